From an optimization exercise on the open Yosys and OpenROAD flow, aimed at small area; shortcuts taken in it are not production practice. Where RTL was checked, it was by simulation tests only, not by an equivalence proof against the original. The runs stand in the order in which they began. Some may have run side by side, so a run need not build on the results above it, and the first need not be the original design. Some runs may be left out. An edit can pass the tests and still lose a function that they never use. Function not checked in runs 2, 3, 6 and 7: the RTL went through the layout flow alone.

## design/flow/config.mk

```make
export PLATFORM = sky130hd
export DESIGN_NAME = avr109
export DESIGN_NICKNAME = avr109
export VERILOG_FILES = /design/flow/design.v
export SDC_FILE = /design/flow/constraint.sdc
export NUM_CORES = 4
export LEC_CHECK = 0
export CAP_MARGIN = 20
export CORE_MARGIN = 2
export CORE_UTILIZATION = 40
export SLEW_MARGIN = 20
```

## design/flow/constraint.sdc

```tcl
create_clock -name core_clock -period 10.0 [get_ports {clk}]
set_input_delay 2.0000 -clock core_clock [delete_from_list [all_inputs] [get_ports {clk}]]
set_output_delay 2.0000 -clock core_clock [all_outputs]
set_load 0.01 [all_outputs]
```

## design/flow/design.v

```verilog
module avr109tx (
		 input rst,
		 input clk,
		 input[7:0] tx_data,
		 input tx_avail,
		 output txd,
		 output tx_ready
		 );
   parameter CLK_FREQUENCY = 1000000;
   parameter BAUD_RATE = 19200;
   function integer log2;
      input integer value;
      begin
         value = value-1;
         for (log2=0; value>0; log2=log2+1)
           value = value>>1;
      end
   endfunction
   localparam BAUDDIV = (CLK_FREQUENCY / BAUD_RATE);
   localparam LOG2_BAUDDIV = log2(BAUDDIV);
   reg [8:0] 		txshift_d, txshift_q;
   reg [3:0] 	   txcnt_d, txcnt_q;
   reg		   tx_active_d, tx_active_q;
   reg [LOG2_BAUDDIV-1:0] txbaud_d, txbaud_q;
   assign txd = txshift_q[0];
   assign tx_ready = ~tx_active_q;
   always @(*) begin
      txshift_d = txshift_q;
      txcnt_d = txcnt_q;
      tx_active_d = tx_active_q;
      txbaud_d = txbaud_q;
      if (tx_active_q) begin
	 if (txbaud_q == BAUDDIV-1) begin
	    txshift_d = {1'b1, txshift_q[8:1]};
	    if (txcnt_q == 9)
	       tx_active_d = 0;
	    txcnt_d = txcnt_q + 1;
	    txbaud_d = 0;
	 end else begin
	    txbaud_d = txbaud_q + 1;
	 end
      end else if (tx_avail) begin
	 txshift_d = {tx_data, 1'b0};
	 txcnt_d = 0;
	 txbaud_d = 0;
	 tx_active_d = 1;
      end
   end
   always @(posedge clk) begin
      if (rst) begin
	 txshift_q <= 9'b111111111;
	 txcnt_q <= 4'b0;
	 tx_active_q <= 1'b0;
	 txbaud_q <= {LOG2_BAUDDIV{1'b0}};
      end else begin
	 txshift_q <= txshift_d;
	 txcnt_q <= txcnt_d;
	 tx_active_q <= tx_active_d;
	 txbaud_q <= txbaud_d;
      end
   end
endmodule  
module avr109rx (
		 input rst,
		 input clk,
		 output[7:0] rx_data,
		 output rx_avail,
		 input rxd,
		 input rx_enabled
		 );
   parameter CLK_FREQUENCY = 1000000;
   parameter BAUD_RATE = 19200;
   function integer log2;
      input integer value;
      begin
         value = value-1;
         for (log2=0; value>0; log2=log2+1)
           value = value>>1;
      end
   endfunction
   localparam BAUDDIV = (CLK_FREQUENCY / BAUD_RATE);
   localparam LOG2_BAUDDIV = log2(BAUDDIV);
   reg [7:0] rxshift_d, rxshift_q;
   reg 	     rx_active_d, rx_active_q;
   reg 	     rx_done_d, rx_done_q;
   reg [3:0] rxcnt_d,   rxcnt_q;
   reg [LOG2_BAUDDIV-1:0] rxbaud_d, rxbaud_q;
   assign rx_data = rxshift_q;
   assign rx_avail = rx_done_q;
   always @(*) begin
      rx_active_d = rx_active_q;
      rx_done_d = 1'b0;
      if (rx_active_q) begin
	 rxshift_d = rxshift_q;
	 rxcnt_d = rxcnt_q;
	 if (rxbaud_q == BAUDDIV-1) begin
	    if (rxcnt_q == 9) begin
	       if (rxd) begin
		  rx_active_d = 1'b0;
		  rx_done_d = 1'b1;
	       end
	    end else begin
	       rxshift_d = {rxd, rxshift_q[7:1]};
	       rxcnt_d = rxcnt_q + 1;
	    end
	    rxbaud_d = 0;
	 end else begin
	    rxbaud_d = rxbaud_q + 1;
	 end
      end else begin
	 rxshift_d = {8{1'b0}};
	 rxcnt_d = 0;
	 rxbaud_d = BAUDDIV/2;
	 if (~rxd) begin
	    rx_active_d = 1'b1;
	 end
      end
   end
   always @(posedge clk) begin
      if (rst | ~rx_enabled) begin
	 rxshift_q <= {8{1'b0}};
	 rx_active_q <= 1'b0;
	 rx_done_q <= 1'b0;
	 rxcnt_q <= 0;
	 rxbaud_q <= 0;
      end else begin
	 rxshift_q <= rxshift_d;
	 rx_active_q <= rx_active_d;
	 rx_done_q <= rx_done_d;
	 rxcnt_q <= rxcnt_d;
	 rxbaud_q <= rxbaud_d;
      end
   end
endmodule  
module avr109 (
	       input rst,
	       input clk,
	       input rxd,
	       output txd,
	       output intercept_mode,
	       output prog_mode,
	       output[15:0] prog_addr,
	       output[15:0] prog_data,
	       input[15:0] prog_data_in,
	       output prog_low,
	       output prog_high
	       );
   parameter CLK_FREQUENCY = 1560000;
   parameter BAUD_RATE = 9600;
   parameter VERSION_HIGH = "1";
   parameter VERSION_LOW = "0";
   reg 	     tx_avail_d, tx_avail_q;
   reg [7:0] tx_data_d, tx_data_q;
   reg [4:0] state_d, state_q;
   reg [7:0] cnt_d, cnt_q;
   reg [15:0] addr_d, addr_q;
   reg 	      prog_strobe;
   reg        prog_mode_d, prog_mode_q;
   wire       tx_ready;
   wire       rx_avail;
   wire [7:0] rx_data;
   wire       rx_enabled;
   wire       send_ok;
   assign     prog_addr = {1'b0,addr_q[15:1]};
   assign     prog_data = {rx_data,rx_data};
   assign     prog_mode = prog_mode_q;
   assign     prog_low = prog_strobe & ~addr_q[0];
   assign     prog_high = prog_strobe & addr_q[0];
   assign     send_ok = tx_ready & ~tx_avail_q;
   localparam STATE_INACTIVE    = 0;
   localparam STATE_ATTACHING   = 1;
   localparam STATE_IDLE        = 2;
   localparam STATE_BAD_COMMAND = 3;
   localparam STATE_GET_V_HIGH  = 4;
   localparam STATE_GET_V_LOW   = 5;
   localparam STATE_SEND_Y      = 6;
   localparam STATE_GET_BS_Y    = 7;
   localparam STATE_GET_BS_HI   = 8;
   localparam STATE_GET_BS_LO   = 9;
   localparam STATE_SEND_00     = 10;
   localparam STATE_IGNORE_DATA = 11;
   localparam STATE_ACK_CMD     = 12;
   localparam STATE_SET_ADDR_HI = 13;
   localparam STATE_SET_ADDR_LO = 14;
   localparam STATE_SET_CNT_HI  = 16;
   localparam STATE_SET_CNT_LO  = 17;
   localparam STATE_CHECK_FLASH = 18;
   localparam STATE_PROG_GET    = 19;
   localparam STATE_PROG_PUT    = 20;
   localparam STATE_EXIT1       = 21;
   localparam STATE_EXIT2       = 22;
   localparam STATE_SET_CNT_HI2  = 24;
   localparam STATE_SET_CNT_LO2  = 25;
   localparam STATE_CHECK_FLASH2 = 26;
   localparam STATE_READ_GET    = 27;
   localparam STATE_READ_PUT    = 28;
	assign     intercept_mode = (state_q >= STATE_IDLE);
   avr109tx #(.CLK_FREQUENCY(CLK_FREQUENCY), .BAUD_RATE(BAUD_RATE))
            avr109tx_inst(.rst(rst), .clk(clk),
			  .tx_data(tx_data_q), .tx_avail(tx_avail_q),
			  .txd(txd), .tx_ready(tx_ready));
   avr109rx #(.CLK_FREQUENCY(CLK_FREQUENCY), .BAUD_RATE(BAUD_RATE))
            avr109rx_inst(.rst(rst), .clk(clk),
			  .rx_data(rx_data), .rx_avail(rx_avail),
			  .rxd(rxd), .rx_enabled(rx_enabled));
   assign rx_enabled = 1'b1;
   always @(*) begin
      tx_avail_d = 0;
      tx_data_d = 8'h00;
      state_d = state_q;
      cnt_d = cnt_q;
      addr_d = addr_q;
      prog_strobe = 1'b0;
      prog_mode_d = prog_mode_q;
      case (state_q)
	STATE_INACTIVE: begin
	   cnt_d = 0;
	   prog_mode_d = 0;
	   if (rx_avail & (rx_data == 8'h1b))
	     state_d = STATE_ATTACHING;
	end
	STATE_ATTACHING: begin
	   if (rx_avail) begin
	      if (rx_data != ((cnt_q&1)? 8'h1b : 8'haa))
		state_d = STATE_INACTIVE;
	      else begin
		 cnt_d[2:0] = cnt_q[2:0] + 1;
		 if (cnt_q[2:0] == 5)
		   state_d = STATE_IDLE;
	      end
	   end
	end
	STATE_IDLE: begin
	   if (rx_avail) begin
	      case (rx_data)
		8'h0a, 8'h1b: ;
		8'h41: state_d = STATE_SET_ADDR_HI;
		8'h42: state_d = STATE_SET_CNT_HI;
		8'h45: state_d = STATE_EXIT1;
		8'h4c: begin
		   prog_mode_d = 1'b0;
		   state_d = STATE_ACK_CMD;
		end
		8'h50: begin
		   prog_mode_d = 1'b1;
		   state_d = STATE_ACK_CMD;
		end
		8'h54: state_d = STATE_IGNORE_DATA;
		8'h56: state_d = STATE_GET_V_HIGH;
		8'h61: state_d = STATE_SEND_Y;
		8'h62: state_d = STATE_GET_BS_Y;
		8'h67: state_d = STATE_SET_CNT_HI2;
		8'h74: state_d = STATE_SEND_00;
		default: state_d = STATE_BAD_COMMAND;
	      endcase  
	   end
	end
	STATE_BAD_COMMAND: begin
	   if (send_ok) begin
	      tx_data_d = 8'h3f;
	      tx_avail_d = 1'b1;
	      state_d = STATE_IDLE;
	   end
	end
	STATE_GET_V_HIGH: begin
	   if (send_ok) begin
	      tx_data_d = VERSION_HIGH;
	      tx_avail_d = 1'b1;
	      state_d = STATE_GET_V_LOW;
	   end
	end
	STATE_GET_V_LOW: begin
	   if (send_ok) begin
	      tx_data_d = VERSION_LOW;
	      tx_avail_d = 1'b1;
	      state_d = STATE_IDLE;
	   end
	end
	STATE_SEND_Y: begin
	   if (send_ok) begin
	      tx_data_d = 8'h59;
	      tx_avail_d = 1'b1;
	      state_d = STATE_IDLE;
	   end
	end
	STATE_GET_BS_Y: begin
	   if (send_ok) begin
	      tx_data_d = 8'h59;
	      tx_avail_d = 1'b1;
	      state_d = STATE_GET_BS_HI;
	   end
	end
	STATE_GET_BS_HI: begin
	   if (send_ok) begin
	      tx_data_d = 8'h00;
	      tx_avail_d = 1'b1;
	      state_d = STATE_GET_BS_LO;
	   end
	end
	STATE_GET_BS_LO: begin
	   if (send_ok) begin
	      tx_data_d = 8'hff;
	      tx_avail_d = 1'b1;
	      state_d = STATE_IDLE;
	   end
	end
	STATE_SEND_00: begin
	   if (send_ok) begin
	      tx_data_d = 8'h00;
	      tx_avail_d = 1'b1;
	      state_d = STATE_IDLE;
	   end
	end
	STATE_IGNORE_DATA: begin
	   if (rx_avail)
	     state_d = STATE_ACK_CMD;
	end
	STATE_ACK_CMD: begin
	   if (send_ok) begin
	      tx_data_d = 8'h0d;
	      tx_avail_d = 1'b1;
	      state_d = STATE_IDLE;
	   end
	end
	STATE_SET_ADDR_HI: begin
	   if (rx_avail) begin
	      addr_d[15:8] = rx_data;
	      state_d = STATE_SET_ADDR_LO;
	   end
	end
	STATE_SET_ADDR_LO: begin
	   if (rx_avail) begin
	      addr_d[7:0] = rx_data;
	      state_d = STATE_ACK_CMD;
	   end
	end
	STATE_SET_CNT_HI: begin
	   if (rx_avail) begin
	      if (rx_data == 0)
		state_d = STATE_SET_CNT_LO;
	      else
		state_d = STATE_BAD_COMMAND;
	   end
	end
	STATE_SET_CNT_LO: begin
	   if (rx_avail) begin
	      cnt_d = rx_data;
	      state_d = STATE_CHECK_FLASH;
	   end
	end
	STATE_CHECK_FLASH: begin
	   if (rx_avail) begin
	      if (rx_data == 8'h46)
		state_d = (cnt_q == 0? STATE_ACK_CMD : STATE_PROG_GET);
	      else
		state_d = STATE_BAD_COMMAND;
	   end
	end
	STATE_PROG_GET: begin
	   if (rx_avail) begin
	      cnt_d = cnt_q - 1;
	      state_d = STATE_PROG_PUT;
	      prog_strobe = 1'b1;
	   end
	end
	STATE_PROG_PUT: begin
	   addr_d = addr_q + 1;
	   state_d = (cnt_q == 0? STATE_ACK_CMD : STATE_PROG_GET);
	end
	STATE_SET_CNT_HI2: begin
	   if (rx_avail) begin
	      if (rx_data == 0)
		state_d = STATE_SET_CNT_LO2;
	      else
		state_d = STATE_BAD_COMMAND;
	   end
	end
	STATE_SET_CNT_LO2: begin
	   if (rx_avail) begin
	      cnt_d = rx_data;
	      state_d = STATE_CHECK_FLASH2;
	   end
	end
	STATE_CHECK_FLASH2: begin
	   if (rx_avail) begin
	      if (rx_data == 8'h46)
		state_d = (cnt_q == 0? STATE_IDLE : STATE_READ_GET);
	      else
		state_d = STATE_BAD_COMMAND;
	   end
	end
	STATE_READ_GET: begin
	   tx_data_d = (addr_q[0]? prog_data_in[15:8]:prog_data_in[7:0]);
	   if (send_ok) begin
	      tx_avail_d = 1'b1;
	      cnt_d = cnt_q - 1;
	      state_d = STATE_READ_PUT;
	   end
	end
	STATE_READ_PUT: begin
	   addr_d = addr_q + 1;
	   state_d = (cnt_q == 0? STATE_IDLE : STATE_READ_GET);
	end
	STATE_EXIT1: begin
	   if (send_ok) begin
	      tx_data_d = 8'h0d;
	      tx_avail_d = 1'b1;
	      state_d = STATE_EXIT2;
	   end
	end
	STATE_EXIT2: begin
	   if (send_ok)
	     state_d = STATE_INACTIVE;
	end
      endcase  
   end
   always @(posedge clk) begin
      if (rst) begin
	 tx_avail_q <= 1'b0;
	 tx_data_q <= 8'h00;
	 state_q <= STATE_INACTIVE;
	 cnt_q <= 0;
	 addr_q <= 0;
	 prog_mode_q <= 1'b0;
      end else begin
	 tx_avail_q <= tx_avail_d;
	 tx_data_q <= tx_data_d;
	 state_q <= state_d;
	 cnt_q <= cnt_d;
	 addr_q <= addr_d;
	 prog_mode_q <= prog_mode_d;
      end
   end
endmodule  
```

## design/flow/run.sh

```bash
#!/bin/bash
# synth_recipe.tcl (not shown) runs the flow's synth.tcl, then flattens the netlist and writes it again
# the make line also repeats each setting of config.mk as NAME=value (left out here)
make -C /OpenROAD-flow-scripts/flow DESIGN_CONFIG=/design/flow/config.mk WORK_HOME=/design/flow/orfs CLKGATE_MAP_FILE= SYNTH_SCRIPT=/design/flow/synth_recipe.tcl finish
```

==> results of run 1 <==
[registers in the layout (all words and copies together), names as in the netlist, 4 cells and up]
register / flops
avr109tx_inst.txbaud_q: 8
avr109tx_inst.txshift_q: 9
avr109rx_inst.rxshift_q: 8
tx_data_q: 8
avr109rx_inst.rxcnt_q: 4
state_q: 5
cnt_q: 8
addr_q: 16
avr109rx_inst.rxbaud_q: 8
avr109tx_inst.txcnt_q: 4
[final cells by class]
class	instances	area [um^2]	share of cell area, %
clock buffers	11	243	3.81
clock inverters	4	98.8	1.55
inverters	19	71.3	1.12
multi-input cells	546	3460	54.3
flip-flops and latches	83	1660	26.0
well taps	180	225	3.53
repair buffers	64	616	9.65
[cells in the final DEF, fill, tap and decap left out, drive strengths merged, types with 11 or more instances in the layout]
cell type	instances
nor2	81
mux2i	12
ha	13
dfxtp	83
xor2	11
nor3	19
clkdlybuf4s50	54
nand2b	14
inv	19
nand3	24
o21ai	40
a211oi	13
a21oi	42
nand2	71
clkbuf	11
[path summary, 6_finish.rpt]
path,start,to,cells after the start
worst max-delay path,state_q[0],prog_high,4
worst min-delay path,avr109tx_inst.txbaud_q[7],avr109tx_inst.txbaud_q[7],1
worst max register to register,state_q[0],state_q[2],6
worst min register to register,avr109tx_inst.txbaud_q[7],avr109tx_inst.txbaud_q[7],1
[per-stage QoR]
step	hold WS (ps)	utilization (%)	setup WS [ps]
after floorplan	434	-	6450
after global placement	451	43.6	5360
after detailed placement	463	43.7	5270
after CTS	469	46.1	4880
after global routing	501	46.1	4590
final	470	46.1	4820
[metal layers]
| layer | GRT usage, % | part of all wire (%) | up-vias |
|---|---|---|---|
| met5 | 0 | 0 | - |
| met4 | 6.61 | 1.6 | 0 |
| met3 | 4.83 | 5.1 | 26 |
| met2 | 34.4 | 46 | 147 |
| met1 | 28.2 | 48 | 2543 |
| li1 | - | - | 2634 |
[worst reg2reg max path: stages (launching register included)]
cell and delay, ps:
dfxtp_1 990, nand4bb_1 770, nor4_1 90, a211oi_1 320
o311ai_0 220, a31oi_1 280, o32ai_1 110
[cells by family (layout without fill, tap and decap cells)]
logic type,after synthesis,in the layout
DFF,83,83
AOI/OAI and AO/OA,194,194
adders and majority gates,15,15
muxes,22,22
and+or+nand+nor,300,300
buffers and inverters,100,98
xor gates and xnor gates,14,14
other,1,1
==> run notes, run 1 <==
Outcome: finished clean
Rows: 43
Core area: 0.0138 mm^2
Setup Fix Bufs, Post-CTS: 0
Worst path bufs/invs: 1
Final Hold Viols: 0
Cells after DPL: 892
Mux share of post-synthesis cell area: 4.21%
Crit. End Element: output port
Cells after Synth: 729
Worst-path clk slew: 60 ps
CP Class: reg -> out
Routed WL: 15.6 mm
Post-synth EDFFs: 0
Gr usage total: 21.3%
Clock Skews: 7.18 ps
Register area share after synthesis: 29.6%
Vias in the first global route: 5087
Area leader, netlist: dfxtp_1
Share of the clock period used by the worst path: 51.8%
Total of fill cells in the finished design: 1356
Reg2Reg Setup Slack: 7070 ps
Max Root-Sink Buffers: 2
Setup violations, final: 0
Worst-Skew Late Latency: 350 ps
Clock sink count: 83
Drt wl/cell: 17.2 um
Share of layout cells above drive strength 1: 7.57%
Crit path max fanout: 32
Area contributors post-synth: dfxtp_1 30%, nor2_1 5.3%, nand2_1 4.7%
Number of library cell types mapped by synthesis: 86
Die width: 123 um
Compound-Gate Fraction of Synth Area: 23.9%
First-pass DRT Iterations: 6
Max-slew violation count: 0
Worst path cell trace: nand2_1 -> nor3_1 -> and4_1 -> clkdlybuf4s50_1
Initial antenna violation count: 0
Post-route DRC: 0
Fin nets: 755
DP Area: 0.00604 mm^2
Cell with the most instances after synthesis: dfxtp_1
H-tree Lvls: 3
F_max: 193 MHz
CTS tree: built
Avg Inst Size Synth: 7.71 um^2
Post-route insts no fill: 907
Yosys warns: 3
Data required time of the critical path: 8000 ps
Synth async-reset ratio: 0%
Die Y: 123 um
Sum of negative setup slack: 0 ps
Design area: 0.00638 mm^2
CTS Root Cell: clkbuf_16
Largest family of logic cells by synthesized area: simple AND/OR/NAND/NOR gates
Worst-Margin Slew: 1020 ps
Die area: 0.0150 mm^2
Share of the synthesized area in the top cell type: 29.6%
Post-synth top cells: 83 x dfxtp_1, 79 x nor2_1, 71 x nand2_1
CP Launch Type: register
Mapped Nets: 761
Post-synthesis simple-gate area fraction: 27.9%
Slew HR: 31.9%
Initial core utilization: 40.6%
ANT cells: 0
Worst Path Arrival: 3180 ps
Post-CTS Hold Buffers: 0
IO Port Bufs: 54
RSZ-0062 raised after global routing: false
Minimum clock period: 5180 ps
Syn Std Cell Area: 0.00562 mm^2
Vias: 5350
Final Wtd Congestion: 0.908
DRC marker count from the first detailed-route iteration: 457
Largest net degree at the start of global routing: 44
DRT antenna net count: 0
Worst-path cell with the longest stage delay: dfxtp_1
Grt total ovfl: 0
Worst min-delay path class: reg -> reg
Max_cap viols: 0
I/O pins: 56
Synth Area in Adders: 3.27%
DR vias/cell: 5.90
Number of synthesized register bits: 83
Post-CTS sizing: 0
CP top delay family: simple AND/OR/NAND/NOR gates
HPWL Detailed: 10.8 mm
Most common flop cell mapped by yosys: dfxtp_1
Largest stage delay on the critical path: 990 ps
Synth Area in XOR/XNOR: 2.18%
CTS buffer count: 9
First-pass GRT wire length: 25.2 mm
Syn-to-layout area delta: 13.5%
Power of run 1 is not shown: the default activity estimate is doubtful for this run.
==> run 2: changes to the inputs <==
--- a/design/flow/design.v
+++ b/design/flow/design.v
@@ -1,137 +1,70 @@
 module avr109tx (
 		 input rst,
 		 input clk,
-		 input[7:0] tx_data,
-		 input tx_avail,
+		 input [7:0] tx_data,
+		 input load,
 		 output txd,
-		 output tx_ready
+		 output busy
 		 );
-   parameter CLK_FREQUENCY = 1000000;
-   parameter BAUD_RATE = 19200;
-   function integer log2;
-      input integer value;
-      begin
-         value = value-1;
-         for (log2=0; value>0; log2=log2+1)
-           value = value>>1;
-      end
-   endfunction
-   localparam BAUDDIV = (CLK_FREQUENCY / BAUD_RATE);
-   localparam LOG2_BAUDDIV = log2(BAUDDIV);
-   reg [8:0] 		txshift_d, txshift_q;
-   reg [3:0] 	   txcnt_d, txcnt_q;
-   reg		   tx_active_d, tx_active_q;
-   reg [LOG2_BAUDDIV-1:0] txbaud_d, txbaud_q;
-   assign txd = txshift_q[0];
-   assign tx_ready = ~tx_active_q;
-   always @(*) begin
-      txshift_d = txshift_q;
-      txcnt_d = txcnt_q;
-      tx_active_d = tx_active_q;
-      txbaud_d = txbaud_q;
-      if (tx_active_q) begin
-	 if (txbaud_q == BAUDDIV-1) begin
-	    txshift_d = {1'b1, txshift_q[8:1]};
-	    if (txcnt_q == 9)
-	       tx_active_d = 0;
-	    txcnt_d = txcnt_q + 1;
-	    txbaud_d = 0;
-	 end else begin
-	    txbaud_d = txbaud_q + 1;
+   reg        act;
+   reg [10:0] sr;
+   reg [7:0]  baud;
+   wire       tick = &baud;
+   assign txd = sr[0];
+   assign busy = act;
+   always @(posedge clk) begin
+      baud <= (baud + 8'd1) | (tick ? 8'd94 : 8'd0);
+      if (act) begin
+	 if (tick) begin
+	    if (sr[10:1] == 10'd0)
+	      act <= 1'b0;
+	    else
+	      sr <= {1'b0, sr[10:1]};
 	 end
-      end else if (tx_avail) begin
-	 txshift_d = {tx_data, 1'b0};
-	 txcnt_d = 0;
-	 txbaud_d = 0;
-	 tx_active_d = 1;
+      end else if (load) begin
+	 act <= 1'b1;
+	 sr[10:1] <= {1'b1, tx_data, 1'b0};
+	 baud <= 8'hff;
       end
-   end
-   always @(posedge clk) begin
       if (rst) begin
-	 txshift_q <= 9'b111111111;
-	 txcnt_q <= 4'b0;
-	 tx_active_q <= 1'b0;
-	 txbaud_q <= {LOG2_BAUDDIV{1'b0}};
-      end else begin
-	 txshift_q <= txshift_d;
-	 txcnt_q <= txcnt_d;
-	 tx_active_q <= tx_active_d;
-	 txbaud_q <= txbaud_d;
+	 act <= 1'b0;
+	 sr[0] <= 1'b1;
       end
    end
-endmodule  
+endmodule
 module avr109rx (
 		 input rst,
 		 input clk,
-		 output[7:0] rx_data,
-		 output rx_avail,
 		 input rxd,
-		 input rx_enabled
+		 output [7:0] rx_data,
+		 output rx_avail
 		 );
-   parameter CLK_FREQUENCY = 1000000;
-   parameter BAUD_RATE = 19200;
-   function integer log2;
-      input integer value;
-      begin
-         value = value-1;
-         for (log2=0; value>0; log2=log2+1)
-           value = value>>1;
-      end
-   endfunction
-   localparam BAUDDIV = (CLK_FREQUENCY / BAUD_RATE);
-   localparam LOG2_BAUDDIV = log2(BAUDDIV);
-   reg [7:0] rxshift_d, rxshift_q;
-   reg 	     rx_active_d, rx_active_q;
-   reg 	     rx_done_d, rx_done_q;
-   reg [3:0] rxcnt_d,   rxcnt_q;
-   reg [LOG2_BAUDDIV-1:0] rxbaud_d, rxbaud_q;
-   assign rx_data = rxshift_q;
-   assign rx_avail = rx_done_q;
-   always @(*) begin
-      rx_active_d = rx_active_q;
-      rx_done_d = 1'b0;
-      if (rx_active_q) begin
-	 rxshift_d = rxshift_q;
-	 rxcnt_d = rxcnt_q;
-	 if (rxbaud_q == BAUDDIV-1) begin
-	    if (rxcnt_q == 9) begin
-	       if (rxd) begin
-		  rx_active_d = 1'b0;
-		  rx_done_d = 1'b1;
-	       end
-	    end else begin
-	       rxshift_d = {rxd, rxshift_q[7:1]};
-	       rxcnt_d = rxcnt_q + 1;
-	    end
-	    rxbaud_d = 0;
-	 end else begin
-	    rxbaud_d = rxbaud_q + 1;
+   reg       act;
+   reg [8:0] sr;
+   reg [7:0] baud;
+   wire      tick = &baud;
+   assign rx_data = sr[8:1];
+   assign rx_avail = ~act & sr[0];
+   always @(posedge clk) begin
+      if (act) begin
+	 baud <= (baud + 8'd1) | (tick ? 8'd94 : 8'd0);
+	 if (tick) begin
+	    if (~sr[0])
+	      sr <= {rxd, sr[8:1]};
+	    else if (rxd)
+	      act <= 1'b0;
 	 end
       end else begin
-	 rxshift_d = {8{1'b0}};
-	 rxcnt_d = 0;
-	 rxbaud_d = BAUDDIV/2;
-	 if (~rxd) begin
-	    rx_active_d = 1'b1;
-	 end
+	 baud <= 8'd13;
+	 sr <= 9'b100000000;
+	 act <= ~rxd;
       end
-   end
-   always @(posedge clk) begin
-      if (rst | ~rx_enabled) begin
-	 rxshift_q <= {8{1'b0}};
-	 rx_active_q <= 1'b0;
-	 rx_done_q <= 1'b0;
-	 rxcnt_q <= 0;
-	 rxbaud_q <= 0;
-      end else begin
-	 rxshift_q <= rxshift_d;
-	 rx_active_q <= rx_active_d;
-	 rx_done_q <= rx_done_d;
-	 rxcnt_q <= rxcnt_d;
-	 rxbaud_q <= rxbaud_d;
+      if (rst) begin
+	 act <= 1'b0;
+	 sr[0] <= 1'b0;
       end
    end
-endmodule  
+endmodule
 module avr109 (
 	       input rst,
 	       input clk,
@@ -149,24 +82,23 @@
    parameter BAUD_RATE = 9600;
    parameter VERSION_HIGH = "1";
    parameter VERSION_LOW = "0";
-   reg 	     tx_avail_d, tx_avail_q;
-   reg [7:0] tx_data_d, tx_data_q;
+   reg 	     tx_avail_d;
+   reg [7:0] tx_data_d;
    reg [4:0] state_d, state_q;
    reg [7:0] cnt_d, cnt_q;
    reg [15:0] addr_d, addr_q;
    reg 	      prog_strobe;
    reg        prog_mode_d, prog_mode_q;
-   wire       tx_ready;
+   wire       tx_busy;
    wire       rx_avail;
    wire [7:0] rx_data;
-   wire       rx_enabled;
    wire       send_ok;
    assign     prog_addr = {1'b0,addr_q[15:1]};
    assign     prog_data = {rx_data,rx_data};
    assign     prog_mode = prog_mode_q;
    assign     prog_low = prog_strobe & ~addr_q[0];
    assign     prog_high = prog_strobe & addr_q[0];
-   assign     send_ok = tx_ready & ~tx_avail_q;
+   assign     send_ok = ~tx_busy;
    localparam STATE_INACTIVE    = 0;
    localparam STATE_ATTACHING   = 1;
    localparam STATE_IDLE        = 2;
@@ -195,15 +127,12 @@
    localparam STATE_READ_GET    = 27;
    localparam STATE_READ_PUT    = 28;
 	assign     intercept_mode = (state_q >= STATE_IDLE);
-   avr109tx #(.CLK_FREQUENCY(CLK_FREQUENCY), .BAUD_RATE(BAUD_RATE))
-            avr109tx_inst(.rst(rst), .clk(clk),
-			  .tx_data(tx_data_q), .tx_avail(tx_avail_q),
-			  .txd(txd), .tx_ready(tx_ready));
-   avr109rx #(.CLK_FREQUENCY(CLK_FREQUENCY), .BAUD_RATE(BAUD_RATE))
-            avr109rx_inst(.rst(rst), .clk(clk),
+   avr109tx avr109tx_inst(.rst(rst), .clk(clk),
+			  .tx_data(tx_data_d), .load(tx_avail_d),
+			  .txd(txd), .busy(tx_busy));
+   avr109rx avr109rx_inst(.rst(rst), .clk(clk),
 			  .rx_data(rx_data), .rx_avail(rx_avail),
-			  .rxd(rxd), .rx_enabled(rx_enabled));
-   assign rx_enabled = 1'b1;
+			  .rxd(rxd));
    always @(*) begin
       tx_avail_d = 0;
       tx_data_d = 8'h00;
@@ -415,18 +344,13 @@
       endcase  
    end
    always @(posedge clk) begin
+      cnt_q <= cnt_d;
       if (rst) begin
-	 tx_avail_q <= 1'b0;
-	 tx_data_q <= 8'h00;
 	 state_q <= STATE_INACTIVE;
-	 cnt_q <= 0;
 	 addr_q <= 0;
 	 prog_mode_q <= 1'b0;
       end else begin
-	 tx_avail_q <= tx_avail_d;
-	 tx_data_q <= tx_data_d;
 	 state_q <= state_d;
-	 cnt_q <= cnt_d;
 	 addr_q <= addr_d;
 	 prog_mode_q <= prog_mode_d;
       end
--- a/design/flow/config.mk
+++ b/design/flow/config.mk
@@ -5,7 +5,9 @@
 export SDC_FILE = /design/flow/constraint.sdc
 export NUM_CORES = 4
 export LEC_CHECK = 0
+export ABC_AREA = 1
 export CAP_MARGIN = 20
 export CORE_MARGIN = 2
-export CORE_UTILIZATION = 40
+export CORE_UTILIZATION = 70
+export PLACE_DENSITY = 0.8
 export SLEW_MARGIN = 20
==> run notes, run 2 <==
Clock sink count: 68
Top Registers: addr_q (16), avr109tx_inst.sr (11), avr109rx_inst.sr (9)
Avg Inst Size Synth: 6.53 um^2
Register area share after synthesis: 32.2%
Share of the synthesized area in the top cell type: 20.9%
Worst-Skew Late Latency: 360 ps
DR vias/cell: 5.99
WHS Path Cells: 1
Mapped Nets: 760
Most frequent cells in the layout: 167 x nand2_1, 110 x nor2_1, 75 x inv_1
CTS buffer count: 9
Setup violations, final: 0
CTS Root Cell: clkbuf_8
I/O pins: 56
Cell with the most instances after synthesis: nand2_1
Max reg flops: 16
Crit path max fanout: 16
Number of library cell types mapped by synthesis: 46
Max-slew violation count: 0
Worst path cell trace: inv_1 -> nand2_1 -> nor3_1 -> clkdlybuf4s50_1
Max_cap viols: 0
Grt total ovfl: 0
Minimum clock period: 4310 ps
Reg2Reg Launch Point: state_q[3]
Die Y: 86.8 um
Core area: 0.00672 mm^2
CTS tree: built
RR Endpoint: avr109tx_inst.sr[10]
Slew HR: 57.4%
CP Launch Type: register
Setup Fix Bufs, Post-CTS: 0
Largest reg by FF count: addr_q
Clock Skews: 13.9 ps
Largest net degree at the start of global routing: 20
RSZ-0062 raised after global routing: false
Area leader, netlist: dfxtp_1
DRT antenna net count: 0
Initial core utilization: 71.3%
Final Wtd Congestion: 1.00
First-pass GRT wire length: 20.5 mm
Hold path endpoint: avr109rx_inst.baud[0]
Die width: 86.8 um
CP Class: reg -> out
Most common flop cell mapped by yosys: dfxtp_1
Largest stage delay on the critical path: 600 ps
Max Root-Sink Buffers: 2
Share of layout cells above drive strength 1: 6.22%
Post-route DRC: 0
Commonest non-fill, non-tap cell in the layout: nand2_1
R2r worst-path depth: 9
DRC marker count from the first detailed-route iteration: 500
Data required time of the critical path: 8000 ps
Outcome: finished clean
Routed WL: 12.9 mm
Initial antenna violation count: 0
Vias in the first global route: 4428
Worst Min Path Start: avr109rx_inst.baud[0]
Yosys warns: 3
Rows: 30
Area contributors post-synth: dfxtp_1 21%, nand2_1 13%, edfxtp_1 11%
DP Area: 0.00513 mm^2
Cells after Synth: 734
Fin nets: 777
Post-CTS Hold Buffers: 0
F_max: 232 MHz
HPWL Detailed: 9.67 mm
Sum of negative setup slack: 0 ps
Worst min-delay path class: reg -> reg
IO Port Bufs: 54
Syn Std Cell Area: 0.00479 mm^2
Vias: 5011
Drt wl/cell: 15.5 um
Design area: 0.00531 mm^2
Gr usage total: 34.5%
Worst-path cell with the longest stage delay: clkdlybuf4s50_1
ANT cells: 0
Post-CTS sizing: 0
Crit. End Element: output port
H-tree Lvls: 3
Syn-to-layout area delta: 10.8%
Share of the clock period used by the worst path: 43.1%
Number of synthesized register bits: 68
Worst Path Arrival: 2310 ps
Post-synth EDFFs: 18
Post-synth top cells: 167 x nand2_1, 110 x nor2_1, 75 x inv_1
Reg2Reg Setup Slack: 7350 ps
Worst-path clk slew: 70 ps
Worst-Margin Slew: 636 ps
Synth async-reset ratio: 0%
Final Hold Viols: 0
First-pass DRT Iterations: 5
Die area: 0.00753 mm^2
[run 2: changes by cell type after synthesis, moves of 12 or more]
cell / delta
nand2_1: +96
buf_2: -12
nor2_1: +31
edfxtp_1: +18
clkbuf_1: -25
nand2b_1: -14
nand3_1: +38
o21ai_0: +21
inv_1: +57
dfxtp_1: -33
mux2i_1: -12
[run 2: cell type report]
| cell class | instances | area [um^2] |
|---|---|---|
| tap | 80 | 100 |
| clock inverter | 5 | 53.8 |
| sequential | 68 | 1540 |
| multi-input combinational | 535 | 2630 |
| clock buffer | 11 | 131 |
| timing repair buffer | 55 | 548 |
| fill | 495 | 1410 |
| inverter | 82 | 308 |
[run 2: kinds of logic after synthesis]
group / count (synthesis) / synth area share [%]
other: 1 / 0.0782
adder cells (fa/ha/maj): 7 / 1.83
AND/OR/NAND/NOR: 388 / 35.3
XOR/XNOR: 15 / 2.74
buffers and inverters: 131 / 13.0
flip-flops: 68 / 32.2
AO/OA/AOI/OAI: 124 / 14.9
[run 2: per-layer routing]
layer	global-route usage (%)	routed length, um	vias up
met5	0	0	-
met4	11.8	373	0
met3	7.33	1220	51
met2	54.6	5910	294
met1	47.1	5440	2244
li1	-	-	2422
[run 2: worst max-delay path, delay by kind of cell, from the launching register on]
kind,cells,cell delay (ps)
and+or+nand+nor,2,710
DFF,1,460
buffers and inverters,2,790
[run 2: worst max path at each step]
| stage | endpoint | start |
|---|---|---|
| after global routing | prog_low | avr109rx_inst.act |
| after CTS | prog_high | avr109rx_inst.act |
| after floorplan | prog_high | state_q[4] |
| final | prog_low | avr109rx_inst.act |
| after detailed placement | prog_high | avr109rx_inst.act |
| after global placement | prog_high | avr109rx_inst.act |
[run 2: through the flow]
| step | worst slack [ps] | hold slack (ps) | cells | util (%) |
|---|---|---|---|---|
| after global routing | 5520 | 439 | 836 | 79.1 |
| final | 5690 | 412 | 836 | 79.1 |
| after CTS | 5730 | 410 | 836 | 79.1 |
| after floorplan | 6850 | 376 | 734 | - |
| after detailed placement | 6100 | 394 | 820 | 76.3 |
| after global placement | 6130 | 389 | 820 | 76.3 |
Power of run 2 is not shown: the default activity estimate is doubtful for this run.
==> run 3: changes to the inputs <==
==> design/flow/config.mk (replaced) <==
export PLATFORM = sky130hd
export DESIGN_NAME = avr109
export DESIGN_NICKNAME = avr109
export VERILOG_FILES = /design/flow/design.v
export SDC_FILE = /design/flow/constraint.sdc
export NUM_CORES = 4
export LEC_CHECK = 0
export CAP_MARGIN = 20
export CORE_MARGIN = 2
export CORE_UTILIZATION = 40
export SLEW_MARGIN = 20
==> run notes, run 3 <==
Max_cap viols: 0
Rows: 41
Reg2Reg Launch Point: state_q[3]
Syn-to-layout area delta: 12.7%
Total of fill cells in the finished design: 1269
Worst min-delay path class: reg -> reg
Mux share of post-synthesis cell area: 3.60%
DRT antenna net count: 0
Setup violations, final: 0
Cells after Synth: 643
Yosys warns: 3
Initial antenna violation count: 0
Initial core utilization: 40.6%
Most common flop cell mapped by yosys: dfxtp_1
Core area: 0.0125 mm^2
Largest reg by FF count: addr_q
Crit. End Element: output port
WHS Path Cells: 1
Synth Area in Adders: 1.92%
Area leader, netlist: dfxtp_1
Storage cell area: 0.00154 mm^2
Post-CTS sizing: 0
F_max: 225 MHz
Outcome: finished clean
Avg Inst Size Synth: 7.90 um^2
Sum of negative setup slack: 0 ps
Vias in the first global route: 4468
Vias: 4806
Worst-path clk slew: 60 ps
First-pass GRT wire length: 23.2 mm
DR vias/cell: 5.95
CTS buffer count: 9
IO Port Bufs: 54
Routed WL: 14.3 mm
Number of library cell types mapped by synthesis: 76
Largest stage delay on the critical path: 620 ps
Max Root-Sink Buffers: 2
Top Registers: addr_q (16), avr109tx_inst.sr (11), avr109rx_inst.sr (9)
Largest net degree at the start of global routing: 47
Worst-Margin Slew: 1080 ps
CP Class: reg -> out
Compound-Gate Fraction of Synth Area: 23.7%
Post-route DRC: 0
Fin nets: 657
Worst path bufs/invs: 1
First-pass DRT Iterations: 5
Worst Min Path Start: avr109tx_inst.baud[0]
Clock Skews: 7.52 ps
Max reg flops: 16
Most frequent cells in the layout: 60 x nand2_1, 54 x clkdlybuf4s50_1, 50 x dfxtp_1
Max-slew violation count: 0
ANT cells: 0
Slew HR: 27.9%
RR Endpoint: addr_q[3]
R2r worst-path depth: 6
Post-CTS Hold Buffers: 0
CTS tree: built
Post-synth EDFFs: 18
CP Launch Type: register
Worst-Skew Late Latency: 340 ps
Worst path cell trace: nor2b_1 -> nand2_1 -> nor4_1 -> clkdlybuf4s50_1
Pre-CTS WS: 5860 ps
Gr usage total: 21.7%
Minimum clock period: 4450 ps
Commonest non-fill, non-tap cell in the layout: nand2_1
Grt total ovfl: 0
Reg2Reg Setup Slack: 6790 ps
Crit path max fanout: 20
Number of synthesized register bits: 68
Area contributors post-synth: dfxtp_1 20%, edfxtp_1 11%, buf_4 5.2%
RSZ-0062 raised after global routing: false
I/O pins: 56
Setup Fix Bufs, Post-CTS: 0
DRC marker count from the first detailed-route iteration: 455
Mapped Nets: 669
Worst Path Arrival: 2450 ps
Share of the synthesized area in the top cell type: 19.7%
Share of layout cells above drive strength 1: 5.97%
Drt wl/cell: 17.7 um
Post-synth top cells: 60 x nand2_1, 50 x dfxtp_1, 49 x o21ai_0
Cell with the most instances after synthesis: nand2_1
Final Hold Viols: 0
Clock sink count: 68
H-tree Lvls: 3
Multi-input logic area: 0.00302 mm^2
Data required time of the critical path: 8000 ps
Die Y: 117 um
Register area share after synthesis: 30.3%
Hold path endpoint: avr109tx_inst.baud[0]
Worst-path cell with the longest stage delay: clkdlybuf4s50_1
Setup ws final: 5550 ps
Syn Std Cell Area: 0.00508 mm^2
HPWL Detailed: 9.93 mm
Post-synthesis simple-gate area fraction: 27.7%
CP top delay family: simple AND/OR/NAND/NOR gates
Synth Area in XOR/XNOR: 2.41%
Die width: 117 um
Die area: 0.0136 mm^2
Largest family of logic cells by synthesized area: simple AND/OR/NAND/NOR gates
CTS Root Cell: clkbuf_16
Share of the clock period used by the worst path: 44.5%
Synth async-reset ratio: 0%
Final Wtd Congestion: 0.930
==> run 3: metal layers <==
metal,vias to the layer above,global-route usage (%),routed length (um)
met5,-,0,0
met4,0,6.98,287
met3,22,4.51,729
met2,136,34.1,6530
met1,2307,29.8,6790
li1,2341,-,-
==> run 3: layout make-up <==
type                    instances  area share (%)
multi-input cells             484            52.7
well taps                     172            3.76
flip-flops and latches         68            26.9
clock buffers                   9            3.93
clock inverters                 7            1.99
repair buffers                 59            10.1
inverters                       9           0.590
==> run 3: worst max path at each step <==
stage	startpoint	endpoint	slack, ps	depth (start not counted)
2_1_floorplan	state_q[1]	prog_high	6380	7
3_3_place_gp	avr109rx_inst.act	prog_high	6020	4
3_5_place_dp	avr109rx_inst.act	prog_high	5860	4
4_1_cts	avr109rx_inst.act	prog_high	5490	4
5_1_grt	avr109rx_inst.act	prog_high	5310	4
6_report	avr109rx_inst.act	prog_high	5550	4
==> run 3: cell families (layout without fill, tap and decap cells) <==
kind of cell / Yosys count / after routing
muxes: 18 / 18
buffers and inverters: 91 / 84
xor gates and xnor gates: 14 / 14
DFF: 68 / 68
adders and majority gates: 8 / 8
and+or+nand+nor: 261 / 261
AOI/OAI and AO/OA: 182 / 182
other: 1 / 1
==> run 3: metrics by stage <==
| step | instance area (um^2) | utilization [%] | cells | hold WS, ps |
|---|---|---|---|---|
| floorplan | 5080 | - | 643 | 389 |
| global placement | 5390 | 43.1 | 792 | 404 |
| detailed placement | 5390 | 43.1 | 792 | 410 |
| CTS | 5730 | 45.8 | 808 | 423 |
| global route | 5730 | 45.8 | 808 | 434 |
| finish | 5730 | 45.8 | 808 | 418 |
==> run 3: worst reg2reg max path: cells and delay by family (launching register included) <==
kind	cells	cell delay, ps
flip-flops	1	900
AND/OR/NAND/NOR	3	840
AO/OA/AOI/OAI	3	1330
Power of run 3 is not shown: the default activity estimate is doubtful for this run.
==> run 4: changes to the inputs <==
==> design/flow/design.v (replaced) <==
module avr109tx (
		 input rst,
		 input clk,
		 input [7:0] tx_data,
		 input load,
		 output txd,
		 output busy
		 );
   reg        act;
   reg [10:0] sr;
   reg [7:0]  baud;
   wire       tick = baud[6] && baud[4:0] == 5'b10101;
   wire       fb = baud[7] ^ baud[5] ^ baud[2] ^ baud[1];
   assign txd = sr[0];
   assign busy = act;
   always @(posedge clk) begin
      baud <= {baud[6:0], fb ^ tick};
      if (load) begin
	 act <= 1'b1;
	 sr[10:1] <= {1'b1, tx_data, 1'b0};
	 baud <= 8'h75;
      end else if (act & tick) begin
	 if (sr[10:1] == 10'd0)
	   act <= 1'b0;
	 else
	   sr <= {1'b0, sr[10:1]};
      end
      if (rst) begin
	 act <= 1'b0;
	 sr[0] <= 1'b1;
      end
   end
endmodule
module avr109rx (
		 input rst,
		 input clk,
		 input rxd,
		 output [7:0] rx_data,
		 output rx_avail
		 );
   reg       act;
   reg [8:0] sr;
   reg [7:0] baud;
   wire      tick = baud[7:6] == 2'b01 && baud[4:0] == 5'b10101;
   wire      fb = baud[7] ^ baud[5] ^ baud[2] ^ baud[1];
   assign rx_data = sr[8:1];
   assign rx_avail = ~act & sr[0];
   always @(posedge clk) begin
      if (act) begin
	 baud <= {baud[6:0], fb ^ tick};
	 if (tick) begin
	    if (~sr[0])
	      sr <= {rxd, sr[8:1]};
	    else if (rxd)
	      act <= 1'b0;
	 end
      end else begin
	 baud <= 8'h93;
	 sr <= 9'b100000000;
	 act <= ~rxd;
      end
      if (rst) begin
	 act <= 1'b0;
	 sr[0] <= 1'b0;
      end
   end
endmodule
module avr109 (
	       input rst,
	       input clk,
	       input rxd,
	       output txd,
	       output intercept_mode,
	       output prog_mode,
	       output[15:0] prog_addr,
	       output[15:0] prog_data,
	       input[15:0] prog_data_in,
	       output prog_low,
	       output prog_high
	       );
   localparam [4:0] S_INACTIVE  = 5'd0;
   localparam [4:0] S_ATTACHING = 5'd1;
   localparam [4:0] S_IDLE      = 5'd2;
   localparam [4:0] S_BAD       = 5'd3;
   localparam [4:0] S_V_HIGH    = 5'd4;
   localparam [4:0] S_V_LOW     = 5'd5;
   localparam [4:0] S_SEND_Y    = 5'd6;
   localparam [4:0] S_BS_Y      = 5'd7;
   localparam [4:0] S_BS_HI     = 5'd8;
   localparam [4:0] S_BS_LO     = 5'd9;
   localparam [4:0] S_SEND_00   = 5'd10;
   localparam [4:0] S_IGNORE    = 5'd11;
   localparam [4:0] S_ACK       = 5'd12;
   localparam [4:0] S_ADDR_HI   = 5'd13;
   localparam [4:0] S_ADDR_LO   = 5'd14;
   localparam [4:0] S_CNT_HI    = 5'd16;
   localparam [4:0] S_CNT_LO    = 5'd17;
   localparam [4:0] S_CHECK     = 5'd18;
   localparam [4:0] S_PROG_GET  = 5'd19;
   localparam [4:0] S_PROG_PUT  = 5'd20;
   localparam [4:0] S_EXIT1     = 5'd21;
   localparam [4:0] S_EXIT2     = 5'd22;
   localparam [4:0] S_CNT_HI2   = 5'd24;
   localparam [4:0] S_CNT_LO2   = 5'd25;
   localparam [4:0] S_CHECK2    = 5'd26;
   localparam [4:0] S_READ_GET  = 5'd27;
   localparam [4:0] S_READ_PUT  = 5'd28;
   reg [4:0]  state_q, state_d;
   reg [7:0]  cnt_q, cnt_d;
   reg [15:0] addr_q, addr_d;
   reg 	      prog_mode_q, prog_mode_d;
   reg 	      prog_strobe;
   reg 	      tx_load;
   reg [7:0]  tx_data;
   wire       tx_busy;
   wire       rx_avail;
   wire [7:0] rx_data;
   wire       send_ok = ~tx_busy;
   wire       cnt_zero = (cnt_q == 8'd0);
   assign prog_addr = {1'b0, addr_q[15:1]};
   assign prog_data = {rx_data, rx_data};
   assign prog_mode = prog_mode_q;
   assign prog_low = prog_strobe & ~addr_q[0];
   assign prog_high = prog_strobe & addr_q[0];
   assign intercept_mode = (state_q != S_INACTIVE) && (state_q != S_ATTACHING);
   avr109tx tx_inst(.rst(rst), .clk(clk), .tx_data(tx_data), .load(tx_load),
		    .txd(txd), .busy(tx_busy));
   avr109rx rx_inst(.rst(rst), .clk(clk), .rxd(rxd),
		    .rx_data(rx_data), .rx_avail(rx_avail));
   always @(*) begin
      tx_load = 1'b0;
      tx_data = 8'h00;
      state_d = state_q;
      cnt_d = cnt_q;
      addr_d = addr_q;
      prog_strobe = 1'b0;
      prog_mode_d = prog_mode_q;
      case (state_q)
	S_INACTIVE: begin
	   cnt_d[2:0] = 3'd0;
	   prog_mode_d = 1'b0;
	   if (rx_avail & (rx_data == 8'h1b))
	     state_d = S_ATTACHING;
	end
	S_ATTACHING: begin
	   if (rx_avail) begin
	      if (rx_data != (cnt_q[0] ? 8'h1b : 8'haa))
		state_d = S_INACTIVE;
	      else begin
		 cnt_d[2:0] = cnt_q[2:0] + 3'd1;
		 if (cnt_q[2] & cnt_q[0])
		   state_d = S_IDLE;
	      end
	   end
	end
	S_IDLE: begin
	   if (rx_avail) begin
	      case (rx_data)
		8'h0a, 8'h1b: ;
		8'h41: state_d = S_ADDR_HI;
		8'h42: state_d = S_CNT_HI;
		8'h45: state_d = S_EXIT1;
		8'h4c: begin prog_mode_d = 1'b0; state_d = S_ACK; end
		8'h50: begin prog_mode_d = 1'b1; state_d = S_ACK; end
		8'h54: state_d = S_IGNORE;
		8'h56: state_d = S_V_HIGH;
		8'h61: state_d = S_SEND_Y;
		8'h62: state_d = S_BS_Y;
		8'h67: state_d = S_CNT_HI2;
		8'h74: state_d = S_SEND_00;
		default: state_d = S_BAD;
	      endcase
	   end
	end
	S_BAD:     begin tx_data = 8'h3f; if (send_ok) begin tx_load = 1'b1; state_d = S_IDLE; end end
	S_V_HIGH:  begin tx_data = 8'h31; if (send_ok) begin tx_load = 1'b1; state_d = S_V_LOW; end end
	S_V_LOW:   begin tx_data = 8'h30; if (send_ok) begin tx_load = 1'b1; state_d = S_IDLE; end end
	S_SEND_Y:  begin tx_data = 8'h59; if (send_ok) begin tx_load = 1'b1; state_d = S_IDLE; end end
	S_BS_Y:    begin tx_data = 8'h59; if (send_ok) begin tx_load = 1'b1; state_d = S_BS_HI; end end
	S_BS_HI:   begin tx_data = 8'h00; if (send_ok) begin tx_load = 1'b1; state_d = S_BS_LO; end end
	S_BS_LO:   begin tx_data = 8'hff; if (send_ok) begin tx_load = 1'b1; state_d = S_IDLE; end end
	S_SEND_00: begin tx_data = 8'h00; if (send_ok) begin tx_load = 1'b1; state_d = S_IDLE; end end
	S_ACK:     begin tx_data = 8'h0d; if (send_ok) begin tx_load = 1'b1; state_d = S_IDLE; end end
	S_EXIT1:   begin tx_data = 8'h0d; if (send_ok) begin tx_load = 1'b1; state_d = S_EXIT2; end end
	S_EXIT2:   begin if (send_ok) state_d = S_INACTIVE; end
	S_IGNORE: begin
	   if (rx_avail) state_d = S_ACK;
	end
	S_ADDR_HI: begin
	   if (rx_avail) begin addr_d[15:8] = rx_data; state_d = S_ADDR_LO; end
	end
	S_ADDR_LO: begin
	   if (rx_avail) begin addr_d[7:0] = rx_data; state_d = S_ACK; end
	end
	S_CNT_HI: begin
	   if (rx_avail) state_d = (rx_data == 8'h00) ? S_CNT_LO : S_BAD;
	end
	S_CNT_LO: begin
	   if (rx_avail) begin cnt_d = rx_data; state_d = S_CHECK; end
	end
	S_CHECK: begin
	   if (rx_avail)
	     state_d = (rx_data != 8'h46) ? S_BAD : cnt_zero ? S_ACK : S_PROG_GET;
	end
	S_PROG_GET: begin
	   if (rx_avail) begin
	      cnt_d = cnt_q - 8'd1;
	      prog_strobe = 1'b1;
	      state_d = S_PROG_PUT;
	   end
	end
	S_PROG_PUT: begin
	   addr_d = addr_q + 16'd1;
	   state_d = cnt_zero ? S_ACK : S_PROG_GET;
	end
	S_CNT_HI2: begin
	   if (rx_avail) state_d = (rx_data == 8'h00) ? S_CNT_LO2 : S_BAD;
	end
	S_CNT_LO2: begin
	   if (rx_avail) begin cnt_d = rx_data; state_d = S_CHECK2; end
	end
	S_CHECK2: begin
	   if (rx_avail)
	     state_d = (rx_data != 8'h46) ? S_BAD : cnt_zero ? S_IDLE : S_READ_GET;
	end
	S_READ_GET: begin
	   tx_data = addr_q[0] ? prog_data_in[15:8] : prog_data_in[7:0];
	   if (send_ok) begin
	      tx_load = 1'b1;
	      cnt_d = cnt_q - 8'd1;
	      state_d = S_READ_PUT;
	   end
	end
	S_READ_PUT: begin
	   addr_d = addr_q + 16'd1;
	   state_d = cnt_zero ? S_IDLE : S_READ_GET;
	end
	default: state_d = S_INACTIVE;
      endcase
   end
   always @(posedge clk) begin
      cnt_q <= cnt_d;
      if (rst) begin
	 state_q <= S_INACTIVE;
	 addr_q <= 16'd0;
	 prog_mode_q <= 1'b0;
      end else begin
	 state_q <= state_d;
	 addr_q <= addr_d;
	 prog_mode_q <= prog_mode_d;
      end
   end
endmodule
--- a/design/flow/config.mk
+++ b/design/flow/config.mk
@@ -5,6 +5,7 @@
 export SDC_FILE = /design/flow/constraint.sdc
 export NUM_CORES = 4
 export LEC_CHECK = 0
+export ABC_AREA = 1
 export CAP_MARGIN = 20
 export CORE_MARGIN = 2
 export CORE_UTILIZATION = 40
==> run notes, run 4 <==
Outcome: finished clean
Synth async-reset ratio: 0%
Post-synth top cells: 200 x nand2_1, 86 x nor2_1, 73 x inv_1
Die Y: 110 um
Mux share of post-synthesis cell area: 0.250%
Worst path cell trace: inv_2 -> nor2_2 -> nand2_1 -> nor3_1 -> clkdlybuf4s50_1
Final Hold Viols: 0
Syn-to-layout area delta: 15.1%
Fin nets: 738
Largest reg by FF count: addr_q
Minimum clock period: 4360 ps
Number of synthesized register bits: 68
Commonest non-fill, non-tap cell in the layout: nand2_1
Post-synth EDFFs: 16
Routed WL: 12.2 mm
Share of the synthesized area in the top cell type: 23.1%
Area leader, netlist: dfxtp_1
Register area share after synthesis: 33.7%
Worst min-delay path class: reg -> reg
Worst Path Arrival: 2360 ps
Data required time of the critical path: 8000 ps
DR vias/cell: 5.15
CTS Root Cell: clkbuf_16
Max-slew violation count: 0
CTS tree: built
I/O pins: 56
Post-synthesis simple-gate area fraction: 33.5%
Core area: 0.0109 mm^2
Vias: 4426
Share of the clock period used by the worst path: 43.6%
Area contributors post-synth: dfxtp_1 23%, nand2_1 17%, edfxtp_1 11%
Worst-Margin Slew: 824 ps
Setup Fix Bufs, Post-CTS: 0
Most common flop cell mapped by yosys: dfxtp_1
Max Root-Sink Buffers: 2
R2r worst-path depth: 8
Design area: 0.00519 mm^2
Worst-path cell with the longest stage delay: dfxtp_1
Die area: 0.0121 mm^2
H-tree Lvls: 3
Post-route insts no fill: 860
Setup violations, final: 0
Avg Inst Size Synth: 6.45 um^2
Post-route DRC: 0
Initial antenna violation count: 0
Die width: 110 um
Slew HR: 44.9%
WHS Path Cells: 2
Most frequent cells in the layout: 200 x nand2_1, 86 x nor2_1, 73 x inv_1
Initial core utilization: 41.3%
Number of library cell types mapped by synthesis: 39
Drt wl/cell: 14.2 um
Mapped Nets: 723
Syn Std Cell Area: 0.00451 mm^2
ANT cells: 0
CP Class: reg -> out
Share of layout cells above drive strength 1: 5.28%
Worst-Skew Late Latency: 350 ps
F_max: 230 MHz
Cell with the most instances after synthesis: nand2_1
CTS buffer count: 9
Max_cap viols: 0
Final Wtd Congestion: 0.936
DRT antenna net count: 0
Sum of negative setup slack: 0 ps
Compound-Gate Fraction of Synth Area: 14.5%
Gr usage total: 21.3%
Cells after DPL: 844
Largest family of logic cells by synthesized area: simple AND/OR/NAND/NOR gates
Vias in the first global route: 4083
Synth Area in Adders: 1.11%
CP Launch Type: register
Rows: 38
Crit path max fanout: 17
First-pass GRT wire length: 19.7 mm
Worst-path clk slew: 50 ps
Post-CTS sizing: 0
Clock sink count: 68
RSZ-0062 raised after global routing: false
Max reg flops: 16
Yosys warns: 3
Post-CTS Hold Buffers: 0
IO Port Bufs: 54
First-pass DRT Iterations: 5
Synth Area in XOR/XNOR: 3.11%
Top Registers: addr_q (16), tx_inst.sr (11), rx_inst.sr (9)
HPWL Detailed: 9.21 mm
Crit. End Element: output port
Cells after Synth: 700
Largest net degree at the start of global routing: 19
Clock Skews: 9.67 ps
Final core utilization: 47.5%
Grt total ovfl: 0
DP Area: 0.00490 mm^2
Largest stage delay on the critical path: 730 ps
DRC marker count from the first detailed-route iteration: 454
## run 4: cells by family after synthesis
| family | Yosys count |
|---|---|
| and+or+nand+nor | 365 |
| buffers and inverters | 127 |
| muxes | 1 |
| xor gates and xnor gates | 16 |
| other | 1 |
| DFF | 68 |
| adders and majority gates | 4 |
| AOI/OAI and AO/OA | 118 |
## run 4: stage by stage
step | hold slack (ps) | worst slack, ps
3_5_place_dp | 409 | 6060
2_1_floorplan | 392 | 6780
5_1_grt | 450 | 5520
3_3_place_gp | 407 | 6100
6_report | 418 | 5640
4_1_cts | 423 | 5690
## run 4: cell type report
cell class	count	area, um^2
timing repair buffer	54	541
multi-input combinational	505	2370
clock inverter	7	67.6
clock buffer	9	225
fill	1138	5740
inverter	77	289
sequential	68	1520
tap	140	175
## run 4: routing by layer
metal  up-vias  global-route usage, %  routed length [um]
met5         -                      0                   0
met2       135                   33.0                5530
met4         0                   9.29                 297
met3        19                   4.70                 600
li1       2258                      -                   -
met1      2014                   28.4                5810
## run 4: worst max-delay path, delay by kind of cell (launching register included)
family / cells / cell delay [ps]
buffers and inverters: 2 / 750
DFF: 1 / 730
and+or+nand+nor: 3 / 530
## run 4: path summary, 6_finish.rpt
check | from | endpoint | slack [ps]
worst max-delay path | state_q[4] | prog_low | 5640
worst min-delay path | rx_inst.baud[6] | rx_inst.baud[7] | 420
worst max register to register | state_q[4] | tx_inst.sr[7] | 7370
worst min register to register | rx_inst.baud[6] | rx_inst.baud[7] | 420
Power of run 4 is not shown: the default activity estimate is doubtful for this run.
==> run 5: changes to the inputs <==
==> design/flow/flow/run.sh (new file) <==
#!/bin/bash
# Layout flow: the standard ORFS flow (standard.sh's make command) with
#  - synthesis: the standard flow's script, with an area-oriented ABC script (flow/abc_area.script)
#    in place of ORFS's; registers are mapped exactly as in the standard synthesis
#  - port buffers: sky130_fd_sc_hd__buf_1 on every input and output port
#  - CTS: small clock buffers, no dummy loads
# Each tool's output goes to a log file in this folder.
set -euo pipefail
W=$(pwd)
export MY_ABC_SCRIPT=$W/flow/abc_area.script
cat > $W/my_synth.tcl <<EOT
proc abc {args} {
  set i [lsearch \$args -script]
  if {\$i >= 0} { set args [lreplace \$args \$i [expr {\$i+1}] -script \$::env(MY_ABC_SCRIPT)] }
  yosys abc {*}\$args
}
source $W/synth_recipe.tcl
EOT
export BUFFER_PORTS_ARGS="-buffer_cell sky130_fd_sc_hd__buf_1"
export CTS_ARGS="-sink_clustering_enable -repair_clock_nets -dont_use_dummy_load -buf_list {sky130_fd_sc_hd__clkbuf_2 sky130_fd_sc_hd__clkbuf_4 sky130_fd_sc_hd__clkbuf_8}"
sed -e "s|SYNTH_SCRIPT=[^ ]*synth_recipe.tcl|SYNTH_SCRIPT=$W/my_synth.tcl|" standard.sh > my_standard.sh
grep -q "SYNTH_SCRIPT=$W/my_synth.tcl" my_standard.sh
bash my_standard.sh finish > $W/orfs_flow.log 2>&1
cp -f orfs/logs/*/avr109/base/1_2_yosys.log $W/yosys.log 2>/dev/null || true
==> design/flow/flow/abc_area.script (new file) <==
strash
dc2
strash
&get -n
&deepsyn -T 30 -S 1
&put
dch -f
map -a
mfs2 -a
strash
dch -f
amap
topo
==> design/flow/standard.sh (new file) <==
#!/bin/bash
# synth_recipe.tcl (not shown) runs the flow's synth.tcl, then flattens the netlist and writes it again
# the make line also repeats each setting of config.mk as NAME=value (left out here)
make -C /OpenROAD-flow-scripts/flow DESIGN_CONFIG=/design/flow/config.mk WORK_HOME=/design/flow/orfs CLKGATE_MAP_FILE= SYNTH_SCRIPT=/design/flow/synth_recipe.tcl "${@:-finish}"
removed: design/flow/run.sh
==> run notes, run 5 <==
Worst path bufs/invs: 2
DRT antenna net count: 0
Minimum clock period: 5030 ps
Final Hold Viols: 0
Die width: 100 um
Post-synth EDFFs: 16
Synth async-reset ratio: 0%
Slew HR: 47.4%
Data required time of the critical path: 8000 ps
Initial core utilization: 40.7%
Reg2Reg Setup Slack: 6040 ps
Largest stage delay on the critical path: 530 ps
Register area share after synthesis: 41.1%
Post-route insts no fill: 627
Post-synth top cells: 84 x nor2_1, 66 x clkinv_1, 52 x dfxtp_1
CP Launch Type: register
Gr usage total: 19.9%
CTS tree: built
Largest reg by FF count: addr_q
Clock sink count: 68
Yosys warns: 3
Syn Std Cell Area: 0.00371 mm^2
IO Port Bufs: 54
Worst Path Arrival: 3030 ps
Fin nets: 541
Number of library cell types mapped by synthesis: 48
Worst-path clk slew: 80 ps
Area contributors post-synth: dfxtp_1 28%, edfxtp_1 13%, nor2_1 8.5%
Sum of negative setup slack: 0 ps
Top Registers: addr_q (16), tx_inst.sr (11), rx_inst.sr (9)
Mapped Nets: 506
F_max: 199 MHz
Area leader, netlist: dfxtp_1
Cells after DPL: 618
Most frequent cells in the layout: 84 x nor2_1, 66 x clkinv_1, 54 x buf_1
Worst path cell trace: clkinv_1 -> nor2_1 -> nor2_1 -> nor2_1 -> nor2_1 -> a311oi_1 -> nand2_1 -> o21ai_0 -> nand3_1 -> nor2_1 -> buf_1
Setup violations, final: 0
CTS buffer count: 9
Crit path max fanout: 12
Outcome: finished clean
ANT cells: 0
First-pass GRT wire length: 15.8 mm
CP top delay family: simple AND/OR/NAND/NOR gates
Most numerous cell on the critical path: nor2_1
Post-route DRC: 0
Most common flop cell mapped by yosys: dfxtp_1
Worst-Skew Late Latency: 350 ps
Largest net degree at the start of global routing: 18
Die Y: 100 um
Grt total ovfl: 0
H-tree Lvls: 3
I/O pins: 56
Setup Fix Bufs, Post-CTS: 0
Vias: 3447
Share of the synthesized area in the top cell type: 28.1%
Max_cap viols: 0
DP Area: 0.00382 mm^2
Drt wl/cell: 15.4 um
Rows: 35
Share of the clock period used by the worst path: 50.3%
HPWL Detailed: 7.44 mm
Max Root-Sink Buffers: 2
CTS Root Cell: clkbuf_8
First-pass DRT Iterations: 4
Crit. End Element: output port
Max-slew violation count: 0
Cells after Synth: 483
RSZ-0062 raised after global routing: false
Post-CTS Hold Buffers: 0
CP Class: reg -> out
Design area: 0.00395 mm^2
Worst-Margin Slew: 779 ps
Avg Inst Size Synth: 7.67 um^2
Cell with the most instances after synthesis: nor2_1
Die area: 0.0101 mm^2
Worst min-delay path class: reg -> reg
Share of layout cells above drive strength 1: 2.13%
Worst-path cell with the longest stage delay: dfxtp_1
Vias in the first global route: 3258
Initial antenna violation count: 0
DR vias/cell: 5.50
Post-CTS sizing: 0
Final Wtd Congestion: 0.885
Commonest non-fill, non-tap cell in the layout: nor2_1
Clock Skews: 22.5 ps
Max reg flops: 16
Routed WL: 9.66 mm
Syn-to-layout area delta: 6.48%
Number of synthesized register bits: 68
Core area: 0.00911 mm^2
DRC marker count from the first detailed-route iteration: 133
run 5: final timing paths:
path,from,endpoint,depth (start not counted)
worst min register to register,rx_inst.baud[4],rx_inst.baud[5],2
worst max-delay path,state_q[1],prog_high,11
worst min-delay path,rx_inst.baud[4],rx_inst.baud[5],2
worst max register to register,state_q[1],state_q[3],17
run 5: worst register-to-register path, delay by kind of cell, from the launching register on:
family          cells  cell delay, ps
compound gates      8            1950
simple gates        7             890
flops               1             530
buf+inv             2             500
run 5: per-layer routing:
| metal | global-route usage, % | up-vias | part of all wire, % |
|---|---|---|---|
| met2 | 33.2 | 75 | 47 |
| li1 | - | 1738 | - |
| met3 | 4.04 | 19 | 4.2 |
| met4 | 8.22 | 0 | 2.2 |
| met5 | 0 | - | 0 |
| met1 | 25.1 | 1615 | 46 |
run 5: stage by stage:
| stage | hold slack, ps | setup WS [ps] | util, % |
|---|---|---|---|
| 3_3_place_gp | 416 | 5460 | 42.0 |
| 6_report | 426 | 4970 | 43.3 |
| 2_1_floorplan | 399 | 5880 | - |
| 3_5_place_dp | 422 | 5350 | 42.0 |
| 4_1_cts | 434 | 4970 | 43.3 |
| 5_1_grt | 453 | 4640 | 43.3 |
run 5: kinds of logic (layout without fill, tap and decap cells):
family          after synthesis  count (layout)  share of synthesized area (%)
buf+inv                      98             131                           13.2
fa+ha+maj                     4               4                           1.35
compound gates              125             125                           22.2
simple gates                187             187                           22.1
other cells                   1               1                          0.101
flops                        68              68                           41.1
run 5: area by class of cell:
class	instances	area, um^2
clock buffer	9	124
fill	948	5160
multi-input combinational	317	1700
inverter	66	248
sequential	68	1520
tap	111	139
timing repair buffer	56	218
Power of run 5 is not shown: the default activity estimate is doubtful for this run.
==> run 6: changes to the inputs <==
--- a/design/flow/design.v
+++ b/design/flow/design.v
@@ -144,11 +144,11 @@
 	end
 	S_ATTACHING: begin
 	   if (rx_avail) begin
-	      if (rx_data != (cnt_q[0] ? 8'h1b : 8'haa))
+	      if (rx_data != (^cnt_q[2:0] ? 8'h1b : 8'haa))
 		state_d = S_INACTIVE;
 	      else begin
-		 cnt_d[2:0] = cnt_q[2:0] + 3'd1;
-		 if (cnt_q[2] & cnt_q[0])
+		 cnt_d[2:0] = {cnt_q[1:0], ~cnt_q[2]};
+		 if (cnt_q[2] & ~cnt_q[1])
 		   state_d = S_IDLE;
 	      end
 	   end
--- a/design/flow/flow/run.sh
+++ b/design/flow/flow/run.sh
@@ -17,7 +17,7 @@
 source $W/synth_recipe.tcl
 EOT
 export BUFFER_PORTS_ARGS="-buffer_cell sky130_fd_sc_hd__buf_1"
-export CTS_ARGS="-sink_clustering_enable -repair_clock_nets -dont_use_dummy_load -buf_list {sky130_fd_sc_hd__clkbuf_2 sky130_fd_sc_hd__clkbuf_4 sky130_fd_sc_hd__clkbuf_8}"
+export CTS_ARGS="-sink_clustering_enable -sink_clustering_size 40 -sink_clustering_max_diameter 100 -repair_clock_nets -dont_use_dummy_load -buf_list {sky130_fd_sc_hd__clkbuf_4 sky130_fd_sc_hd__clkbuf_8}"
 sed -e "s|SYNTH_SCRIPT=[^ ]*synth_recipe.tcl|SYNTH_SCRIPT=$W/my_synth.tcl|" standard.sh > my_standard.sh
 grep -q "SYNTH_SCRIPT=$W/my_synth.tcl" my_standard.sh
 bash my_standard.sh finish > $W/orfs_flow.log 2>&1
==> run notes, run 6 <==
Post-route DRC: 0
Initial core utilization: 40.5%
CTS buffer count: 9
Commonest non-fill, non-tap cell in the layout: nor2_1
Area contributors post-synth: dfxtp_1 28%, edfxtp_1 13%, nor2_1 9.5%
Die width: 100 um
Share of the clock period used by the worst path: 43.8%
Worst Path Arrival: 2380 ps
Hold path endpoint: rx_inst.baud[5]
First-pass DRT Iterations: 6
Max_cap viols: 0
Area leader, netlist: dfxtp_1
CTS Root Cell: clkbuf_8
Minimum clock period: 4380 ps
Crit path max fanout: 11
Fin nets: 529
Setup violations, final: 0
Die Y: 100 um
CTS tree: built
Vias: 3500
Cells after Synth: 474
Metal2 WL: 4.39 mm
Syn-to-layout area delta: 6.11%
CP Launch Type: register
DR vias/cell: 5.68
Share of the synthesized area in the top cell type: 28.2%
Largest reg by FF count: addr_q
Die area: 0.0100 mm^2
HPWL Detailed: 7.11 mm
Sum of negative setup slack: 0 ps
Syn Std Cell Area: 0.00369 mm^2
First-pass GRT wire length: 16.0 mm
Final Hold Viols: 0
IO Port Bufs: 54
Slew HR: 50.7%
Post-CTS Hold Buffers: 0
Crit. End Element: output port
Most frequent cells in the layout: 93 x nor2_1, 59 x clkinv_1, 54 x buf_1
Most common flop cell mapped by yosys: dfxtp_1
Clock Skews: 27.6 ps
Worst-Skew Late Latency: 350 ps
DRT antenna net count: 0
Top Registers: addr_q (16), tx_inst.sr (11), rx_inst.sr (9)
Mapped Nets: 496
RSZ-0062 raised after global routing: false
F_max: 228 MHz
Worst-path clk slew: 70 ps
Routed WL: 9.83 mm
Share of layout cells above drive strength 1: 1.78%
Number of library cell types mapped by synthesis: 43
Avg Inst Size Synth: 7.78 um^2
Total of fill cells in the finished design: 951
Largest net degree at the start of global routing: 15
Max layer used: met4
Post-synth EDFFs: 16
Worst min-delay path class: reg -> reg
Synth async-reset ratio: 0%
Yosys warns: 3
Core area: 0.00911 mm^2
Number of synthesized register bits: 68
H-tree Lvls: 3
Drt wl/cell: 16.0 um
R2r worst-path depth: 18
WHS Path Cells: 2
Routed wl met3: 652 um
Gr usage total: 20.3%
Setup Fix Bufs, Post-CTS: 0
Worst-Margin Slew: 740 ps
I/O pins: 56
Vias in the first global route: 3188
Reg2Reg Launch Point: state_q[1]
Reg2Reg Setup Slack: 6320 ps
RR Endpoint: addr_q[15]
CP Class: reg -> out
Post-CTS sizing: 0
Cell with the most instances after synthesis: nor2_1
Register area share after synthesis: 41.3%
Met1 WL: 4.65 mm
Outcome: finished clean
Clock sink count: 68
Worst Min Path Start: rx_inst.baud[4]
Grt total ovfl: 0
Post-synth top cells: 93 x nor2_1, 59 x clkinv_1, 52 x dfxtp_1
Max-slew violation count: 0
Max Root-Sink Buffers: 2
Data required time of the critical path: 8000 ps
ANT cells: 0
Final Wtd Congestion: 0.879
DRC marker count from the first detailed-route iteration: 334
Initial antenna violation count: 0
Max reg flops: 16
Rows: 35
## run 6: changes by cell type in the layout (fill, tap and decap cells not counted), moves of 3 or more
cell	delta
nand3_1	+3
o32ai_1	+5
o21a_1	-3
a31oi_1	-3
nor2_1	+9
nor3_1	-5
a21oi_1	+3
o21ai_0	-9
nor4_1	+3
o221ai_1	+3
and3_1	+6
nand2_1	-13
clkinv_1	-7
## run 6: critical path, stage by stage, from the launching register on
cell and delay (ps):
dfxtp_1 580, clkinv_1 270, nor2_1 250, nand2_1 140
nor2_1 270, clkinv_1 170, nor3_1 200, buf_1 170
## run 6: cell type report
cell class | instances | area (um^2) | share of cell area, %
clock buffer | 9 | 124 | 3.17
sequential | 68 | 1520 | 38.9
multi-input combinational | 315 | 1700 | 43.6
timing repair buffer | 54 | 203 | 5.18
inverter | 59 | 221 | 5.66
tap | 111 | 139 | 3.55
## run 6: metal layers
metal,GRT usage [%],vias up
li1,-,1733
met1,27.9,1600
met2,32.5,148
met3,4.18,19
met4,6.01,0
met5,0,-
## run 6: cells by family after synthesis
family,synth area share (%)
buffers and inverters,12.5
and+or+nand+nor,23.5
other,0.102
AOI/OAI and AO/OA,21.6
adders and majority gates,1.02
DFF,41.3
## run 6: worst max path at each step
stage	startpoint	end	slack [ps]	depth (start not counted)
after global placement	state_q[0]	prog_low	6150	7
final	state_q[0]	prog_low	5620	7
after CTS	state_q[0]	prog_low	5620	7
after detailed placement	state_q[0]	prog_low	6010	7
after floorplan	state_q[0]	prog_low	6460	6
after global routing	state_q[0]	prog_low	5390	7
## run 6: metrics by stage
stage / area [um^2] / utilization [%] / std cells / hold slack [ps] / worst slack (ps)
2_1_floorplan: 3690 / - / 474 / 399 / 6460
3_5_place_dp: 3790 / 41.6 / 607 / 415 / 6010
3_3_place_gp: 3790 / 41.6 / 607 / 416 / 6150
5_1_grt: 3910 / 43.0 / 616 / 459 / 5390
6_report: 3910 / 43.0 / 616 / 426 / 5620
4_1_cts: 3910 / 43.0 / 616 / 429 / 5620
Power of run 6 is not shown: the default activity estimate is doubtful for this run.
==> run 7: changes to the inputs <==
--- a/design/flow/flow/run.sh
+++ b/design/flow/flow/run.sh
@@ -17,7 +17,7 @@
 source $W/synth_recipe.tcl
 EOT
 export BUFFER_PORTS_ARGS="-buffer_cell sky130_fd_sc_hd__buf_1"
-export CTS_ARGS="-sink_clustering_enable -sink_clustering_size 40 -sink_clustering_max_diameter 100 -repair_clock_nets -dont_use_dummy_load -buf_list {sky130_fd_sc_hd__clkbuf_4 sky130_fd_sc_hd__clkbuf_8}"
+export CTS_ARGS="-sink_clustering_enable -sink_clustering_size 80 -sink_clustering_max_diameter 300 -repair_clock_nets -dont_use_dummy_load -buf_list {sky130_fd_sc_hd__clkbuf_8 sky130_fd_sc_hd__clkbuf_16}"
 sed -e "s|SYNTH_SCRIPT=[^ ]*synth_recipe.tcl|SYNTH_SCRIPT=$W/my_synth.tcl|" standard.sh > my_standard.sh
 grep -q "SYNTH_SCRIPT=$W/my_synth.tcl" my_standard.sh
 bash my_standard.sh finish > $W/orfs_flow.log 2>&1
==> run notes, run 7 <==
Outcome: finished clean
CP Launch Type: register
CTS Root Cell: clkbuf_8
Post-CTS sizing: 0
Die width: 100 um
Share of layout cells above drive strength 1: 1.78%
Share of the clock period used by the worst path: 43.8%
Syn-to-layout area delta: 6.11%
Avg Inst Size Synth: 7.78 um^2
Share of the synthesized area in the top cell type: 28.2%
Cell with the most instances after synthesis: nor2_1
Fin nets: 529
H-tree Lvls: 3
Area leader, netlist: dfxtp_1
Post-CTS Hold Buffers: 0
Post-synth top cells: 93 x nor2_1, 59 x clkinv_1, 52 x dfxtp_1
Largest net degree at the start of global routing: 15
Crit path max fanout: 11
Max-slew violation count: 0
Die area: 0.0100 mm^2
Cells after DPL: 607
Minimum clock period: 4380 ps
Initial antenna violation count: 0
Crit. End Element: output port
Worst hold slack: 426 ps
Final core utilization: 43.0%
Area contributors post-synth: dfxtp_1 28%, edfxtp_1 13%, nor2_1 9.5%
Initial core utilization: 40.5%
Top Registers: addr_q (16), tx_inst.sr (11), rx_inst.sr (9)
Clock sink count: 68
Grt total ovfl: 0
CTS buffer count: 9
Post-synthesis simple-gate area fraction: 23.5%
Worst-Skew Late Latency: 350 ps
Routed WL: 9.83 mm
I/O pins: 56
Synth Area in XOR/XNOR: 0%
RSZ-0062 raised after global routing: false
Worst-path clk slew: 70 ps
Largest family of logic cells by synthesized area: simple AND/OR/NAND/NOR gates
Max_cap viols: 0
ANT cells: 0
Rows: 35
Synth async-reset ratio: 0%
IO Port Bufs: 54
Compound-Gate Fraction of Synth Area: 21.6%
Mux share of post-synthesis cell area: 0%
Max reg flops: 16
Worst-Margin Slew: 740 ps
Data required time of the critical path: 8000 ps
Core area: 0.00911 mm^2
Number of library cell types mapped by synthesis: 43
Syn Std Cell Area: 0.00369 mm^2
Number of synthesized register bits: 68
Yosys warns: 3
Max Root-Sink Buffers: 2
Sum of negative setup slack: 0 ps
DRT antenna net count: 0
Setup violations, final: 0
Final Hold Viols: 0
Post-route DRC: 0
Worst min-delay path class: reg -> reg
CTS tree: built
Synth Area in Adders: 1.02%
DRC marker count from the first detailed-route iteration: 334
Most common flop cell mapped by yosys: dfxtp_1
Setup Fix Bufs, Post-CTS: 0
Post-synth EDFFs: 16
Gr usage total: 20.3%
Mapped Nets: 496
First-pass GRT wire length: 16.0 mm
CP Class: reg -> out
Most frequent cells in the layout: 93 x nor2_1, 59 x clkinv_1, 54 x buf_1
Cells after Synth: 474
Vias: 3500
First-pass DRT Iterations: 6
Drt wl/cell: 16.0 um
Slew HR: 50.7%
Register area share after synthesis: 41.3%
Final Wtd Congestion: 0.879
HPWL Detailed: 7.11 mm
Largest reg by FF count: addr_q
Die Y: 100 um
DR vias/cell: 5.68
Worst Path Arrival: 2380 ps
Vias in the first global route: 3188
Clock Skews: 27.6 ps
Commonest non-fill, non-tap cell in the layout: nor2_1
Post-route insts no fill: 616
F_max: 228 MHz
==> run 7: cell counts after synthesis <==
Identical to the previous run, type by type.
==> run 7: cell families (layout without fill, tap and decap cells) <==
kind of cell,after synthesis,count (layout)
other,1,1
AND/OR/NAND/NOR,193,193
adder cells (fa/ha/maj),3,3
buffers and inverters,91,122
AO/OA/AOI/OAI,118,118
flip-flops,68,68
==> run 7: path summary, 6_finish.rpt <==
check	slack [ps]	end	start	depth (start not counted)
setup / recovery	5620	prog_low	state_q[0]	7
hold / removal	430	rx_inst.baud[5]	rx_inst.baud[4]	2
setup reg to reg	6320	addr_q[15]	state_q[1]	18
hold reg to reg	430	rx_inst.baud[5]	rx_inst.baud[4]	2
==> run 7: stage by stage <==
| step | setup WS, ps | cell area, um^2 |
|---|---|---|
| 2_1_floorplan | 6460 | 3690 |
| 3_3_place_gp | 6150 | 3790 |
| 3_5_place_dp | 6010 | 3790 |
| 4_1_cts | 5620 | 3910 |
| 5_1_grt | 5390 | 3910 |
| 6_report | 5620 | 3910 |
==> run 7: worst max-delay path: stages (launching register included) <==
cell,delay (ps)
dfxtp_1,580
clkinv_1,270
nor2_1,250
nand2_1,140
nor2_1,270
clkinv_1,170
nor3_1,200
buf_1,170
==> run 7: final cells by class <==
class	instances	area, um^2
Multi-Input combinational cell	315	1700
Timing Repair Buffer	54	203
Sequential cell	68	1520
Fill cell	951	5200
Clock buffer	9	124
Tap cell	111	139
Inverter	59	221
==> run 7: routing by layer <==
layer	track usage, %	wire length, um	part of all wire (%)	vias to the layer above
met1	27.9	4650	47	1600
li1	-	-	-	1733
met4	6.01	139	1.4	0
met3	4.18	652	6.6	19
met2	32.5	4390	45	148
met5	0	0	0	-
Power of run 7 is not shown: the default activity estimate is doubtful for this run.
==> run 8: changes to the inputs <==
--- a/design/flow/design.v
+++ b/design/flow/design.v
@@ -144,11 +144,11 @@
 	end
 	S_ATTACHING: begin
 	   if (rx_avail) begin
-	      if (rx_data != (^cnt_q[2:0] ? 8'h1b : 8'haa))
+	      if (rx_data != (cnt_q[0] ? 8'h1b : 8'haa))
 		state_d = S_INACTIVE;
 	      else begin
-		 cnt_d[2:0] = {cnt_q[1:0], ~cnt_q[2]};
-		 if (cnt_q[2] & ~cnt_q[1])
+		 cnt_d[2:0] = cnt_q[2:0] + 3'd1;
+		 if (cnt_q[2] & cnt_q[0])
 		   state_d = S_IDLE;
 	      end
 	   end
--- a/design/flow/flow/run.sh
+++ b/design/flow/flow/run.sh
@@ -17,7 +17,7 @@
 source $W/synth_recipe.tcl
 EOT
 export BUFFER_PORTS_ARGS="-buffer_cell sky130_fd_sc_hd__buf_1"
-export CTS_ARGS="-sink_clustering_enable -sink_clustering_size 80 -sink_clustering_max_diameter 300 -repair_clock_nets -dont_use_dummy_load -buf_list {sky130_fd_sc_hd__clkbuf_8 sky130_fd_sc_hd__clkbuf_16}"
+export CTS_ARGS="-sink_clustering_enable -repair_clock_nets -dont_use_dummy_load -buf_list {sky130_fd_sc_hd__clkbuf_2 sky130_fd_sc_hd__clkbuf_4 sky130_fd_sc_hd__clkbuf_8}"
 sed -e "s|SYNTH_SCRIPT=[^ ]*synth_recipe.tcl|SYNTH_SCRIPT=$W/my_synth.tcl|" standard.sh > my_standard.sh
 grep -q "SYNTH_SCRIPT=$W/my_synth.tcl" my_standard.sh
 bash my_standard.sh finish > $W/orfs_flow.log 2>&1
==> design/flow/flow/abc_area.script (replaced) <==
strash
dc2
strash
&get -n
&deepsyn -J 200 -S 1
&put
dch -f
map -a
mfs2 -a
strash
dch -f
amap
topo
==> run notes, run 8 <==
Worst path cell trace: clkinv_1 -> nor2_1 -> nor2_1 -> nor2_1 -> nor2_1 -> a311oi_1 -> nand2_1 -> o21ai_0 -> nand3_1 -> nor2_1 -> buf_1
Post-CTS sizing: 0
Mapped Nets: 506
Max layer used: met4
Routed wl met3: 406 um
Setup violations, final: 0
Die width: 100 um
Share of the clock period used by the worst path: 50.3%
Most common flop cell mapped by yosys: dfxtp_1
Share of layout cells above drive strength 1: 2.13%
DR vias/cell: 5.50
Minimum clock period: 5030 ps
Rows: 35
Initial core utilization: 40.7%
Largest reg by FF count: addr_q
Commonest non-fill, non-tap cell in the layout: nor2_1
Met1 WL: 4.48 mm
Post-CTS Hold Buffers: 0
Most frequent cells in the layout: 84 x nor2_1, 66 x clkinv_1, 54 x buf_1
Drt wl/cell: 15.4 um
Setup Fix Bufs, Post-CTS: 0
Avg Inst Size Synth: 7.67 um^2
Fin nets: 541
Worst-Skew Late Latency: 350 ps
Post-route DRC: 0
HPWL Detailed: 7.44 mm
First-pass GRT wire length: 15.8 mm
Crit. End Element: output port
Yosys warns: 3
Worst-path clk slew: 80 ps
Slew HR: 47.4%
CTS Root Cell: clkbuf_8
Initial antenna violation count: 0
CTS buffer count: 9
Vias: 3447
Number of synthesized register bits: 68
Max Root-Sink Buffers: 2
Max_cap viols: 0
DRT antenna net count: 0
Synth async-reset ratio: 0%
Vias in the first global route: 3258
Metal2 WL: 4.57 mm
CP top delay family: simple AND/OR/NAND/NOR gates
DRC marker count from the first detailed-route iteration: 133
Post-synth EDFFs: 16
CTS tree: built
Worst-path cell with the longest stage delay: dfxtp_1
Max reg flops: 16
Syn Std Cell Area: 0.00371 mm^2
Pre-CTS WS: 5350 ps
Outcome: finished clean
Clock sink count: 68
Top Registers: addr_q (16), tx_inst.sr (11), rx_inst.sr (9)
Cell with the most instances after synthesis: nor2_1
Core area: 0.00911 mm^2
Crit path max fanout: 12
Share of the synthesized area in the top cell type: 28.1%
Most numerous cell on the critical path: nor2_1
Register area share after synthesis: 41.1%
Area leader, netlist: dfxtp_1
RSZ-0062 raised after global routing: false
Final Hold Viols: 0
Cells after Synth: 483
Grt total ovfl: 0
Largest net degree at the start of global routing: 18
Clock Skews: 22.5 ps
First-pass DRT Iterations: 4
Sum of negative setup slack: 0 ps
Gr usage total: 19.9%
Largest stage delay on the critical path: 530 ps
Final Wtd Congestion: 0.885
Setup ws final: 4970 ps
Data required time of the critical path: 8000 ps
Worst Path Arrival: 3030 ps
Syn-to-layout area delta: 6.48%
Worst-Margin Slew: 779 ps
ANT cells: 0
Die area: 0.0101 mm^2
Area contributors post-synth: dfxtp_1 28%, edfxtp_1 13%, nor2_1 8.5%
I/O pins: 56
CP Launch Type: register
Worst path bufs/invs: 2
Post-synth top cells: 84 x nor2_1, 66 x clkinv_1, 52 x dfxtp_1
H-tree Lvls: 3
Number of library cell types mapped by synthesis: 48
Max-slew violation count: 0
Routed WL: 9.66 mm
Die Y: 100 um
IO Port Bufs: 54
F_max: 199 MHz
CP Class: reg -> out
Worst min-delay path class: reg -> reg
[run 8: kinds of logic (layout without fill, tap and decap cells)]
kind of cell,after synthesis,in the layout,synth area share [%]
adder cells (fa/ha/maj),4,4,1.35
AND/OR/NAND/NOR,187,187,22.1
buffers and inverters,98,131,13.2
flip-flops,68,68,41.1
AO/OA/AOI/OAI,125,125,22.2
other,1,1,0.101
[run 8: routing by layer]
metal	up-vias	GRT usage (%)
met1	1615	25.1
met4	0	8.22
li1	1738	-
met3	19	4.04
met2	75	33.2
met5	-	0
[run 8: path summary, 6_finish.rpt]
check | startpoint | endpoint | slack (ps) | cells past startpoint
worst max register to register | state_q[1] | state_q[3] | 6040 | 17
worst min register to register | rx_inst.baud[4] | rx_inst.baud[5] | 430 | 2
worst min-delay path | rx_inst.baud[4] | rx_inst.baud[5] | 430 | 2
worst max-delay path | state_q[1] | prog_high | 4970 | 11
[run 8: metrics by stage]
step | utilization (%) | cell area [um^2] | hold WS (ps) | instances
floorplan | - | 3710 | 399 | 483
global placement | 42.0 | 3820 | 416 | 618
detailed placement | 42.0 | 3820 | 422 | 618
CTS | 43.3 | 3950 | 434 | 627
global route | 43.3 | 3950 | 453 | 627
finish | 43.3 | 3950 | 426 | 627
[run 8: final cells by class]
type                       instances  area (um^2)
inverter                          66          248
sequential                        68         1520
timing repair buffer              56          218
fill                             948         5160
clock buffer                       9          124
multi-input combinational        317         1700
tap                              111          139
[run 8: worst reg2reg max path, cell delays in order (launching register included)]
cell and delay, ps:
dfxtp_1 530, clkinv_1 390, nor2_1 280, nor2_1 80, nor2_1 110, nor2_1 50, a311oi_1 380, nand2_1 80
o21ai_0 340, clkinv_1 110, o22ai_1 360, nor2_1 90, o21ai_0 260, a31oi_1 140, a21oi_1 180, nand2b_1 200
a2111oi_0 110, a211oi_1 180
Power of run 8 is not shown: the default activity estimate is doubtful for this run.
==> run 9: changes to the inputs <==
--- a/design/flow/flow/run.sh
+++ b/design/flow/flow/run.sh
@@ -17,7 +17,7 @@
 source $W/synth_recipe.tcl
 EOT
 export BUFFER_PORTS_ARGS="-buffer_cell sky130_fd_sc_hd__buf_1"
-export CTS_ARGS="-sink_clustering_enable -repair_clock_nets -dont_use_dummy_load -buf_list {sky130_fd_sc_hd__clkbuf_2 sky130_fd_sc_hd__clkbuf_4 sky130_fd_sc_hd__clkbuf_8}"
+export CTS_ARGS="-sink_clustering_enable -repair_clock_nets -dont_use_dummy_load -buf_list {sky130_fd_sc_hd__clkbuf_4}"
 sed -e "s|SYNTH_SCRIPT=[^ ]*synth_recipe.tcl|SYNTH_SCRIPT=$W/my_synth.tcl|" standard.sh > my_standard.sh
 grep -q "SYNTH_SCRIPT=$W/my_synth.tcl" my_standard.sh
 bash my_standard.sh finish > $W/orfs_flow.log 2>&1
--- a/design/flow/config.mk
+++ b/design/flow/config.mk
@@ -8,5 +8,6 @@
 export ABC_AREA = 1
 export CAP_MARGIN = 20
 export CORE_MARGIN = 2
-export CORE_UTILIZATION = 40
+export CORE_UTILIZATION = 85
+export PLACE_DENSITY = 0.92
 export SLEW_MARGIN = 20
==> run notes, run 9 <==
Outcome: stopped before the end
Halt Stage: global placement without I/O (3_1_place_gp_skip_io)
Tool Error: [ERROR GPL-0301] Utilization 100.409 % exceeds 100%.
Yosys warns: 3
Cells after Synth: 483
Syn Std Cell Area: 0.00371 mm^2
Die Y: 70.0 um
Mapped Nets: 506
Synth async-reset ratio: 0%
Most common flop cell mapped by yosys: dfxtp_1
Rows: 24
Initial core utilization: 86.9%
Cell with the most instances after synthesis: nor2_1
Area leader, netlist: dfxtp_1
Number of library cell types mapped by synthesis: 48
Post-synth top cells: 84 x nor2_1, 66 x clkinv_1, 52 x dfxtp_1
Area contributors post-synth: dfxtp_1 28%, edfxtp_1 13%, nor2_1 8.5%
Share of the synthesized area in the top cell type: 28.1%
Register area share after synthesis: 41.1%
Post-synth EDFFs: 16
Number of synthesized register bits: 68
Avg Inst Size Synth: 7.67 um^2
Die width: 70.0 um
## run 9: cell families after synthesis
kind of cell / count (synthesis) / synth area share (%)
simple gates: 187 / 22.1
compound gates: 125 / 22.2
buf+inv: 98 / 13.2
flops: 68 / 41.1
fa+ha+maj: 4 / 1.35
other cells: 1 / 0.101
==> run 10: changes to the inputs <==
--- a/design/flow/config.mk
+++ b/design/flow/config.mk
@@ -8,6 +8,6 @@
 export ABC_AREA = 1
 export CAP_MARGIN = 20
 export CORE_MARGIN = 2
-export CORE_UTILIZATION = 85
-export PLACE_DENSITY = 0.92
+export CORE_UTILIZATION = 75
+export PLACE_DENSITY = 0.85
 export SLEW_MARGIN = 20
==> run notes, run 10 <==
Outcome: finished clean
First-pass GRT wire length: 15.2 mm
Post-CTS sizing: 0
Clock Skews: 43.8 ps
Slew HR: 29.9%
Drt wl/cell: 16.8 um
Worst min-delay path class: reg -> reg
CTS tree: built
Vias in the first global route: 3303
Commonest non-fill, non-tap cell in the layout: nor2_1
Fin nets: 541
Largest net degree at the start of global routing: 18
Cells after Synth: 483
Area leader, netlist: dfxtp_1
Most common flop cell mapped by yosys: dfxtp_1
CTS buffer count: 9
Post-CTS Hold Buffers: 0
Share of the synthesized area in the top cell type: 28.1%
Setup Fix Bufs, Post-CTS: 0
F_max: 193 MHz
Die width: 74.3 um
H-tree Lvls: 3
Clock sink count: 68
Setup violations, final: 0
CP Launch Type: register
Number of synthesized register bits: 68
Die area: 0.00552 mm^2
CTS Root Cell: clkbuf_4
Grt total ovfl: 0
Final Wtd Congestion: 1.01
Top Registers: addr_q (16), tx_inst.sr (11), rx_inst.sr (9)
Core area: 0.00475 mm^2
Total of fill cells in the finished design: 337
Mapped Nets: 506
Crit path max fanout: 12
Largest reg by FF count: addr_q
Worst Path Arrival: 3180 ps
Syn-to-layout area delta: 3.48%
Crit. End Element: output port
DR vias/cell: 6.44
HPWL Detailed: 7.34 mm
Sum of negative setup slack: 0 ps
Post-route DRC: 0
ANT cells: 0
Max_cap viols: 0
Area contributors post-synth: dfxtp_1 28%, edfxtp_1 13%, nor2_1 8.5%
IO Port Bufs: 54
Worst-path clk slew: 120 ps
Post-synth top cells: 84 x nor2_1, 66 x clkinv_1, 52 x dfxtp_1
Final Hold Viols: 0
Die Y: 74.3 um
Max-slew violation count: 0
Most frequent cells in the layout: 84 x nor2_1, 66 x clkinv_1, 54 x buf_1
Syn Std Cell Area: 0.00371 mm^2
Worst-Skew Late Latency: 420 ps
Worst-Margin Slew: 1040 ps
Rows: 25
Max Root-Sink Buffers: 2
Synth async-reset ratio: 0%
Minimum clock period: 5180 ps
RSZ-0062 raised after global routing: false
Yosys warns: 3
Vias: 3752
DRC marker count from the first detailed-route iteration: 449
Avg Inst Size Synth: 7.67 um^2
I/O pins: 56
Initial core utilization: 77.9%
Max reg flops: 16
Number of library cell types mapped by synthesis: 48
Post-synth EDFFs: 16
DRT antenna net count: 0
Cell with the most instances after synthesis: nor2_1
Share of the clock period used by the worst path: 51.8%
CP Class: reg -> out
Initial antenna violation count: 0
Data required time of the critical path: 8000 ps
Share of layout cells above drive strength 1: 2.13%
Gr usage total: 36.9%
Register area share after synthesis: 41.1%
First-pass DRT Iterations: 5
Routed WL: 9.81 mm
## run 10: final timing paths
kind / start / endpoint / slack, ps / depth (start not counted)
hold / removal: rx_inst.baud[5] / rx_inst.baud[6] / 420 / 2
setup / recovery: state_q[1] / prog_high / 4820 / 11
setup reg to reg: state_q[1] / state_q[3] / 5960 / 17
hold reg to reg: rx_inst.baud[5] / rx_inst.baud[6] / 420 / 2
## run 10: layout make-up
| cell class | count | area [um^2] | area share, % |
|---|---|---|---|
| Multi-Input combinational cell | 317 | 1700 | 44.2 |
| Sequential cell | 68 | 1520 | 39.7 |
| Inverter | 66 | 248 | 6.46 |
| Timing Repair Buffer | 56 | 218 | 5.68 |
| Tap cell | 67 | 83.8 | 2.19 |
| Clock buffer | 9 | 67.6 | 1.76 |
## run 10: through the flow
step,std cells,setup WS (ps),instance area (um^2),utilization (%),hold slack (ps)
detailed placement,574,5350,3770,79.2,430
global placement,574,5470,3770,79.2,411
floorplan,483,5880,3710,-,399
CTS,583,4950,3830,80.7,415
finish,583,4820,3830,80.7,423
global route,583,4570,3830,80.7,434
## run 10: logic make-up (layout without fill, tap and decap cells)
| kind of cell | after synthesis | after routing | synth area share, % |
|---|---|---|---|
| flip-flops | 68 | 68 | 41.1 |
| other | 1 | 1 | 0.101 |
| AO/OA/AOI/OAI | 125 | 125 | 22.2 |
| buffers and inverters | 98 | 131 | 13.2 |
| AND/OR/NAND/NOR | 187 | 187 | 22.1 |
| adder cells (fa/ha/maj) | 4 | 4 | 1.35 |
## run 10: critical path, stage by stage, from the launching register on
cell and delay (ps):
dfxtp_1 540, clkinv_1 390, nor2_1 290, nor2_1 80, nor2_1 110, nor2_1 50
a311oi_1 390, nand2_1 100, o21ai_0 370, nand3_1 180, nor2_1 130, buf_1 160
## run 10: per-layer routing
| metal | part of all wire [%] | vias up | global-route usage [%] |
|---|---|---|---|
| li1 | - | 1743 | - |
| met1 | 39 | 1732 | 46.9 |
| met2 | 47 | 247 | 60.1 |
| met3 | 11 | 30 | 8.54 |
| met4 | 2.9 | 0 | 17.1 |
| met5 | 0 | - | 0 |
Power of run 10 is not shown: the default activity estimate is doubtful for this run.
==> run 11: changes to the inputs <==
--- a/design/flow/config.mk
+++ b/design/flow/config.mk
@@ -8,6 +8,6 @@
 export ABC_AREA = 1
 export CAP_MARGIN = 20
 export CORE_MARGIN = 2
-export CORE_UTILIZATION = 75
-export PLACE_DENSITY = 0.85
+export CORE_UTILIZATION = 65
+export PLACE_DENSITY = 0.75
 export SLEW_MARGIN = 20
==> run notes, run 11 <==
CTS tree: built
Commonest non-fill, non-tap cell in the layout: nor2_1
Worst-Skew Late Latency: 430 ps
Most frequent cells in the layout: 84 x nor2_1, 66 x clkinv_1, 54 x buf_1
Stages on the worst setup path: 11
Clock sink count: 68
Final Wtd Congestion: 0.929
R2r worst-path depth: 17
Area contributors post-synth: dfxtp_1 28%, edfxtp_1 13%, nor2_1 8.5%
Minimum clock period: 5250 ps
Rows: 27
Yosys warns: 3
CP top delay family: simple AND/OR/NAND/NOR gates
F_max: 190 MHz
WHS Path Cells: 2
Post-route DRC: 0
Most numerous cell on the critical path: nor2_1
Number of synthesized register bits: 68
Number of library cell types mapped by synthesis: 48
Initial antenna violation count: 0
Storage cell area: 0.00152 mm^2
Syn-to-layout area delta: 3.65%
Initial core utilization: 67.3%
Drt wl/cell: 16.4 um
Share of the synthesized area in the top cell type: 28.1%
Clock Skews: 26.4 ps
Worst path bufs/invs: 2
Max_cap viols: 0
Max reg flops: 16
Post-CTS sizing: 0
Largest net degree at the start of global routing: 18
Avg Inst Size Synth: 7.67 um^2
HPWL Detailed: 7.14 mm
Final core utilization: 69.8%
First-pass DRT Iterations: 5
Die Y: 79.5 um
Multi-input logic area: 0.00170 mm^2
DRC marker count from the first detailed-route iteration: 299
Sum of negative setup slack: 0 ps
RSZ-0062 raised after global routing: false
Final Hold Viols: 0
CP Launch Type: register
CP Class: reg -> out
Post-route insts no fill: 588
Cells after Synth: 483
Area leader, netlist: dfxtp_1
Largest reg by FF count: addr_q
Worst min-delay path class: reg -> reg
Max Root-Sink Buffers: 2
Top Registers: addr_q (16), tx_inst.sr (11), rx_inst.sr (9)
Slew HR: 35.7%
Grt total ovfl: 0
Cells after DPL: 579
CTS buffer count: 9
Worst-path cell with the longest stage delay: dfxtp_1
CTS Root Cell: clkbuf_4
IO Port Bufs: 54
Setup Fix Bufs, Post-CTS: 0
Crit. End Element: output port
ANT cells: 0
Worst-path clk slew: 100 ps
DR vias/cell: 6.14
Synth async-reset ratio: 0%
Gr usage total: 32.6%
Worst hold slack: 440 ps
Routed WL: 9.63 mm
Die area: 0.00632 mm^2
Syn Std Cell Area: 0.00371 mm^2
Register area share after synthesis: 41.1%
Die width: 79.5 um
Post-synth EDFFs: 16
Mapped Nets: 506
Most common flop cell mapped by yosys: dfxtp_1
Core area: 0.00551 mm^2
Cell with the most instances after synthesis: nor2_1
Post-CTS Hold Buffers: 0
H-tree Lvls: 3
Share of layout cells above drive strength 1: 2.13%
DRT antenna net count: 0
I/O pins: 56
Fin nets: 541
Data required time of the critical path: 8000 ps
First-pass GRT wire length: 15.9 mm
Worst path cell trace: clkinv_1 -> nor2_1 -> nor2_1 -> nor2_1 -> nor2_1 -> a311oi_1 -> nand2_1 -> o21ai_0 -> nand3_1 -> nor2_1 -> buf_1
Post-synth top cells: 84 x nor2_1, 66 x clkinv_1, 52 x dfxtp_1
Worst Path Arrival: 3250 ps
Total of fill cells in the finished design: 465
Vias in the first global route: 3311
Outcome: finished clean
Share of the clock period used by the worst path: 52.5%
Vias: 3613
Worst-Margin Slew: 952 ps
Setup violations, final: 0
Largest stage delay on the critical path: 540 ps
Max-slew violation count: 0
Crit path max fanout: 12
-- run 11: cell counts in the layout (fill, tap and decap cells not counted) --
Identical to the previous run, type by type.
-- run 11: kinds of logic after synthesis --
group | count (synthesis) | share of synthesized area (%)
buffers and inverters | 98 | 13.2
DFF | 68 | 41.1
other | 1 | 0.101
AOI/OAI and AO/OA | 125 | 22.2
adders and majority gates | 4 | 1.35
and+or+nand+nor | 187 | 22.1
-- run 11: area by class of cell --
class | count | area share, %
multi-input combinational | 317 | 44.2
sequential | 68 | 39.6
inverter | 66 | 6.45
timing repair buffer | 56 | 5.67
tap | 72 | 2.35
clock buffer | 9 | 1.76
-- run 11: final timing paths --
| path | start | to | slack [ps] |
|---|---|---|---|
| setup / recovery | state_q[1] | prog_high | 4750 |
| setup reg to reg | state_q[1] | state_q[3] | 5840 |
| hold / removal | rx_inst.baud[4] | rx_inst.baud[5] | 440 |
| hold reg to reg | rx_inst.baud[4] | rx_inst.baud[5] | 440 |
-- run 11: worst register-to-register path, stage by stage (launching register included) --
cell	delay (ps)
dfxtp_1	540
clkinv_1	410
nor2_1	310
nor2_1	90
nor2_1	110
nor2_1	50
a311oi_1	430
nand2_1	80
o21ai_0	360
clkinv_1	140
o22ai_1	350
nor2_1	110
o21ai_0	290
a31oi_1	140
a21oi_1	160
nand2b_1	200
a2111oi_0	120
a211oi_1	210
-- run 11: per-stage QoR --
stage | area, um^2 | setup slack (ps)
after floorplan | 3710 | 5880
after global placement | 3770 | 5500
after detailed placement | 3770 | 5330
after CTS | 3840 | 4860
after global routing | 3840 | 4450
final | 3840 | 4750
-- run 11: routing by layer --
layer  track usage, %  share of wire [%]  up-vias
li1                 -                  -     1739
met1             46.2                 45     1645
met2             49.2                 45      208
met3             4.64                8.5       21
met4             14.8                2.2        0
met5                0                  0        -
Power of run 11 is not shown: the default activity estimate is doubtful for this run.
==> run 12: changes to the inputs <==
--- a/design/flow/design.v
+++ b/design/flow/design.v
@@ -43,14 +43,14 @@
    reg [7:0] baud;
    wire      tick = baud[7:6] == 2'b01 && baud[4:0] == 5'b10101;
    wire      fb = baud[7] ^ baud[5] ^ baud[2] ^ baud[1];
-   assign rx_data = sr[8:1];
+   assign rx_data = ~sr[8:1];
    assign rx_avail = ~act & sr[0];
    always @(posedge clk) begin
       if (act) begin
 	 baud <= {baud[6:0], fb ^ tick};
 	 if (tick) begin
 	    if (~sr[0])
-	      sr <= {rxd, sr[8:1]};
+	      sr <= {~rxd, sr[8:1]};
 	    else if (rxd)
 	      act <= 1'b0;
 	 end
@@ -116,7 +116,7 @@
    wire       rx_avail;
    wire [7:0] rx_data;
    wire       send_ok = ~tx_busy;
-   wire       cnt_zero = (cnt_q == 8'd0);
+   wire       cnt_zero = (cnt_q == 8'hff);   
    assign prog_addr = {1'b0, addr_q[15:1]};
    assign prog_data = {rx_data, rx_data};
    assign prog_mode = prog_mode_q;
@@ -137,18 +137,18 @@
       prog_mode_d = prog_mode_q;
       case (state_q)
 	S_INACTIVE: begin
-	   cnt_d[2:0] = 3'd0;
+	   cnt_d[2:0] = 3'b111;
 	   prog_mode_d = 1'b0;
 	   if (rx_avail & (rx_data == 8'h1b))
 	     state_d = S_ATTACHING;
 	end
 	S_ATTACHING: begin
 	   if (rx_avail) begin
-	      if (rx_data != (cnt_q[0] ? 8'h1b : 8'haa))
+	      if (rx_data != (~cnt_q[0] ? 8'h1b : 8'haa))
 		state_d = S_INACTIVE;
 	      else begin
-		 cnt_d[2:0] = cnt_q[2:0] + 3'd1;
-		 if (cnt_q[2] & cnt_q[0])
+		 cnt_d[2:0] = cnt_q[2:0] - 3'd1;
+		 if (~cnt_q[2] & ~cnt_q[0])
 		   state_d = S_IDLE;
 	      end
 	   end
@@ -196,7 +196,7 @@
 	   if (rx_avail) state_d = (rx_data == 8'h00) ? S_CNT_LO : S_BAD;
 	end
 	S_CNT_LO: begin
-	   if (rx_avail) begin cnt_d = rx_data; state_d = S_CHECK; end
+	   if (rx_avail) begin cnt_d = ~rx_data; state_d = S_CHECK; end
 	end
 	S_CHECK: begin
 	   if (rx_avail)
@@ -204,7 +204,7 @@
 	end
 	S_PROG_GET: begin
 	   if (rx_avail) begin
-	      cnt_d = cnt_q - 8'd1;
+	      cnt_d = cnt_q + 8'd1;
 	      prog_strobe = 1'b1;
 	      state_d = S_PROG_PUT;
 	   end
@@ -217,7 +217,7 @@
 	   if (rx_avail) state_d = (rx_data == 8'h00) ? S_CNT_LO2 : S_BAD;
 	end
 	S_CNT_LO2: begin
-	   if (rx_avail) begin cnt_d = rx_data; state_d = S_CHECK2; end
+	   if (rx_avail) begin cnt_d = ~rx_data; state_d = S_CHECK2; end
 	end
 	S_CHECK2: begin
 	   if (rx_avail)
@@ -227,7 +227,7 @@
 	   tx_data = addr_q[0] ? prog_data_in[15:8] : prog_data_in[7:0];
 	   if (send_ok) begin
 	      tx_load = 1'b1;
-	      cnt_d = cnt_q - 8'd1;
+	      cnt_d = cnt_q + 8'd1;
 	      state_d = S_READ_PUT;
 	   end
 	end
==> run notes, run 12 <==
Syn Std Cell Area: 0.00358 mm^2
WHS Path Cells: 2
Post-synthesis simple-gate area fraction: 22.1%
Multi-input logic area: 0.00165 mm^2
Post-CTS sizing: 0
Largest net degree at the start of global routing: 14
Max Root-Sink Buffers: 2
Initial core utilization: 66.2%
Area leader, netlist: dfxtp_1
Largest reg by FF count: addr_q
Max reg flops: 16
Compound-Gate Fraction of Synth Area: 22.9%
CTS Root Cell: clkbuf_4
CTS tree: built
Rows: 27
Max-slew violation count: 0
Data required time of the critical path: 8000 ps
Sum of negative setup slack: 0 ps
Routed WL: 8.98 mm
Setup violations, final: 0
Clock Skews: 37.6 ps
Worst hold slack: 429 ps
Post-synth top cells: 70 x nor2_1, 60 x clkinv_1, 52 x dfxtp_1
Grt total ovfl: 0
Top Registers: addr_q (16), tx_inst.sr (11), rx_inst.sr (9)
CP Launch Type: register
Number of library cell types mapped by synthesis: 36
Register area share after synthesis: 42.5%
HPWL Detailed: 6.67 mm
Total of fill cells in the finished design: 483
Largest family of logic cells by synthesized area: compound AO/OA/AOI/OAI gates
Most frequent cells in the layout: 70 x nor2_1, 60 x clkinv_1, 54 x buf_1
Die Y: 78.2 um
IO Port Bufs: 54
Max_cap viols: 0
Worst Path Arrival: 3390 ps
Worst-Margin Slew: 845 ps
DRT antenna net count: 0
Worst-Skew Late Latency: 430 ps
First-pass DRT Iterations: 5
Share of the synthesized area in the top cell type: 29.1%
Post-synth EDFFs: 16
Crit path max fanout: 13
Storage cell area: 0.00152 mm^2
Avg Inst Size Synth: 7.87 um^2
Worst min-delay path class: reg -> reg
Share of the clock period used by the worst path: 53.9%
Pre-CTS WS: 5160 ps
Vias in the first global route: 3220
Drt wl/cell: 15.9 um
R2r worst-path depth: 10
Commonest non-fill, non-tap cell in the layout: nor2_1
Slew HR: 43.1%
Cell with the most instances after synthesis: nor2_1
Final Wtd Congestion: 0.941
Fin nets: 518
Clock sink count: 68
Vias: 3524
CP Class: reg -> out
Share of layout cells above drive strength 1: 1.82%
Setup ws final: 4610 ps
Outcome: finished clean
Worst-path clk slew: 100 ps
Initial antenna violation count: 0
Most common flop cell mapped by yosys: dfxtp_1
Synth Area in Adders: 1.05%
H-tree Lvls: 3
DRC marker count from the first detailed-route iteration: 338
Core area: 0.00541 mm^2
ANT cells: 0
Minimum clock period: 5390 ps
F_max: 186 MHz
Area contributors post-synth: dfxtp_1 29%, edfxtp_1 13%, nor2_1 7.3%
Final Hold Viols: 0
Mux share of post-synthesis cell area: 0%
Gr usage total: 31.2%
Setup Fix Bufs, Post-CTS: 0
DR vias/cell: 6.23
Post-CTS Hold Buffers: 0
Mapped Nets: 477
Synth async-reset ratio: 0%
Synth Area in XOR/XNOR: 0%
Syn-to-layout area delta: 5.03%
Cells after Synth: 455
RSZ-0062 raised after global routing: false
Post-route DRC: 0
Final core utilization: 69.6%
Die width: 78.2 um
Crit. End Element: output port
CTS buffer count: 9
I/O pins: 56
Die area: 0.00612 mm^2
First-pass GRT wire length: 15.0 mm
Number of synthesized register bits: 68
Yosys warns: 3
-- run 12: cell types whose count changed in the layout (fill, tap and decap cells not counted), moves of 8 or more --
cell     before  now
o21ai_0      31   23
o22ai_1      19   29
nor2_1       84   70
nand2_1      47   35
o32ai_1       7   15
and3_1        5   14
-- run 12: area by class of cell --
type	count	area share [%]
clock buffers	9	1.80
inverters	60	5.99
multi-input cells	303	44.0
flip-flops and latches	68	40.5
well taps	72	2.40
repair buffers	54	5.39
-- run 12: worst max-delay path: stages (launching register included) --
cell and delay, ps:
dfxtp_1 500, clkinv_1 390, nor2_1 350, o32ai_1 150, a2111oi_0 550, o21ai_0 340
or3_1 420, nor2_1 100, buf_1 170
-- run 12: kinds of logic after synthesis --
logic type | count (synthesis)
AO/OA/AOI/OAI | 126
buffers and inverters | 84
adder cells (fa/ha/maj) | 3
flip-flops | 68
AND/OR/NAND/NOR | 173
other | 1
-- run 12: routing by layer --
layer	wire length (um)	part of all wire (%)	vias to the layer above	track usage [%]
li1	-	-	1695	-
met4	212	2.4	0	12.5
met1	3880	43	1627	42.9
met2	4120	46	176	48.4
met5	0	0	-	0
met3	770	8.6	26	6.44
-- run 12: worst paths after layout --
| kind | from | slack (ps) | endpoint |
|---|---|---|---|
| min reg2reg | rx_inst.baud[4] | 430 | rx_inst.baud[5] |
| max | state_q[1] | 4610 | prog_low |
| min | rx_inst.baud[4] | 430 | rx_inst.baud[5] |
| max reg2reg | state_q[1] | 5990 | state_q[4] |
-- run 12: stage by stage --
stage | instance area [um^2] | std cells
floorplan | 3580 | 455
global placement | 3690 | 557
detailed placement | 3690 | 557
CTS | 3760 | 566
global route | 3760 | 566
finish | 3760 | 566
Power of run 12 is not shown: the default activity estimate is doubtful for this run.
==> run 13: changes to the inputs <==
--- a/design/flow/flow/run.sh
+++ b/design/flow/flow/run.sh
@@ -17,7 +17,7 @@
 source $W/synth_recipe.tcl
 EOT
 export BUFFER_PORTS_ARGS="-buffer_cell sky130_fd_sc_hd__buf_1"
-export CTS_ARGS="-sink_clustering_enable -repair_clock_nets -dont_use_dummy_load -buf_list {sky130_fd_sc_hd__clkbuf_4}"
+export CTS_ARGS="-sink_clustering_enable -repair_clock_nets -dont_use_dummy_load -buf_list {sky130_fd_sc_hd__clkbuf_8}"
 sed -e "s|SYNTH_SCRIPT=[^ ]*synth_recipe.tcl|SYNTH_SCRIPT=$W/my_synth.tcl|" standard.sh > my_standard.sh
 grep -q "SYNTH_SCRIPT=$W/my_synth.tcl" my_standard.sh
 bash my_standard.sh finish > $W/orfs_flow.log 2>&1
==> run notes, run 13 <==
Final Wtd Congestion: 0.941
Yosys warns: 3
Post-route insts no fill: 566
Max Root-Sink Buffers: 2
Worst Path Arrival: 3340 ps
Worst min-delay path class: reg -> reg
Post-synth top cells: 70 x nor2_1, 60 x clkinv_1, 52 x dfxtp_1
Number of library cell types mapped by synthesis: 36
Vias in the first global route: 3195
Die width: 78.2 um
Share of the clock period used by the worst path: 53.4%
Cells after Synth: 455
Data required time of the critical path: 8000 ps
F_max: 187 MHz
Rows: 27
Routed WL: 9.00 mm
I/O pins: 56
Most common flop cell mapped by yosys: dfxtp_1
Post-route DRC: 0
Mapped Nets: 477
HPWL Detailed: 6.67 mm
Total of fill cells in the finished design: 459
Share of layout cells above drive strength 1: 1.82%
Largest net degree at the start of global routing: 14
RSZ-0062 raised after global routing: false
Drt wl/cell: 15.9 um
Pre-CTS WS: 5160 ps
First-pass GRT wire length: 15.0 mm
Area contributors post-synth: dfxtp_1 29%, edfxtp_1 13%, nor2_1 7.3%
Post-CTS Hold Buffers: 0
Multi-input logic area: 0.00165 mm^2
Sum of negative setup slack: 0 ps
Top Registers: addr_q (16), tx_inst.sr (11), rx_inst.sr (9)
Register area share after synthesis: 42.5%
Clock Skews: 27.9 ps
Initial core utilization: 66.2%
Storage cell area: 0.00152 mm^2
Setup Fix Bufs, Post-CTS: 0
Core area: 0.00541 mm^2
Crit path max fanout: 13
Worst-path clk slew: 60 ps
DRT antenna net count: 0
Crit. End Element: output port
Final Hold Viols: 0
Outcome: finished clean
Avg Inst Size Synth: 7.87 um^2
Commonest non-fill, non-tap cell in the layout: nor2_1
Cell with the most instances after synthesis: nor2_1
CP Launch Type: register
First-pass DRT Iterations: 5
Largest reg by FF count: addr_q
Synth async-reset ratio: 0%
DRC marker count from the first detailed-route iteration: 289
Max-slew violation count: 0
Die Y: 78.2 um
Share of the synthesized area in the top cell type: 29.1%
Post-CTS sizing: 0
Minimum clock period: 5340 ps
Vias: 3490
DR vias/cell: 6.17
Worst-Skew Late Latency: 360 ps
Max reg flops: 16
Cells after DPL: 557
Die area: 0.00612 mm^2
CTS tree: built
Setup ws final: 4660 ps
Initial antenna violation count: 0
Area leader, netlist: dfxtp_1
Gr usage total: 31.2%
Fin nets: 518
ANT cells: 0
Worst-Margin Slew: 822 ps
CTS buffer count: 9
Post-synth EDFFs: 16
IO Port Bufs: 54
CP Class: reg -> out
Syn Std Cell Area: 0.00358 mm^2
Syn-to-layout area delta: 6.61%
Grt total ovfl: 0
Slew HR: 44.6%
CTS Root Cell: clkbuf_8
Clock sink count: 68
Most frequent cells in the layout: 70 x nor2_1, 60 x clkinv_1, 54 x buf_1
Setup violations, final: 0
Max_cap viols: 0
H-tree Lvls: 3
Number of synthesized register bits: 68
## run 13: final timing paths
check,startpoint,to,slack (ps),cells after the start
worst max-delay path,state_q[1],prog_low,4660,8
worst min-delay path,rx_inst.baud[4],rx_inst.baud[5],430,2
worst max register to register,state_q[1],state_q[4],5990,10
worst min register to register,rx_inst.baud[4],rx_inst.baud[5],430,2
## run 13: area by class of cell
type / instances / area share, %
multi-input combinational: 303 / 43.3
timing repair buffer: 54 / 5.31
sequential: 68 / 39.9
clock buffer: 9 / 3.25
inverter: 60 / 5.90
tap: 72 / 2.36
## run 13: worst max-delay path, cell delays in order, from the launching register on
cell and delay, ps:
dfxtp_1 500, clkinv_1 400, nor2_1 360, o32ai_1 150
a2111oi_0 550, o21ai_0 330, or3_1 420, nor2_1 100
buf_1 160
## run 13: metal layers
metal	vias up	routed length [um]	global-route usage [%]
met4	0	257	13.2
met3	31	707	5.98
met2	156	4070	48.3
li1	1691	-	-
met5	-	0	0
met1	1612	3960	43.0
## run 13: kinds of logic (layout without fill, tap and decap cells)
group	after synthesis	count (layout)	share of synthesized area [%]
and+or+nand+nor	173	173	22.1
AOI/OAI and AO/OA	126	126	22.9
adders and majority gates	3	3	1.05
DFF	68	68	42.5
buffers and inverters	84	123	11.3
other	1	1	0.105
## run 13: per-stage QoR
step,hold slack (ps),util [%],instance area (um^2)
2_1_floorplan,404,-,3580
3_3_place_gp,411,68.3,3690
3_5_place_dp,417,68.3,3690
4_1_cts,426,70.6,3820
5_1_grt,442,70.6,3820
6_report,426,70.6,3820
Power of run 13 is not shown: the default activity estimate is doubtful for this run.
==> run 14: changes to the inputs <==
==> design/flow/flow/abc_area.script (replaced) <==
strash
dc2
strash
&get -n
&deepsyn -J 1000 -S 1
&put
dch -f
map -a
mfs2 -a
strash
dch -f
amap
topo
==> run notes, run 14 <==
Outcome: finished clean
F_max: 211 MHz
Syn-to-layout area delta: 6.99%
Vias in the first global route: 3190
RSZ-0062 raised after global routing: false
Worst Path Arrival: 2740 ps
Most common flop cell mapped by yosys: dfxtp_1
Cells after Synth: 437
Critical Path Start: state_q[0]
Setup violations, final: 0
Post-CTS Hold Buffers: 0
Syn Std Cell Area: 0.00353 mm^2
CP Class: reg -> out
Data required time of the critical path: 8000 ps
Worst-Skew Late Latency: 340 ps
Core area: 0.00517 mm^2
Post-route insts no fill: 547
Worst-path clk slew: 60 ps
Synth async-reset ratio: 0%
Yosys warns: 3
I/O pins: 56
Worst-Margin Slew: 882 ps
Mapped Nets: 459
H-tree Lvls: 3
Final Wtd Congestion: 0.951
DRC marker count from the first detailed-route iteration: 351
Die width: 77.7 um
ANT cells: 0
CTS Root Cell: clkbuf_8
Vias: 3406
Gr usage total: 31.9%
First-pass DRT Iterations: 5
Clock Skews: 14.6 ps
Cells after DPL: 537
Crit path max fanout: 12
Area contributors post-synth: dfxtp_1 30%, edfxtp_1 14%, nor2_1 6.7%
DP Area: 0.00364 mm^2
Max Root-Sink Buffers: 2
Design area: 0.00377 mm^2
Crit. End Element: output port
Fin nets: 501
Largest reg by FF count: addr_q
Top Registers: addr_q (16), tx_inst.sr (11), rx_inst.sr (9)
Setup Fix Bufs, Post-CTS: 0
Share of the synthesized area in the top cell type: 29.5%
Final Hold Viols: 0
Grt total ovfl: 0
Largest net degree at the start of global routing: 18
Max-slew violation count: 0
Register area share after synthesis: 43.1%
Number of synthesized register bits: 68
First-pass GRT wire length: 15.0 mm
Die Y: 77.7 um
HPWL Detailed: 6.75 mm
Area leader, netlist: dfxtp_1
Avg Inst Size Synth: 8.07 um^2
Post-synth EDFFs: 16
Post-CTS sizing: 0
Rows: 26
Post-synth top cells: 63 x nor2_1, 59 x clkinv_1, 52 x dfxtp_1
Post-route DRC: 0
Initial core utilization: 68.2%
Share of layout cells above drive strength 1: 1.89%
Worst min-delay path class: reg -> reg
Number of library cell types mapped by synthesis: 38
Minimum clock period: 4740 ps
DRT antenna net count: 0
Slew HR: 40.6%
Worst Min Path Start: tx_inst.baud[0]
Share of the clock period used by the worst path: 47.4%
CTS tree: built
Reg2Reg Launch Point: state_q[4]
Max reg flops: 16
DR vias/cell: 6.23
Routed WL: 9.15 mm
Max_cap viols: 0
Drt wl/cell: 16.7 um
Worst hold slack: 415 ps
IO Port Bufs: 54
Sum of negative setup slack: 0 ps
Cell with the most instances after synthesis: nor2_1
Initial antenna violation count: 0
Most frequent cells in the layout: 63 x nor2_1, 59 x clkinv_1, 54 x buf_1
Commonest non-fill, non-tap cell in the layout: nor2_1
CP Launch Type: register
CTS buffer count: 9
Die area: 0.00603 mm^2
Clock sink count: 68
-- run 14: cell types whose count changed after synthesis, sizes merged, moves of 3 or more --
cell   previous run  this run
o22ai            29        22
or2               6         9
nand3             9        14
nor2             70        63
nand2            35        26
nor3             13         6
o32ai            15        20
-- run 14: per-stage QoR --
stage / util [%] / setup WS (ps)
final: 73.0 / 5260
after detailed placement: 70.3 / 5740
after floorplan: - / 6200
after global routing: 73.0 / 5000
after CTS: 72.7 / 5370
after global placement: 70.3 / 5770
-- run 14: metal layers --
metal | up-vias | part of all wire, % | GRT usage (%)
li1 | 1654 | - | -
met3 | 14 | 8.6 | 6.74
met5 | - | 0 | 0
met4 | 0 | 1.3 | 14.3
met1 | 1561 | 46 | 45.4
met2 | 177 | 45 | 46.8
-- run 14: final timing paths --
kind,to,slack (ps),cells after the start
hold reg to reg,tx_inst.baud[1],420,2
setup / recovery,prog_high,5260,9
setup reg to reg,tx_inst.sr[8],6480,10
hold / removal,tx_inst.baud[1],420,2
-- run 14: layout make-up --
| cell class | instances | area (um^2) |
|---|---|---|
| clock buffer | 9 | 124 |
| timing repair buffer | 55 | 215 |
| inverter | 59 | 221 |
| fill | 422 | 1400 |
| sequential | 68 | 1520 |
| tap | 70 | 87.6 |
| multi-input combinational | 286 | 1610 |
-- run 14: worst max-delay path: stages (launching register included) --
cell	delay (ps)
dfxtp_1	610
clkinv_1	380
o21ai_0	390
o21ai_0	140
nor2_1	110
o21ai_0	90
a31oi_1	230
nand4_1	170
nor2_1	130
buf_1	160
-- run 14: logic make-up after synthesis --
| family | count (synthesis) | share of synthesized area, % |
|---|---|---|
| buffers and inverters | 83 | 11.4 |
| adders and majority gates | 3 | 1.06 |
| AOI/OAI and AO/OA | 125 | 23.4 |
| DFF | 68 | 43.1 |
| other | 1 | 0.106 |
| and+or+nand+nor | 157 | 21.0 |
Power of run 14 is not shown: the default activity estimate is doubtful for this run.
==> run 15: changes to the inputs <==
--- a/design/flow/flow/run.sh
+++ b/design/flow/flow/run.sh
@@ -17,7 +17,7 @@
 source $W/synth_recipe.tcl
 EOT
 export BUFFER_PORTS_ARGS="-buffer_cell sky130_fd_sc_hd__buf_1"
-export CTS_ARGS="-sink_clustering_enable -repair_clock_nets -dont_use_dummy_load -buf_list {sky130_fd_sc_hd__clkbuf_8}"
+export CTS_ARGS="-sink_clustering_enable -repair_clock_nets -dont_use_dummy_load -buf_list {sky130_fd_sc_hd__clkbuf_4}"
 sed -e "s|SYNTH_SCRIPT=[^ ]*synth_recipe.tcl|SYNTH_SCRIPT=$W/my_synth.tcl|" standard.sh > my_standard.sh
 grep -q "SYNTH_SCRIPT=$W/my_synth.tcl" my_standard.sh
 bash my_standard.sh finish > $W/orfs_flow.log 2>&1
==> run notes, run 15 <==
Cell with the most instances after synthesis: nor2_1
Minimum clock period: 4750 ps
Clock sink count: 68
Sum of negative setup slack: 0 ps
Die area: 0.00603 mm^2
Busiest layer in global routing: met2
Multi-input logic area: 0.00161 mm^2
I/O pins: 56
Synth async-reset ratio: 0%
Top Registers: addr_q (16), tx_inst.sr (11), rx_inst.sr (9)
Worst-Skew Late Latency: 430 ps
Cells after DPL: 537
Largest stage delay on the critical path: 600 ps
Largest net degree at the start of global routing: 18
Design area: 0.00372 mm^2
Commonest non-fill, non-tap cell in the layout: nor2_1
Worst min-delay path class: reg -> reg
DP Area: 0.00364 mm^2
DR vias/cell: 6.28
Core area: 0.00517 mm^2
Share of the synthesized area in the top cell type: 29.5%
Initial antenna violation count: 0
CTS tree: built
Max-slew violation count: 0
Max reg flops: 16
Post-route DRC: 0
Met1 GRT Util: 45.6%
Largest reg by FF count: addr_q
Rows: 26
Register area share after synthesis: 43.1%
Worst Path Arrival: 2750 ps
DRT antenna net count: 0
Post-CTS Hold Buffers: 0
Setup Fix Bufs, Post-CTS: 0
Most frequent cells in the layout: 63 x nor2_1, 59 x clkinv_1, 54 x buf_1
CTS Root Cell: clkbuf_4
IO Port Bufs: 54
Share of layout cells above drive strength 1: 1.89%
Avg Inst Size Synth: 8.07 um^2
Yosys warns: 3
Post-synth EDFFs: 16
RSZ-0062 raised after global routing: false
Most numerous cell on the critical path: o21ai_0
GR met2 Demand/Resource: 46.4%
Routed WL: 9.08 mm
Grt total ovfl: 0
CP Class: reg -> out
Area leader, netlist: dfxtp_1
Clock Skews: 21.4 ps
F_max: 210 MHz
Outcome: finished clean
Storage cell area: 0.00152 mm^2
Syn-to-layout area delta: 5.39%
Crit. End Element: output port
First-pass GRT wire length: 15.0 mm
Reg2Reg Setup Slack: 6460 ps
Final Wtd Congestion: 0.951
Gr usage total: 31.8%
H-tree Lvls: 3
Die Y: 77.7 um
HPWL Detailed: 6.75 mm
Worst hold slack: 418 ps
Data required time of the critical path: 8000 ps
CTS buffer count: 9
Met3 Resource Use GR: 7.44%
Max_cap viols: 0
Vias: 3435
Area contributors post-synth: dfxtp_1 30%, edfxtp_1 14%, nor2_1 6.7%
Worst-path cell with the longest stage delay: dfxtp_1
Drt wl/cell: 16.6 um
Total of fill cells in the finished design: 431
Post-synth top cells: 63 x nor2_1, 59 x clkinv_1, 52 x dfxtp_1
Slew HR: 38.8%
Setup violations, final: 0
Vias in the first global route: 3151
Fin nets: 501
CP top delay family: compound AO/OA/AOI/OAI gates
Post-route insts no fill: 547
Share of the clock period used by the worst path: 47.5%
Post-CTS sizing: 0
Worst path bufs/invs: 2
Mapped Nets: 459
Die width: 77.7 um
Max Root-Sink Buffers: 2
Final Hold Viols: 0
ANT cells: 0
Worst path cell trace: clkinv_1 -> o21ai_0 -> o21ai_0 -> nor2_1 -> o21ai_0 -> a31oi_1 -> nand4_1 -> nor2_1 -> buf_1
Number of synthesized register bits: 68
Cells after Synth: 437
Initial core utilization: 68.2%
CP Launch Type: register
Worst-Margin Slew: 908 ps
Number of library cell types mapped by synthesis: 38
DRC marker count from the first detailed-route iteration: 340
Crit path max fanout: 12
Syn Std Cell Area: 0.00353 mm^2
First-pass DRT Iterations: 5
Worst-path clk slew: 90 ps
Most common flop cell mapped by yosys: dfxtp_1
## run 15: routing by layer
layer  share of wire [%]  vias to the layer above
met1                  46                     1573
met2                  43                      198
li1                    -                     1646
met3                 8.8                       18
met5                   0                        -
met4                 2.1                        0
## run 15: path summary, 6_finish.rpt
path,startpoint,endpoint,cells past startpoint
worst max-delay path,state_q[0],prog_high,9
worst min-delay path,tx_inst.baud[0],tx_inst.baud[1],2
worst max register to register,state_q[4],tx_inst.sr[9],10
worst min register to register,tx_inst.baud[0],tx_inst.baud[1],2
## run 15: layout make-up
class / instances / area share [%]
clock buffers: 9 / 1.82
multi-input cells: 286 / 43.2
flip-flops and latches: 68 / 40.9
repair buffers: 55 / 5.79
well taps: 70 / 2.36
inverters: 59 / 5.96
## run 15: through the flow
stage	util (%)	setup slack, ps
final	71.9	5250
after global routing	71.9	4910
after CTS	71.6	5290
after detailed placement	70.3	5740
after global placement	70.3	5770
after floorplan	-	6200
## run 15: worst reg2reg max path, cell delays in order (launching register included)
cell	delay, ps
dfxtp_1	500
nor2_1	560
o22ai_1	190
nor2_1	240
nor2_1	70
o21ai_0	180
nor2b_1	240
clkinv_1	150
nor2_1	460
clkinv_1	260
nand2_1	360
## run 15: kinds of logic after synthesis
| family | synth area share, % |
|---|---|
| flops | 43.1 |
| buf+inv | 11.4 |
| fa+ha+maj | 1.06 |
| compound gates | 23.4 |
| other cells | 0.106 |
| simple gates | 21.0 |
Power of run 15 is not shown: the default activity estimate is doubtful for this run.
==> run 16: changes to the inputs <==
--- a/design/flow/flow/run.sh
+++ b/design/flow/flow/run.sh
@@ -1,6 +1,7 @@
 #!/bin/bash
 # Layout flow: the standard ORFS flow (standard.sh's make command) with
-#  - synthesis: the standard flow's script, with an area-oriented ABC script (flow/abc_area.script)
+#  - synthesis: the standard flow's script, with an area-oriented ABC script (flow/abc_area.script,
+#    deterministic: &deepsyn runs a fixed number of steps with a fixed seed)
 #    in place of ORFS's; registers are mapped exactly as in the standard synthesis
 #  - port buffers: sky130_fd_sc_hd__buf_1 on every input and output port
 #  - CTS: small clock buffers, no dummy loads
==> run notes, run 16 <==
Outcome: finished clean
Register area share after synthesis: 43.1%
Die area: 0.00603 mm^2
Fin nets: 501
Sum of negative setup slack: 0 ps
ANT cells: 0
Share of the clock period used by the worst path: 47.5%
Die Y: 77.7 um
Worst min-delay path class: reg -> reg
Initial core utilization: 68.2%
Share of the synthesized area in the top cell type: 29.5%
Worst-path clk slew: 90 ps
I/O pins: 56
Clock Skews: 21.4 ps
Post-synth EDFFs: 16
Crit path max fanout: 12
Area leader, netlist: dfxtp_1
Commonest non-fill, non-tap cell in the layout: nor2_1
Slew HR: 38.8%
Number of library cell types mapped by synthesis: 38
Avg Inst Size Synth: 8.07 um^2
DR vias/cell: 6.28
Largest net degree at the start of global routing: 18
Post-CTS Hold Buffers: 0
Data required time of the critical path: 8000 ps
Drt wl/cell: 16.6 um
Mapped Nets: 459
HPWL Detailed: 6.75 mm
CP Class: reg -> out
Worst-Margin Slew: 908 ps
Largest stage delay on the critical path: 600 ps
Design area: 0.00372 mm^2
Worst Path Arrival: 2750 ps
RSZ-0062 raised after global routing: false
First-pass DRT Iterations: 5
Most numerous cell on the critical path: o21ai_0
Clock sink count: 68
Max reg flops: 16
Post-synth top cells: 63 x nor2_1, 59 x clkinv_1, 52 x dfxtp_1
Max Root-Sink Buffers: 2
Setup violations, final: 0
Largest reg by FF count: addr_q
Vias: 3435
CTS buffer count: 9
Max-slew violation count: 0
Top Registers: addr_q (16), tx_inst.sr (11), rx_inst.sr (9)
Core area: 0.00517 mm^2
Worst path cell trace: clkinv_1 -> o21ai_0 -> o21ai_0 -> nor2_1 -> o21ai_0 -> a31oi_1 -> nand4_1 -> nor2_1 -> buf_1
Share of layout cells above drive strength 1: 1.89%
DRC marker count from the first detailed-route iteration: 340
Gr usage total: 31.8%
Setup Fix Bufs, Post-CTS: 0
H-tree Lvls: 3
F_max: 210 MHz
Post-CTS sizing: 0
Worst-path cell with the longest stage delay: dfxtp_1
Final Wtd Congestion: 0.951
Area contributors post-synth: dfxtp_1 30%, edfxtp_1 14%, nor2_1 6.7%
Initial antenna violation count: 0
Yosys warns: 3
CP Launch Type: register
Die width: 77.7 um
Grt total ovfl: 0
Most common flop cell mapped by yosys: dfxtp_1
Synth async-reset ratio: 0%
Max_cap viols: 0
DP Area: 0.00364 mm^2
Final Hold Viols: 0
Cell with the most instances after synthesis: nor2_1
Minimum clock period: 4750 ps
Worst-Skew Late Latency: 430 ps
Vias in the first global route: 3151
Syn-to-layout area delta: 5.39%
IO Port Bufs: 54
Cells after Synth: 437
DRT antenna net count: 0
Post-route DRC: 0
Routed WL: 9.08 mm
Number of synthesized register bits: 68
First-pass GRT wire length: 15.0 mm
Crit. End Element: output port
CTS tree: built
CTS Root Cell: clkbuf_4
Syn Std Cell Area: 0.00353 mm^2
Rows: 26
Most frequent cells in the layout: 63 x nor2_1, 59 x clkinv_1, 54 x buf_1
## run 16: cell counts in the layout (fill, tap and decap cells not counted)
No cell type changed its count.
## run 16: worst max-delay path: cells and delay by family, from the launching register on
family	cells	cell delay (ps)
buffers and inverters	2	520
DFF	1	600
AOI/OAI and AO/OA	4	810
and+or+nand+nor	3	410
## run 16: logic make-up (layout without fill, tap and decap cells)
kind of cell	Yosys count	count (layout)	share of synthesized area [%]
AOI/OAI and AO/OA	125	125	23.4
adders and majority gates	3	3	1.06
and+or+nand+nor	157	157	21.0
other	1	1	0.106
buffers and inverters	83	123	11.4
DFF	68	68	43.1
## run 16: stage by stage
step	instances	hold slack (ps)	util (%)	setup WS, ps
after floorplan	437	404	-	6200
after global placement	537	406	70.3	5770
after detailed placement	537	416	70.3	5740
after CTS	546	414	71.6	5290
after global routing	547	445	71.9	4910
final	547	418	71.9	5250
## run 16: final cells by class
type	count	area, um^2
Multi-Input combinational cell	286	1610
Sequential cell	68	1520
Fill cell	431	1450
Inverter	59	221
Timing Repair Buffer	55	215
Tap cell	70	87.6
Clock buffer	9	67.6
## run 16: final timing paths
check / slack [ps] / to / from / depth (start not counted)
max: 5250 / prog_high / state_q[0] / 9
min: 420 / tx_inst.baud[1] / tx_inst.baud[0] / 2
max reg2reg: 6460 / tx_inst.sr[9] / state_q[4] / 10
min reg2reg: 420 / tx_inst.baud[1] / tx_inst.baud[0] / 2
## run 16: per-layer routing
| layer | GRT usage [%] | vias up | routed length (um) |
|---|---|---|---|
| met4 | 12.9 | 0 | 188 |
| li1 | - | 1646 | - |
| met1 | 45.6 | 1573 | 4170 |
| met3 | 7.44 | 18 | 800 |
| met5 | 0 | - | 0 |
| met2 | 46.4 | 198 | 3930 |
Power of run 16 is not shown: the default activity estimate is doubtful for this run.

re-timing with driven ports:
The results above use ideal ports. As a check the final layouts listed here were re-extracted and re-timed, cells and wires unchanged.
Step 1 sets driving cells, clkbuf_16 on the clock port and buf_2 on the other inputs (assumed; they add their load-dependent delay and slew).
Step 2 adds t to the input delays and takes it off the output delays; t is the mean of the earliest and latest rising clock arrival at the registers after step 1. Input paths then give back, and output paths get back, about the clock's delay inside the block.
Three values: ideal ports, drivers, drivers and shift; two values: the first two.
| run | t, ns | setup slack, ns | worst data-port slew with drivers (ns) |
|---|---|---|---|
| run 1 | 0.390 | 4.817 / 4.776 / 5.166 | 0.04 |
| run 2 | 0.380 | 5.691 / 5.660 / 6.040 | 0.04 |
| run 3 | 0.373 | 5.548 / 5.510 / 5.883 | 0.04 |
| run 4 | 0.389 | 5.645 / 5.604 / 5.993 | 0.04 |
| run 5 | 0.377 | 4.971 / 4.938 / 5.315 | 0.03 |
| run 6 | 0.370 | 5.619 / 5.589 / 5.959 | 0.04 |
| run 7 | 0.370 | 5.619 / 5.589 / 5.959 | 0.04 |
| run 8 | 0.377 | 4.971 / 4.938 / 5.315 | 0.03 |
| run 10 | 0.428 | 4.820 / 4.791 / 5.219 | 0.03 |
| run 11 | 0.442 | 4.750 / 4.723 / 5.164 | 0.04 |
| run 12 | 0.435 | 4.613 / 4.585 / 5.020 | 0.03 |
| run 13 | 0.374 | 4.663 / 4.634 / 5.009 | 0.03 |
| run 14 | 0.366 | 5.258 / 5.227 / 5.594 | 0.04 |
| run 15 | 0.446 | 5.245 / 5.217 / 5.663 | 0.04 |
| run 16 | 0.446 | 5.245 / 5.217 / 5.663 | 0.04 |
After both steps setup and hold are still met in every run listed.
